What follows belongs to an exercise in optimizing a design on an open flow for small area; a production flow would make more cautious choices.
The RTL was checked by simulation tests, not by an equivalence proof against the original design.
Runs are listed by start time; runs that overlapped did not see each other's results, and the first one shown may already differ from the original design.
The series may have gaps, and a smaller design here may also do less where the tests do not look.
Power is estimated from default activity; no workload was simulated.

<file path="design/flow/config.mk">
export PLATFORM = sky130hd
export DESIGN_NAME = top_freq_test
export DESIGN_NICKNAME = top_freq_test
export VERILOG_FILES = /design/flow/design.v
export SDC_FILE = /design/flow/constraint.sdc
export NUM_CORES = 4
export LEC_CHECK = 0
export CAP_MARGIN = 20
export CORE_MARGIN = 2
export CORE_UTILIZATION = 40
export SLEW_MARGIN = 20
</file>
<file path="design/flow/constraint.sdc">
create_clock -name core_clock -period 100.0 [get_ports {clk}]
set_input_delay 20.0000 -clock core_clock [delete_from_list [all_inputs] [get_ports {clk}]]
set_output_delay 20.0000 -clock core_clock [all_outputs]
set_load 0.01 [all_outputs]
</file>
<file path="design/flow/design.v">
module freq_detector(
    input             clk               ,
    input             rst_n             ,
    input             pulse_in          ,  
    output reg [31:0] freq                 
);
localparam CLK_FREQ = 20000000;   
localparam CLK_300MHz = 300000; 
reg [31:0] freq_reg;  
reg  pulse_in_d1, pulse_in_d2;
wire rising_edge;
always @(posedge clk or negedge rst_n) begin
     if (!rst_n) begin
         pulse_in_d1 <= 1'b0;
         pulse_in_d2 <= 1'b0;
     end 
     else begin
         pulse_in_d1 <= pulse_in;
         pulse_in_d2 <= pulse_in_d1;
     end
 end
assign rising_edge = (pulse_in_d1 && !pulse_in_d2);  
reg [31:0]PULSE_ticks;      
always @(posedge clk or negedge rst_n) begin
    if (!rst_n) begin
        PULSE_ticks <= 0;
        freq_reg <= 0;
    end
    else begin
    PULSE_ticks <= PULSE_ticks + 1;  
        if(rising_edge)begin   
            PULSE_ticks <= 1;  
            freq_reg <= CLK_FREQ / PULSE_ticks;  
        end
    end
end
always @(posedge clk or negedge rst_n) begin
    if(!rst_n)begin
        freq <= 0;
    end
    else if(freq_reg <= CLK_300MHz)begin
        freq <= freq_reg;
    end
end
endmodule
module top_freq_test (
    input wire         clk        ,  
    input wire         rst_n      ,  
    input wire         pulse_sig_1,  
    input wire         pulse_sig_2,  
    input wire         pulse_sig_3,  
    input wire         pulse_sig_4,  
    output wire [19:0] freq_out_1 ,  
    output wire [19:0] freq_out_2 ,  
    output wire [19:0] freq_out_3 ,  
    output wire [19:0] freq_out_4    
);
localparam CLK_FREQ = 20_000_000;   
reg   [19:0] freq;
wire  [31:0] freq_full_1, freq_full_2, freq_full_3, freq_full_4;
assign freq_out_1 = freq_full_1[19:0];
assign freq_out_2 = freq_full_2[19:0];
assign freq_out_3 = freq_full_3[19:0];
assign freq_out_4 = freq_full_4[19:0];
    freq_detector u_freq_detector_0(
        .clk      (clk          ),
        .rst_n    (rst_n        ),
        .pulse_in (pulse_sig_1  ),
        .freq     (freq_full_1  )
    );
    freq_detector u_freq_detector_1(
        .clk      (clk          ),
        .rst_n    (rst_n        ),
        .pulse_in (pulse_sig_2  ),
        .freq     (freq_full_2  )
    );
    freq_detector u_freq_detector_2(
        .clk      (clk          ),
        .rst_n    (rst_n        ),
        .pulse_in (pulse_sig_3 ),
        .freq     (freq_full_3  )
    );
    freq_detector u_freq_detector_3(
        .clk      (clk          ),
        .rst_n    (rst_n        ),
        .pulse_in (pulse_sig_4  ),
        .freq     (freq_full_4  )
    );
endmodule
</file>
<file path="design/flow/run.sh">
#!/bin/bash
# synth_recipe.tcl (not shown) runs the flow's synth.tcl, then flattens the netlist and writes it again
# the make line also repeats each setting of config.mk as NAME=value (left out here)
make -C /OpenROAD-flow-scripts/flow DESIGN_CONFIG=/design/flow/config.mk WORK_HOME=/design/flow/orfs CLKGATE_MAP_FILE= SYNTH_SCRIPT=/design/flow/synth_recipe.tcl finish
</file>
==> impl_metrics.yaml, run 1 <==
status:
  status: "timing/DRC/antenna clean"
finish:
  multi_input_area_sq_um: 124000
  syn2layout_area_growth_pct: 6.57
  drive_gt1_share_pct: 6.19
  n_fill_cell: 36000
  final_core_util_pct: 42.8
  ff_latch_area_sq_um: 8620
  layout.nets: 21900
timing:
  setup_viol: 0
  tns_ns: 0
  clock_skew_ns: 0.0811
  maxSlewViolCount: 0
  tightest_slew_ns: 1.25
  finalCriticalPeriod_ns: 86.64
  rsz0062_at_grt: "false"
  finalCritPeriodShare_pct: 86.6
  relSlewSlack_pct: 16.2
  fmax_ghz: 0.0115
  hold_violations: 0
yosys:
  synth-xor-area-share_pct: 9.88
  synthMuxAreaShare_pct: 3.90
  synth_top_flop_cell: "dfrtp_1"
  synthAdderAreaFrac_pct: 18.2
  yosysWarnings: 1
  avgSynthCellArea_sq_um: 6.89
  synth_area_sq_um: 138000
  seq_area_frac_synth_pct: 6.25
  yosysUniqueCellTypes: 103
  synth_common_cells: "nor2_1 (2,235), nand2_1 (2,089), ha_1 (2,000)"
  yosysMostFrequentCell: "nor2_1"
  synthCells: 20000
  synth_top_family_by_area: "compound AO/OA/AOI/OAI gates"
  synthArstFlopShare_pct: 100
  synth_edf_count: 0
  synth_area_leaders: "ha_1 (18%), xnor2_1 (6.6%), dfrtp_1 (6.3%), a21oi_1 (6.2%), nor2_1 (6.1%)"
  ys_ff_latch: 344
  synth_compound_area_share_pct: 33.5
  yosys.area_share.simple_pct: 24.6
  yosysTopAreaCellShare_pct: 18.2
  synth_largest_area_cell: "ha_1"
worst_setup_path:
  crit_fanout: 40
  worstSetupStartpointType: "flop"
  crit_path_end_kind: "flop"
  required_ns: 100.57
  arrival_ns: 87.21
  slowest_delay_ns: 0.86
  critical_path_class: "flop to flop"
  cp_slowest_cell: "o21ai_1"
  r2r_setup_slack_ns: 13.36
  crit_top_cell: "ha_1"
grt:
  grt_pass1_vias: 142000
  grt_pass1_wl_mm: 844
  grt_max_degree: 117
  antenna_found_initial: 13
  gr-total-overflow: 0
  gr-usage-all-layers_pct: 30.3
routing:
  wl_per_cell_microns: 22.7
  vias: 154000
  viasPerCell: 6.31
  ant_nets: 0
  first_iter_violations: 14500
  first_pass_iters: 9
  drc: 0
  totalWireLength_mm: 556
die:
  fp-row-count: 215
  core_area_sq_um: 343000
  die_h_microns: 591
  start_util_pct: 40.2
  die_w_microns: 591
  dieArea_sq_um: 349000
  io_pins: 86
cts:
  cts-root-buf: "clkbuf_16"
  cts_setup_buffers: 0
  clockBufferDepth: 3
  cts_resized: 0
  cts_buffers: 54
  cts_tree: "yes"
  htreeDepth: 2
  cts_hold_buf: 0
  clkLatencyLatePin_ns: 0.79
  cts.clk_slew.worst_paths_ns: 0.07
  cts_sinks: 344
min_path:
  hp-class: "flop to flop"
placed_design:
  portBuffers: 85
  place.gp.congestion: 1.02
  hpwl_mm: 432
job:
  drv_cap: 0
==> area by class of cell <==
cell class / instances / share of cell area, %
multi-input cells: 18300 / 84.7
flip-flops and latches: 344 / 5.87
well taps: 4557 / 3.88
repair buffers: 423 / 2.32
inverters: 744 / 1.90
clock buffers: 67 / 1.00
clock inverters: 33 / 0.301
diodes: 2 / 0.00341
==> through the flow <==
step           cells  setup slack, ns  cell area, sq um  hold WS [ns]
3_5_place_dp   24300            14.93            145000         0.399
3_3_place_gp   24300            13.64            145000         0.401
2_1_floorplan  20000            27.49            138000         0.368
5_1_grt        24400             8.43            147000         0.440
6_report       24400            13.36            147000         0.420
4_1_cts        24400            14.60            147000         0.424
==> worst max-delay path, delay by kind of cell, from the launching register on <==
| kind | cells | cell delay (ns) |
|---|---|---|
| xor+xnor | 1 | 0.14 |
| simple gates | 81 | 21.69 |
| flops | 1 | 0.54 |
| buf+inv | 16 | 4.48 |
| mux | 6 | 2.33 |
| compound gates | 152 | 47.01 |
| fa+ha+maj | 31 | 10.06 |
==> per-layer routing <==
metal | up-vias | share of wire [%] | track usage (%) | wire length, microns
met1 | 72200 | 44 | 41.3 | 246000
met3 | 1196 | 8.1 | 3.66 | 45100
li1 | 74300 | - | - | -
met5 | - | 0.0088 | 0 | 49
met4 | 8 | 4.7 | 12.6 | 26200
met2 | 6502 | 43 | 47.9 | 239000
==> final timing paths <==
kind | start | to | depth (start not counted)
worst min register to register | u_freq_detector_2.pulse_in_d1$_DFF_PN0_ | u_freq_detector_2.pulse_in_d2$_DFF_PN0_ | 0
min in group asynchronous | rst_n | u_freq_detector_0.freq_reg[16]$_DFFE_PN0P_ | 1
worst max-delay path | u_freq_detector_2.PULSE_ticks[20]$_DFF_PN0_ | u_freq_detector_2.freq_reg[0]$_DFFE_PN0P_ | 287
max in group asynchronous | rst_n | u_freq_detector_2.freq_reg[6]$_DFFE_PN0P_ | 3
worst max register to register | u_freq_detector_2.PULSE_ticks[20]$_DFF_PN0_ | u_freq_detector_2.freq_reg[0]$_DFFE_PN0P_ | 287
worst min-delay path | u_freq_detector_2.pulse_in_d1$_DFF_PN0_ | u_freq_detector_2.pulse_in_d2$_DFF_PN0_ | 0
==> cell families after synthesis <==
group | after synthesis
AND/OR/NAND/NOR | 7273
AO/OA/AOI/OAI | 6960
adder cells (fa/ha/maj) | 2000
XOR/XNOR | 1553
buffers and inverters | 1372
multiplexers | 491
flip-flops | 344
==> cells in the final DEF, fill, tap and decap left out, types with 267 or more instances in the layout <==
master    synthesis  layout
a21o_1          735     735
a21oi_1        1704    1693
a31oi_1         344     338
buf_4             0     337
dfrtp_1         344     340
ha_1           2000    2000
inv_1           741     724
mux2_2          353     353
nand2_1        2089    2089
nand2b_1        314     310
nand3_1         554     554
nor2_1         2235    2229
nor2b_1         271     267
nor3_1          552     549
o21a_1          535     535
o21ai_0        1368    1359
xnor2_1        1030    1030
xor2_1          523     523
Power of run 1 is left out: the tool's default activity adds up to more than one toggle a clock period on the data nets, which glitch-free logic cannot reach.
==> run 2: changes to the inputs <==
==> design/flow/design.v (replaced) <==
module freq_detector(
    input             clk,
    input             rst_n,
    input             pulse_in,
    output reg [18:0] freq
);
reg d1, d2, d3;
reg [24:0] S;       
reg [24:0] R;       
reg [14:0] Y;       
wire edge_c = d1 & ~d2;         
wire edge_d = d2 & ~d3;         
wire enext  = pulse_in & ~d1;   
wire win    = enext | edge_c | edge_d;
wire phase0 = ~(edge_c | edge_d);
wire big   = |S[24:13];
wire valid = big | (S[12:0] >= 13'd67);
wire sat   = &S;
wire [12:0] w0 = R[12:0];
wire [13:0] x1 = {w0, phase0};
wire [14:0] s1 = {1'b0, x1} - {2'b00, S[12:0]};
wire        q1 = ~s1[14];
wire [12:0] w1 = q1 ? s1[12:0] : x1[12:0];
wire [13:0] x2 = {w1, phase0};
wire [14:0] s2 = {1'b0, x2} - {2'b00, S[12:0]};
wire        q2 = ~s2[14];
wire [12:0] w2 = q2 ? s2[12:0] : x2[12:0];
wire [13:0] x3 = {w2, 1'b0};
wire [14:0] s3 = {1'b0, x3} - {2'b00, S[12:0]};
wire        q3 = ~s3[14];
wire [12:0] w3 = q3 ? s3[12:0] : x3[12:0];
wire [13:0] x4 = {w3, phase0};
wire [14:0] s4 = {1'b0, x4} - {2'b00, S[12:0]};
wire        q4 = ~s4[14];
wire [12:0] w4 = q4 ? s4[12:0] : x4[12:0];
wire [3:0]  qb = {q1, q2, q3, q4};
wire [24:0] S1 = S + 25'd1;
wire [25:0] t  = {1'b0, R} - {14'b0, Y[11:0]};
wire [24:0] t2 = t[24:0] + S1;
always @(posedge clk or negedge rst_n) begin
    if (!rst_n) begin
        d1   <= 1'b0;
        d2   <= 1'b0;
        d3   <= 1'b0;
        S    <= 25'd1;
        freq <= 19'd0;
    end else begin
        d1 <= pulse_in;
        d2 <= d1;
        d3 <= d2;
        if (edge_d)
            S <= enext ? 25'd1 : 25'd3;
        else if (!(edge_c | enext | sat))
            S <= S1;
        if (edge_d & valid)
            freq <= big ? {7'd0, Y[11:0]} : {Y, qb};
    end
end
always @(posedge clk) begin
    if (win) begin
        R[12:0] <= w4;
        if (!big)
            Y <= {Y[10:0], qb};
    end else if (S == 25'd66) begin
        Y <= 15'd72;              
        R <= 25'd58;              
    end else if (S == 25'd8191) begin
        Y <= 15'd2441;            
        R <= 25'd3328;            
    end else if (t[25]) begin
        Y[11:0] <= Y[11:0] - 12'd1;
        R <= t2;
    end else begin
        R <= t[24:0];
    end
end
endmodule
module top_freq_test (
    input wire         clk        ,
    input wire         rst_n      ,
    input wire         pulse_sig_1,
    input wire         pulse_sig_2,
    input wire         pulse_sig_3,
    input wire         pulse_sig_4,
    output wire [19:0] freq_out_1 ,
    output wire [19:0] freq_out_2 ,
    output wire [19:0] freq_out_3 ,
    output wire [19:0] freq_out_4
);
wire [18:0] f1, f2, f3, f4;
assign freq_out_1 = {1'b0, f1};
assign freq_out_2 = {1'b0, f2};
assign freq_out_3 = {1'b0, f3};
assign freq_out_4 = {1'b0, f4};
freq_detector u_freq_detector_0(.clk(clk), .rst_n(rst_n), .pulse_in(pulse_sig_1), .freq(f1));
freq_detector u_freq_detector_1(.clk(clk), .rst_n(rst_n), .pulse_in(pulse_sig_2), .freq(f2));
freq_detector u_freq_detector_2(.clk(clk), .rst_n(rst_n), .pulse_in(pulse_sig_3), .freq(f3));
freq_detector u_freq_detector_3(.clk(clk), .rst_n(rst_n), .pulse_in(pulse_sig_4), .freq(f4));
endmodule
==> run 2 against run 1 <==
  * Cell count is 77% lower
  * Synthesized cell count shrank 78%
  * Via count shrank 79%
  * Final area shrank 73%
  * Sequential share of layout area grew 17 points
  * Setup slack improved by 64 ns
  * Die area is 74% lower
  * Non-clock buffer count shrank 310
  * Largest cell class unchanged
==> impl_metrics.yaml, run 2 <==
finish:
  layout.nets: 4766
  diodes: 0
  final_cell_mix: "nor2_1 (378), nand2_1 (377), ha_1 (352)"
  final_common_cell: "nor2_1"
  n_fill_cell: 8811
  syn2layout_area_growth_pct: 9.60
  multi_input_area_sq_um: 25700
  drive_gt1_share_pct: 6.20
  ff_latch_area_sq_um: 8990
routing:
  drc: 0
  first_iter_violations: 2496
  totalWireLength_mm: 101
  viasPerCell: 5.73
  first_pass_iters: 5
  vias: 32000
  wl_per_cell_microns: 18.1
  ant_nets: 0
yosys:
  synth_edf_count: 108
  synth_top_flop_cell: "dfrtp_1"
  yosysWarnings: 1
  seq_area_frac_synth_pct: 25.0
  synthArstFlopShare_pct: 54.0
  synth_largest_area_cell: "dfrtp_1"
  yosysTopAreaCellShare_pct: 12.8
  synth_area_sq_um: 36000
  synthCells: 4350
  synth_common_cells: "nand2_1 (378), nor2_1 (378), ha_1 (352)"
  avgSynthCellArea_sq_um: 8.26
  yosysUniqueCellTypes: 104
  ys_ff_latch: 348
  synth_area_leaders: "dfrtp_1 (13%), ha_1 (12%), edfxtp_1 (9.0%), xnor2_1 (7.4%), a21oi_1 (4.5%)"
cts:
  cts_setup_buffers: 0
  cts_hold_buf: 0
  cts_resized: 0
  cts-root-buf: "clkbuf_16"
  cts_tree: "yes"
  cts.clk_slew.worst_paths_ns: 0.06
  clockBufferDepth: 3
  cts_sinks: 348
  cts_buffers: 43
  clkLatencyLatePin_ns: 0.61
  htreeDepth: 2
grt:
  antenna_found_initial: 0
  gr-total-overflow: 0
  grt_pass1_vias: 30400
  gr-usage-all-layers_pct: 21.3
  grt_max_degree: 71
  grt_pass1_wl_mm: 164
timing:
  rsz0062_at_grt: "false"
  fmax_ghz: 0.0442
  relSlewSlack_pct: 32.5
  finalCritPeriodShare_pct: 22.6
  maxSlewViolCount: 0
  hold_violations: 0
  setup_viol: 0
  tightest_slew_ns: 1.01
  tns_ns: 0
  finalCriticalPeriod_ns: 22.63
  clock_skew_ns: 0.0365
status:
  status: "timing/DRC/antenna clean"
die:
  die_w_microns: 304
  dieArea_sq_um: 92300
  start_util_pct: 40.5
  core_area_sq_um: 88800
  fp-row-count: 109
  io_pins: 86
  die_h_microns: 304
worst_setup_path:
  critical_path_class: "input pin to flop"
  crit_fanout: 38
  required_ns: 100.30
  worstSetupStartpointType: "input pin"
  worst_r2r_endpoint: "u_freq_detector_3.Y[0]$_DFFE_PP_"
  arrival_ns: 22.93
  critPathLaunch: "pulse_sig_2"
  critPathCapture: "u_freq_detector_1.Y[9]$_DFFE_PP_"
  r2r_setup_slack_ns: 87.58
  worstReg2RegStart: "u_freq_detector_3.d3$_DFF_PN0_"
  crit_path_end_kind: "flop"
  rr_worst_depth: 38
min_path:
  hp-class: "flop to flop"
  whs_path_depth: 0
placed_design:
  portBuffers: 81
  hpwl_mm: 79.4
  place.gp.congestion: 0.890
job:
  drv_cap: 0
==> run 2: worst min path at each step <==
stage	startpoint	endpoint	slack, ns
global route	u_freq_detector_1.d1$_DFF_PN0_	u_freq_detector_1.d2$_DFF_PN0_	0.41
CTS	u_freq_detector_1.d1$_DFF_PN0_	u_freq_detector_1.d2$_DFF_PN0_	0.39
floorplan	u_freq_detector_0.d1$_DFF_PN0_	u_freq_detector_0.d2$_DFF_PN0_	0.37
detailed placement	u_freq_detector_0.d1$_DFF_PN0_	u_freq_detector_0.d2$_DFF_PN0_	0.38
global placement	u_freq_detector_1.d1$_DFF_PN0_	u_freq_detector_1.d2$_DFF_PN0_	0.38
finish	u_freq_detector_1.d1$_DFF_PN0_	u_freq_detector_1.d2$_DFF_PN0_	0.39
==> run 2: stage by stage <==
step           worst slack (ns)  hold WS [ns]  utilization (%)  std cells  area, sq um
2_1_floorplan             78.13         0.367                -       4353        36000
3_3_place_gp              76.56         0.380             42.7       5501        38000
3_5_place_dp              76.45         0.379             42.8       5504        38000
4_1_cts                   77.08         0.394             44.4       5584        39400
5_1_grt                   77.07         0.411             44.4       5584        39400
6_report                  77.37         0.394             44.4       5584        39400
==> run 2: worst max-delay path, stage by stage <==
cell             delay, ns
clkdlybuf4s50_1       0.48
nand2b_1              0.09
nand2_1               0.47
clkinv_1              0.13
buf_4                 0.28
o21ai_1               0.35
nor2_1                0.24
a22oi_1               0.57
buf_4                 0.28
==> run 2: metal layers <==
metal  routed length [microns]  vias to the layer above  global-route usage (%)
met2                     45300                      742                    34.4
met3                      4810                      106                    2.31
met5                         0                        -                       0
met1                     49100                    15100                    30.9
li1                          -                    16000                       -
met4                      1750                        0                    4.11
==> run 2: cells by family after synthesis <==
group	synth area share (%)
mux	5.37
buf+inv	3.65
fa+ha+maj	13.6
xor+xnor	11.1
simple gates	19.2
other cells	0.0104
compound gates	22.1
flops	25.0
==> run 2: area by class of cell <==
cell class,count,area share [%]
clock buffers,60,3.18
clock inverters,20,0.416
inverters,207,1.97
multi-input cells,3671,65.2
flip-flops and latches,348,22.8
well taps,1165,3.70
repair buffers,113,2.69
Power of run 2 is left out for the same reason.
==> run 3: changes to the inputs <==
--- a/design/flow/design.v
+++ b/design/flow/design.v
@@ -1,2 +1,33 @@
+module rca #(parameter N = 8) (
+    input  [N-1:0] a,
+    input  [N-1:0] b,
+    input          ci,
+    output [N-1:0] s,
+    output         co
+);
+wire [N:0] c;
+assign c[0] = ci;
+genvar i;
+generate
+    for (i = 0; i < N; i = i + 1) begin : g
+        assign s[i]   = a[i] ^ b[i] ^ c[i];
+        assign c[i+1] = (a[i] & b[i]) | (a[i] & c[i]) | (b[i] & c[i]);
+    end
+endgenerate
+assign co = c[N];
+endmodule
+module divrow (
+    input  [12:0] w,
+    input         a,
+    input  [12:0] nd,      
+    output [12:0] wo,
+    output        q
+);
+wire [12:0] diff;
+wire        c13;
+rca #(13) u_sub(.a({w[11:0], a}), .b(nd), .ci(1'b1), .s(diff), .co(c13));
+assign q  = w[12] | c13;
+assign wo = q ? diff : {w[11:0], a};
+endmodule
 module freq_detector(
     input             clk,
@@ -8,5 +39,5 @@
 reg [24:0] S;       
 reg [24:0] R;       
-reg [14:0] Y;       
+reg [11:0] Z;       
 wire edge_c = d1 & ~d2;         
 wire edge_d = d2 & ~d3;         
@@ -15,27 +46,29 @@
 wire phase0 = ~(edge_c | edge_d);
 wire big   = |S[24:13];
-wire valid = big | (S[12:0] >= 13'd67);
-wire sat   = &S;
-wire [12:0] w0 = R[12:0];
-wire [13:0] x1 = {w0, phase0};
-wire [14:0] s1 = {1'b0, x1} - {2'b00, S[12:0]};
-wire        q1 = ~s1[14];
-wire [12:0] w1 = q1 ? s1[12:0] : x1[12:0];
-wire [13:0] x2 = {w1, phase0};
-wire [14:0] s2 = {1'b0, x2} - {2'b00, S[12:0]};
-wire        q2 = ~s2[14];
-wire [12:0] w2 = q2 ? s2[12:0] : x2[12:0];
-wire [13:0] x3 = {w2, 1'b0};
-wire [14:0] s3 = {1'b0, x3} - {2'b00, S[12:0]};
-wire        q3 = ~s3[14];
-wire [12:0] w3 = q3 ? s3[12:0] : x3[12:0];
-wire [13:0] x4 = {w3, phase0};
-wire [14:0] s4 = {1'b0, x4} - {2'b00, S[12:0]};
-wire        q4 = ~s4[14];
-wire [12:0] w4 = q4 ? s4[12:0] : x4[12:0];
-wire [3:0]  qb = {q1, q2, q3, q4};
-wire [24:0] S1 = S + 25'd1;
-wire [25:0] t  = {1'b0, R} - {14'b0, Y[11:0]};
-wire [24:0] t2 = t[24:0] + S1;
+wire valid = big | (|S[12:7]) | (S[6:0] >= 7'd67);
+wire [24:0] S1;
+wire        sat;
+rca #(25) u_inc(.a(S), .b(25'd0), .ci(1'b1), .s(S1), .co(sat));
+wire [12:0] nS = ~S[12:0];
+wire [12:0] w1, w2, w3, w4;
+wire        q1, q2, q3, q4;
+divrow u_r1(.w(R[12:0]), .a(phase0), .nd(nS), .wo(w1), .q(q1));
+divrow u_r2(.w(w1),      .a(phase0), .nd(nS), .wo(w2), .q(q2));
+divrow u_r3(.w(w2),      .a(1'b0),   .nd(nS), .wo(w3), .q(q3));
+divrow u_r4(.w(w3),      .a(phase0), .nd(nS), .wo(w4), .q(q4));
+wire [3:0] qb = {q1, q2, q3, q4};
+wire [11:0] tl, t2l;
+wire        tc, t2c;
+rca #(12) u_t (.a(R[11:0]), .b(Z), .ci(1'b1), .s(tl), .co(tc));
+wire        wrap = ~tc & ~|R[24:12];
+rca #(12) u_t2(.a(S1[11:0]), .b(tl), .ci(1'b0), .s(t2l), .co(t2c));
+wire [12:0] uh = wrap ? S1[24:12] : R[24:12];
+wire        ub = wrap ? ~t2c : ~tc;
+wire [12:0] th;
+wire        thc;
+rca #(13) u_th(.a(uh), .b(13'h1fff), .ci(~ub), .s(th), .co(thc));
+wire [11:0] Zp1;
+wire        zc;
+rca #(12) u_zinc(.a(Z), .b(12'd0), .ci(1'b1), .s(Zp1), .co(zc));
 always @(posedge clk or negedge rst_n) begin
     if (!rst_n) begin
@@ -54,23 +87,21 @@
             S <= S1;
         if (edge_d & valid)
-            freq <= big ? {7'd0, Y[11:0]} : {Y, qb};
+            freq <= big ? {7'd0, ~Z} : {~Z[6:0], R[20:13], qb};
     end
 end
 always @(posedge clk) begin
     if (win) begin
-        R[12:0] <= w4;
-        if (!big)
-            Y <= {Y[10:0], qb};
+        R[12:0]  <= w4;
+        R[20:13] <= {R[16:13], qb};
     end else if (S == 25'd66) begin
-        Y <= 15'd72;              
+        Z <= ~12'd72;             
         R <= 25'd58;              
     end else if (S == 25'd8191) begin
-        Y <= 15'd2441;            
+        Z <= ~12'd2441;           
         R <= 25'd3328;            
-    end else if (t[25]) begin
-        Y[11:0] <= Y[11:0] - 12'd1;
-        R <= t2;
     end else begin
-        R <= t[24:0];
+        if (wrap)
+            Z <= Zp1;
+        R <= {th, wrap ? t2l : tl};
     end
 end
==> run 3 against run 2 <==
  * Worst hold slack improved by 0.015 ns
  * Setup slack lost 2.0 ns
  * Synthesized cell count is 42% lower
  * Global-route usage is 0.40 points lower
  * Clock-buffer cell count up 1
  * Maximum frequency is 8.1% lower
  * Die area shrank 28%
==> impl_metrics.yaml, run 3 <==
yosys:
  synth_top_flop_cell: "dfrtp_1"
  yosysTopAreaCellShare_pct: 21.3
  synthArstFlopShare_pct: 56.0
  yosysWarnings: 1
  synth_area_sq_um: 25900
  ys_ff_latch: 336
  yosysUniqueCellTypes: 75
  avgSynthCellArea_sq_um: 10.2
  synth_area_leaders: "fa_1 (21%), dfrtp_1 (18%), ha_1 (10%), edfxtp_1 (7.4%), dfxtp_1 (6.5%)"
  synth_largest_area_cell: "fa_1"
  synth_edf_count: 64
  seq_area_frac_synth_pct: 32.1
  yosysMostFrequentCell: "nand2_1"
  synthCells: 2529
  synth_common_cells: "nand2_1 (322), fa_1 (276), inv_1 (265)"
worst_setup_path:
  crit_fanout: 20
  required_ns: 100.46
  arrival_ns: 25.07
  slowest_delay_ns: 0.61
  cp_slowest_cell: "o21a_1"
  critical_path_class: "flop to flop"
  worstSetupStartpointType: "flop"
  crit_path_end_kind: "flop"
  crit_top_cell: "fa_1"
timing:
  relSlewSlack_pct: 30.2
  finalCriticalPeriod_ns: 24.61
  finalCritPeriodShare_pct: 24.6
  rsz0062_at_grt: "false"
  tns_ns: 0
  clock_skew_ns: 0.0200
  maxSlewViolCount: 0
  setup_viol: 0
  hold_violations: 0
  fmax_ghz: 0.0406
  tightest_slew_ns: 1.04
routing:
  first_pass_iters: 5
  vias: 19200
  totalWireLength_mm: 68.0
  drc: 0
  wl_per_cell_microns: 19.6
  first_iter_violations: 1331
  viasPerCell: 5.56
  ant_nets: 0
grt:
  gr-usage-all-layers_pct: 20.9
  gr-total-overflow: 0
  antenna_found_initial: 0
  grt_pass1_vias: 20300
  grt_pass1_wl_mm: 112
  grt_max_degree: 67
die:
  die_h_microns: 258
  start_util_pct: 40.3
  dieArea_sq_um: 66800
  io_pins: 86
  fp-row-count: 93
  core_area_sq_um: 64200
  die_w_microns: 258
placed_design:
  place_area_sq_um: 27600
  place.gp.congestion: 0.931
  hpwl_mm: 52.3
  portBuffers: 81
  dp.cells: 3383
cts:
  cts_tree: "yes"
  cts_sinks: 336
  clkLatencyLatePin_ns: 0.58
  htreeDepth: 2
  cts.clk_slew.worst_paths_ns: 0.06
  cts_resized: 0
  cts-root-buf: "clkbuf_16"
  cts_hold_buf: 0
  cts_buffers: 43
  clockBufferDepth: 3
  cts_setup_buffers: 0
power:
  combPwrFrac_pct: 53.6
  power.density_nw_per_um2: 26.3
  power.switching_mw: 0.322
  internal_power_mw: 0.447
  irDropWorstVdd_uv: 15.9
  p_sw_share_pct: 41.9
  clkPwrFrac_pct: 23.0
  power_frac_seq_pct: 23.5
  p_leak_nw: 13.1
status:
  status: "timing/DRC/antenna clean"
job:
  drv_cap: 0
finish:
  diodes: 0
  syn2layout_area_growth_pct: 13.0
  drive_gt1_share_pct: 6.67
  fin_cells: 3463
  final_cell_mix: "nand2_1 (322), fa_1 (276), inv_1 (265)"
  final_cell_area_sq_um: 29300
  final_common_cell: "nand2_1"
  layout.nets: 3067
  n_fill_cell: 6022
min_path:
  hp-class: "flop to flop"
-- run 3: metal layers --
metal / GRT usage, % / share of wire, %
met5: 0 / 0
met4: 6.60 / 2.8
met3: 3.43 / 5.5
met2: 34.0 / 47
met1: 28.7 / 45
-- run 3: worst paths after layout --
check / cells past startpoint / slack [ns] / end / startpoint
min in group asynchronous: 1 / 19.38 / u_freq_detector_1.S[1]$_DFFE_PN0P_ / rst_n
max: 72 / 75.39 / u_freq_detector_0.R[11]$_DFF_P_ / u_freq_detector_0.d2$_DFF_PN0_
max in group asynchronous: 2 / 79.26 / u_freq_detector_2.d1$_DFF_PN0_ / rst_n
min reg2reg: 0 / 0.41 / u_freq_detector_0.d2$_DFF_PN0_ / u_freq_detector_0.d1$_DFF_PN0_
max reg2reg: 72 / 75.39 / u_freq_detector_0.R[11]$_DFF_P_ / u_freq_detector_0.d2$_DFF_PN0_
min: 0 / 0.41 / u_freq_detector_0.d2$_DFF_PN0_ / u_freq_detector_0.d1$_DFF_PN0_
-- run 3: area by class of cell --
cell class	count	area [sq um]	share of cell area (%)
clock buffer	61	1270	4.33
clock inverter	19	345	1.18
inverter	266	998	3.41
multi-input combinational	1810	16200	55.3
sequential	336	8310	28.4
tap	855	1070	3.66
timing repair buffer	116	1080	3.70
-- run 3: critical path, delay by kind of cell, from the launching register on --
kind,cells,cell delay [ns]
mux,2,0.60
compound gates,5,1.41
buf+inv,7,0.76
simple gates,10,1.67
flops,1,0.40
fa+ha+maj,48,19.61
-- run 3: metrics by stage --
step,setup slack (ns),hold WS [ns],total power [mW],util [%]
floorplan,76.57,0.367,0.491,-
global placement,75.79,0.378,0.583,43.0
detailed placement,75.34,0.400,0.598,43.0
CTS,75.28,0.413,0.778,45.5
global route,73.99,0.419,0.849,45.5
finish,75.39,0.410,0.769,45.5
-- run 3: power by group through the flow --
stage          sequential, mW  combinational (mW)  clock [mW]
6_report                0.180               0.412       0.177
2_1_floorplan           0.174               0.317           0
4_1_cts                 0.180               0.418       0.181
3_3_place_gp            0.182               0.400           0
5_1_grt                 0.183               0.479       0.186
3_5_place_dp            0.183               0.416           0
-- run 3: kinds of logic after synthesis --
family	count (synthesis)	share of synthesized area, %
XOR/XNOR	12	0.406
other	1	0.0145
flip-flops	336	32.1
buffers and inverters	386	5.75
AO/OA/AOI/OAI	578	15.3
AND/OR/NAND/NOR	644	11.6
multiplexers	84	3.35
adder cells (fa/ha/maj)	488	31.6
==> run 4: changes to the inputs <==
--- a/design/flow/design.v
+++ b/design/flow/design.v
@@ -46,8 +46,11 @@
 wire phase0 = ~(edge_c | edge_d);
 wire big   = |S[24:13];
-wire valid = big | (|S[12:7]) | (S[6:0] >= 7'd67);
+wire mid   = |S[12:7];
+wire valid = big | mid | (S[6:0] >= 7'd67);
+wire sat   = &S;
+wire        inc = ~(edge_c | enext | sat);
 wire [24:0] S1;
-wire        sat;
-rca #(25) u_inc(.a(S), .b(25'd0), .ci(1'b1), .s(S1), .co(sat));
+wire        s1c;
+rca #(25) u_inc(.a(S), .b(25'd0), .ci(inc), .s(S1), .co(s1c));
 wire [12:0] nS = ~S[12:0];
 wire [12:0] w1, w2, w3, w4;
@@ -62,13 +65,14 @@
 rca #(12) u_t (.a(R[11:0]), .b(Z), .ci(1'b1), .s(tl), .co(tc));
 wire        wrap = ~tc & ~|R[24:12];
-rca #(12) u_t2(.a(S1[11:0]), .b(tl), .ci(1'b0), .s(t2l), .co(t2c));
-wire [12:0] uh = wrap ? S1[24:12] : R[24:12];
-wire        ub = wrap ? ~t2c : ~tc;
+rca #(12) u_t2(.a(tl), .b(S1[11:0] & {12{wrap}}), .ci(1'b0), .s(t2l), .co(t2c));
+wire [12:0] uh = R[24:12] | (S1[24:12] & {13{wrap}});
 wire [12:0] th;
 wire        thc;
-rca #(13) u_th(.a(uh), .b(13'h1fff), .ci(~ub), .s(th), .co(thc));
-wire [11:0] Zp1;
+rca #(13) u_th(.a(uh), .b(13'h1fff), .ci(tc | t2c), .s(th), .co(thc));
+wire [11:0] Zn;
 wire        zc;
-rca #(12) u_zinc(.a(Z), .b(12'd0), .ci(1'b1), .s(Zp1), .co(zc));
+rca #(12) u_zinc(.a(Z), .b(12'd0), .ci(wrap & ~win), .s(Zn), .co(zc));
+wire init_small = ~win & ~big & ~mid & (S[6:0] == 7'd65);
+wire init_big   = ~win & ~big & (&S[12:0]);
 always @(posedge clk or negedge rst_n) begin
     if (!rst_n) begin
@@ -82,8 +86,5 @@
         d2 <= d1;
         d3 <= d2;
-        if (edge_d)
-            S <= enext ? 25'd1 : 25'd3;
-        else if (!(edge_c | enext | sat))
-            S <= S1;
+        S  <= edge_d ? {23'd0, ~enext, 1'b1} : S1;
         if (edge_d & valid)
             freq <= big ? {7'd0, ~Z} : {~Z[6:0], R[20:13], qb};
@@ -91,17 +92,18 @@
 end
 always @(posedge clk) begin
-    if (win) begin
-        R[12:0]  <= w4;
-        R[20:13] <= {R[16:13], qb};
-    end else if (S == 25'd66) begin
-        Z <= ~12'd72;             
-        R <= 25'd58;              
-    end else if (S == 25'd8191) begin
+    if (init_small) begin
+        Z <= ~12'd73;             
+        R <= 25'd64;              
+    end else if (init_big) begin
         Z <= ~12'd2441;           
         R <= 25'd3328;            
     end else begin
-        if (wrap)
-            Z <= Zp1;
-        R <= {th, wrap ? t2l : tl};
+        Z <= Zn;
+        if (win) begin
+            R[12:0]  <= w4;
+            R[20:13] <= {R[16:13], qb};
+        end else begin
+            R <= {th, t2l};
+        end
     end
 end
==> run 4 against run 3 <==
  * Die area decreased by 5.6%
  * Register-to-register slack got worse by 1.4 ns
  * Clock-buffer cell count increased by 3
  * Synthesized cell count decreased by 6.5%
  * Non-clock buffer count decreased by 5
  * Cell count decreased by 6.9%
  * Via count decreased by 11%
  * Clock power decreased by 12%
  * Largest cell class unchanged
==> impl_metrics.yaml, run 4 <==
status:
  status: "timing/DRC/antenna clean"
power:
  irDropWorstVdd_uv: 14.5
  internal_power_mw: 0.417
  p_leak_nw: 12.4
  power.density_nw_per_um2: 26.0
  combPwrFrac_pct: 52.9
  power_frac_seq_pct: 25.5
  power.switching_mw: 0.297
  total_power_mw: 0.714
  clkPwrFrac_pct: 21.7
  p_sw_share_pct: 41.6
cts:
  clockBufferDepth: 3
  cts_hold_buf: 0
  cts-root-buf: "clkbuf_16"
  htreeDepth: 2
  clkLatencyLatePin_ns: 0.56
  cts_tree: "yes"
  cts_buffers: 40
  cts_setup_buffers: 0
  cts_resized: 0
  cts.clk_slew.worst_paths_ns: 0.06
  cts_sinks: 336
yosys:
  yosysWarnings: 1
  avgSynthCellArea_sq_um: 10.3
  synth_top_flop_cell: "dfrtp_1"
  ys_ff_latch: 336
  synthCells: 2364
  yosysMostFrequentCell: "fa_1"
  synthArstFlopShare_pct: 56.0
  synth_common_cells: "fa_1 (276), inv_1 (213), ha_1 (208)"
  seq_area_frac_synth_pct: 31.4
  synth_area_leaders: "fa_1 (23%), dfrtp_1 (19%), dfxtp_1 (12%), ha_1 (11%), mux2i_1 (3.4%)"
  synth_largest_area_cell: "fa_1"
  yosysUniqueCellTypes: 59
  yosysTopAreaCellShare_pct: 22.6
  synth_area_sq_um: 24400
  synth_edf_count: 0
worst_setup_path:
  path_delay_family: "adder cells"
  arrival_ns: 28.59
  cp_slowest_cell: "clkdlybuf4s50_1"
  crit_fanout: 4
  required_ns: 100.42
  critPathLaunch: "pulse_sig_4"
  worstSetupStartpointType: "input pin"
  slowest_delay_ns: 0.47
  crit_buf_inv: 3
  r2r_setup_slack_ns: 74.03
  crit_path_end_kind: "flop"
  critical_path_class: "input pin to flop"
  crit_top_cell: "ha_1"
  worstReg2RegStart: "u_freq_detector_3.d3$_DFF_PN0_"
timing:
  timing.final.ws_setup_ns: 71.83
  setup_viol: 0
  rsz0062_at_grt: "false"
  fmax_ghz: 0.0355
  hold_slack_ns: 0.395
  relSlewSlack_pct: 29.1
  tightest_slew_ns: 1.06
  hold_violations: 0
  finalCriticalPeriod_ns: 28.17
  finalCritPeriodShare_pct: 28.2
  clock_skew_ns: 0.0265
  tns_ns: 0
  maxSlewViolCount: 0
finish:
  layout.nets: 2899
  final_common_cell: "fa_1"
  final_cell_mix: "fa_1 (276), inv_1 (213), ha_1 (208)"
  drive_gt1_share_pct: 7.74
  syn2layout_area_growth_pct: 12.4
  diodes: 0
  final_cell_area_sq_um: 27500
routing:
  vias: 17100
  totalWireLength_mm: 60.0
  drc: 0
  wl_per_cell_microns: 18.6
  first_pass_iters: 5
  ant_nets: 0
  first_iter_violations: 920
  viasPerCell: 5.31
min_path:
  min_from: "u_freq_detector_3.d1$_DFF_PN0_"
  hp-class: "flop to flop"
grt:
  antenna_found_initial: 0
  gr-usage-all-layers_pct: 19.8
  grt_pass1_wl_mm: 100
  grt_pass1_vias: 18400
  grt_max_degree: 96
  gr-total-overflow: 0
die:
  io_pins: 86
  start_util_pct: 40.5
  die_h_microns: 251
  dieArea_sq_um: 63100
  fp-row-count: 90
  die_w_microns: 251
  core_area_sq_um: 60400
placed_design:
  place.gp.congestion: 0.884
  hpwl_mm: 46.0
  portBuffers: 81
  place_area_sq_um: 26100
  place_ws_ns: 71.22
job:
  drv_cap: 0
==> run 4: cell types whose count changed after synthesis, sizes merged, moves of 52 or more <==
cell and change:
nand2 -122, and2 +97, a22o -93, nor2 +65, dfxtp +64, edfxtp -64
inv -52
==> run 4: per-stage QoR <==
step,cells,utilization [%]
floorplan,2367,-
global placement,3149,43.2
detailed placement,3149,43.2
CTS,3223,45.5
global route,3223,45.5
finish,3223,45.5
==> run 4: cell families (layout without fill, tap and decap cells) <==
kind of cell	Yosys count	count (layout)	synth area share (%)
flip-flops	336	336	31.4
other	1	4	0.0154
AND/OR/NAND/NOR	666	666	13.4
AO/OA/AOI/OAI	408	408	10.6
multiplexers	133	133	5.71
XOR/XNOR	12	12	0.430
buffers and inverters	324	398	5.21
adder cells (fa/ha/maj)	484	484	33.3
==> run 4: per-layer routing <==
layer	global-route usage, %	vias up	wire [microns]
li1	-	8115	-
met1	27.3	8513	27400
met2	32.7	379	28600
met3	2.83	103	2510
met4	5.48	0	1510
met5	0	-	0
==> run 4: final timing paths <==
| path | to | cells after the start |
|---|---|---|
| hold reg to reg | u_freq_detector_3.d2$_DFF_PN0_ | 0 |
| setup reg to reg | u_freq_detector_3.R[0]$_SDFF_PP0_ | 73 |
| max in group asynchronous | u_freq_detector_3.freq[6]$_DFFE_PN0P_ | 3 |
| min in group asynchronous | u_freq_detector_2.freq[14]$_DFFE_PN0P_ | 1 |
| hold / removal | u_freq_detector_3.d2$_DFF_PN0_ | 0 |
| setup / recovery | u_freq_detector_3.R[24]$_SDFFE_PP0P_ | 36 |
==> run 4: power groups by stage <==
stage,combinational [mW],clock (mW),sequential [mW]
2_1_floorplan,0.290,0,0.175
3_3_place_gp,0.367,0,0.184
3_5_place_dp,0.382,0,0.184
4_1_cts,0.386,0.159,0.182
5_1_grt,0.445,0.164,0.185
6_report,0.378,0.155,0.182
==> run 4: area by class of cell <==
cell class | instances | area (sq um)
Clock buffer | 64 | 1200
Clock inverter | 10 | 189
Multi-Input combinational cell | 1707 | 15600
Sequential cell | 336 | 7670
Timing Repair Buffer | 111 | 1040
Fill cell | 5639 | 32900
Tap cell | 782 | 978
Inverter | 213 | 800
==> run 4: worst reg2reg max path, delay by kind of cell (launching register included) <==
family                   cells  cell delay, ns
adder cells (fa/ha/maj)     48           19.92
flip-flops                   1            0.38
buffers and inverters        9            0.97
AO/OA/AOI/OAI                7            2.13
AND/OR/NAND/NOR              6            1.58
multiplexers                 3            0.92
==> run 5: changes to the inputs <==
--- a/design/flow/config.mk
+++ b/design/flow/config.mk
@@ -9,3 +9,4 @@
 export CORE_MARGIN = 2
 export CORE_UTILIZATION = 40
+export CTS_BUF_LIST = sky130_fd_sc_hd__clkbuf_4 sky130_fd_sc_hd__clkbuf_8
 export SLEW_MARGIN = 20
==> run 5 against run 4 <==
  * Still clean
  * Global-route usage is essentially flat
  * Final area is essentially flat
  * Clock-buffer cell count grew 39
  * Synthesized cell count is the same
  * Sequential share of layout area is essentially flat
==> impl_metrics.yaml, run 5 <==
routing:
  drc: 0
  first_iter_violations: 1028
  first_pass_iters: 7
  wl_per_cell_microns: 18.5
  totalWireLength_mm: 60.5
  vias: 17300
  ant_nets: 0
  viasPerCell: 5.31
die:
  start_util_pct: 40.5
  fp-row-count: 90
  die_w_microns: 251
  core_area_sq_um: 60400
  io_pins: 86
  die_h_microns: 251
  dieArea_sq_um: 63100
finish:
  diodes: 0
  final_common_cell: "fa_1"
  drive_gt1_share_pct: 9.87
  final_core_util_pct: 45.5
  syn2layout_area_growth_pct: 12.4
  final_cell_mix: "fa_1 (276), inv_1 (213), ha_1 (208)"
  layout.nets: 2920
timing:
  fmax_ghz: 0.0356
  hold_violations: 0
  rsz0062_at_grt: "false"
  setup_viol: 0
  finalCriticalPeriod_ns: 28.08
  relSlewSlack_pct: 26.4
  clock_skew_ns: 0.0397
  finalCritPeriodShare_pct: 28.1
  tightest_slew_ns: 1.10
  tns_ns: 0
  maxSlewViolCount: 0
grt:
  antenna_found_initial: 0
  grt_max_degree: 96
  grt_pass1_vias: 18600
  gr-total-overflow: 0
  grt_pass1_wl_mm: 101
  gr-usage-all-layers_pct: 19.8
cts:
  cts_sinks: 336
  htreeDepth: 2
  cts_buffers: 61
  clkLatencyLatePin_ns: 0.66
  cts.clk_slew.worst_paths_ns: 0.06
  clockBufferDepth: 3
  cts_resized: 0
  cts_hold_buf: 0
  cts_tree: "yes"
  cts-root-buf: "clkbuf_8"
  cts_setup_buffers: 0
yosys:
  synthArstFlopShare_pct: 56.0
  avgSynthCellArea_sq_um: 10.3
  seq_area_frac_synth_pct: 31.4
  synth_largest_area_cell: "fa_1"
  synth_area_leaders: "fa_1 (23%), dfrtp_1 (19%), dfxtp_1 (12%), ha_1 (11%), mux2i_1 (3.4%)"
  yosysTopAreaCellShare_pct: 22.6
  synth_edf_count: 0
  yosysUniqueCellTypes: 59
  synthCells: 2364
  ys_ff_latch: 336
  yosysWarnings: 1
  synth_top_flop_cell: "dfrtp_1"
  synth_common_cells: "fa_1 (276), inv_1 (213), ha_1 (208)"
  synth_area_sq_um: 24400
  yosysMostFrequentCell: "fa_1"
worst_setup_path:
  required_ns: 100.51
  cp_slowest_cell: "clkdlybuf4s50_1"
  worst_r2r_endpoint: "u_freq_detector_3.R[0]$_SDFF_PP0_"
  rr_worst_depth: 73
  worstReg2RegStart: "u_freq_detector_3.d3$_DFF_PN0_"
  r2r_setup_slack_ns: 74.11
  crit_fanout: 4
  critical_path_class: "input pin to flop"
  critPathLaunch: "pulse_sig_4"
  slowest_delay_ns: 0.48
  worstSetupStartpointType: "input pin"
  arrival_ns: 28.59
  crit_path_end_kind: "flop"
  crit_top_cell: "ha_1"
min_path:
  hold-path-endpoint: "u_freq_detector_2.d2$_DFF_PN0_"
  hp-class: "flop to flop"
  min_from: "u_freq_detector_2.d1$_DFF_PN0_"
  whs_path_depth: 0
power:
  power.density_nw_per_um2: 25.8
  p_leak_nw: 12.4
  irDropWorstVdd_uv: 14.5
placed_design:
  place.gp.congestion: 0.884
  portBuffers: 81
  hpwl_mm: 46.0
status:
  status: "timing/DRC/antenna clean"
job:
  drv_cap: 0
-- run 5: power by group --
| part | internal, mW | switching, mW |
|---|---|---|
| registers | 0.157 | 0.0256 |
| logic | 0.165 | 0.212 |
| clock network | 0.0872 | 0.0603 |
| total | 0.409 | 0.298 |
-- run 5: logic make-up (layout without fill, tap and decap cells) --
kind of cell,after synthesis,in the layout,synth area share (%)
simple gates,666,666,13.4
compound gates,408,408,10.6
fa+ha+maj,484,484,33.3
buf+inv,324,439,5.21
mux,133,133,5.71
flops,336,336,31.4
xor+xnor,12,12,0.430
other cells,1,4,0.0154
-- run 5: critical path, delay by kind of cell --
family	cells	cell delay, ns
simple gates	5	0.66
fa+ha+maj	25	6.96
compound gates	2	0.27
mux	1	0.06
buf+inv	3	0.63
-- run 5: per-layer routing --
metal,share of wire (%),global-route usage [%]
met4,2.0,4.98
met3,4.8,2.96
met1,45,27.2
met2,48,33.0
met5,0,0
-- run 5: final cells by class --
type / count / area [sq um]
Fill cell: 5666 / 32900
Multi-Input combinational cell: 1707 / 15600
Sequential cell: 336 / 7670
Clock buffer: 103 / 1220
Timing Repair Buffer: 111 / 1040
Tap cell: 782 / 978
Inverter: 213 / 800
Clock inverter: 12 / 171
-- run 5: worst max path at each step --
stage	endpoint
after CTS	u_freq_detector_3.R[24]$_SDFFE_PP0P_
after global routing	u_freq_detector_3.R[24]$_SDFFE_PP0P_
after floorplan	u_freq_detector_3.R[24]$_SDFFE_PP0P_
after detailed placement	u_freq_detector_3.R[24]$_SDFFE_PP0P_
after global placement	u_freq_detector_3.R[24]$_SDFFE_PP0P_
final	u_freq_detector_3.R[24]$_SDFFE_PP0P_
-- run 5: stage by stage --
step	power (mW)	hold WS, ns	cell area [sq um]	cells	setup slack [ns]
2_1_floorplan	0.465	0.367	24400	2367	72.35
3_3_place_gp	0.550	0.389	26100	3149	71.39
3_5_place_dp	0.566	0.386	26100	3149	71.22
4_1_cts	0.720	0.397	27500	3264	71.95
5_1_grt	0.788	0.410	27500	3264	71.55
6_report	0.707	0.390	27500	3264	71.92
==> run 6: changes to the inputs <==
==> design/flow/flow/run.sh (new file) <==
#!/bin/bash
# Standard ORFS layout (standard.sh, unchanged synthesis) with two
# changes: ports are buffered with the small sky130 buf_1 instead of the
# default pick, and clock tree synthesis uses small clock buffers and no
# dummy loads.
set -euo pipefail
export BUFFER_PORTS_ARGS="-buffer_cell sky130_fd_sc_hd__buf_1"
export CTS_ARGS="-sink_clustering_enable -repair_clock_nets -dont_use_dummy_load -buf_list sky130_fd_sc_hd__clkbuf_4 sky130_fd_sc_hd__clkbuf_8"
bash standard.sh > standard.log 2>&1
==> design/flow/standard.sh (new file) <==
#!/bin/bash
# synth_recipe.tcl (not shown) runs the flow's synth.tcl, then flattens the netlist and writes it again
# the make line also repeats each setting of config.mk as NAME=value (left out here)
make -C /OpenROAD-flow-scripts/flow DESIGN_CONFIG=/design/flow/config.mk WORK_HOME=/design/flow/orfs CLKGATE_MAP_FILE= SYNTH_SCRIPT=/design/flow/synth_recipe.tcl "${@:-finish}"
--- a/design/flow/config.mk
+++ b/design/flow/config.mk
@@ -9,4 +9,3 @@
 export CORE_MARGIN = 2
 export CORE_UTILIZATION = 40
-export CTS_BUF_LIST = sky130_fd_sc_hd__clkbuf_4 sky130_fd_sc_hd__clkbuf_8
 export SLEW_MARGIN = 20
removed: design/flow/run.sh
==> run 6 against run 5 <==
  * The flow now stops in clock tree synthesis
  * Area after synthesis is the same
  * Synthesized cell count is the same
==> impl_metrics.yaml, run 6 <==
placed_design:
  portBuffers: 81
  place.gp.congestion: 0.888
  hpwl_mm: 46.1
yosys:
  yosysTopAreaCellShare_pct: 22.6
  synthArstFlopShare_pct: 56.0
  yosysMostFrequentCell: "fa_1"
  synth_area_leaders: "fa_1 (23%), dfrtp_1 (19%), dfxtp_1 (12%), ha_1 (11%), mux2i_1 (3.4%)"
  synth_common_cells: "fa_1 (276), inv_1 (213), ha_1 (208)"
  avgSynthCellArea_sq_um: 10.3
  synthCells: 2364
  yosysWarnings: 1
  synth_area_sq_um: 24400
  ys_ff_latch: 336
  synth_edf_count: 0
  synth_top_flop_cell: "dfrtp_1"
  synth_largest_area_cell: "fa_1"
  seq_area_frac_synth_pct: 31.4
  yosysUniqueCellTypes: 59
die:
  io_pins: 86
  fp-row-count: 90
  die_h_microns: 251
  die_w_microns: 251
  start_util_pct: 40.5
status:
  lastStage: "clock tree synthesis"
  error_line: "[ERROR STA-0564] clock_tree_synthesis positional arguments not supported."
  status: "stopped before the end"
run 6: cell counts after synthesis:
Identical to the previous run, type by type.
run 6: how the worst min path moves through the flow:
| stage | startpoint | cells past startpoint | slack (ns) | end |
|---|---|---|---|---|
| global placement | u_freq_detector_2.d1$_DFF_PN0_ | 0 | 0.39 | u_freq_detector_2.d2$_DFF_PN0_ |
| detailed placement | u_freq_detector_2.d1$_DFF_PN0_ | 0 | 0.38 | u_freq_detector_2.d2$_DFF_PN0_ |
| floorplan | u_freq_detector_2.d1$_DFF_PN0_ | 0 | 0.37 | u_freq_detector_2.d2$_DFF_PN0_ |
run 6: logic make-up after synthesis:
kind of cell	share of synthesized area, %
flops	31.4
other cells	0.0154
fa+ha+maj	33.3
mux	5.71
compound gates	10.6
buf+inv	5.21
simple gates	13.4
xor+xnor	0.430
run 6: stage by stage:
step | utilization, % | worst slack, ns | cells | instance area, sq um
after global placement | 42.4 | 71.81 | 3151 | 25600
after floorplan | - | 72.35 | 2367 | 24400
after detailed placement | 42.4 | 71.70 | 3151 | 25600
==> run 7: changes to the inputs <==
--- a/design/flow/flow/run.sh
+++ b/design/flow/flow/run.sh
@@ -6,4 +6,4 @@
 set -euo pipefail
 export BUFFER_PORTS_ARGS="-buffer_cell sky130_fd_sc_hd__buf_1"
-export CTS_ARGS="-sink_clustering_enable -repair_clock_nets -dont_use_dummy_load -buf_list sky130_fd_sc_hd__clkbuf_4 sky130_fd_sc_hd__clkbuf_8"
+export CTS_ARGS="-sink_clustering_enable -repair_clock_nets -dont_use_dummy_load -buf_list {sky130_fd_sc_hd__clkbuf_4 sky130_fd_sc_hd__clkbuf_8}"
 bash standard.sh > standard.log 2>&1
==> run 7 against run 6 <==
  * The run now finishes clean
  * Area after synthesis unchanged
  * Synthesized cell count stayed put
==> impl_metrics.yaml, run 7 <==
cts:
  cts.clk_slew.worst_paths_ns: 0.05
  cts_resized: 0
  cts_buffers: 61
  cts_setup_buffers: 0
  cts_sinks: 336
  cts-root-buf: "clkbuf_8"
  clkLatencyLatePin_ns: 0.64
  htreeDepth: 2
  cts_hold_buf: 0
  clockBufferDepth: 3
  cts_tree: "yes"
die:
  io_pins: 86
  die_h_microns: 251
  start_util_pct: 40.5
  core_area_sq_um: 60400
  dieArea_sq_um: 63100
  die_w_microns: 251
  fp-row-count: 90
finish:
  layout.nets: 2922
  diodes: 0
  drive_gt1_share_pct: 7.98
  fin_cells: 3212
  final_common_cell: "fa_1"
  n_fill_cell: 5794
  final_cell_mix: "fa_1 (276), inv_1 (213), ha_1 (208)"
  syn2layout_area_growth_pct: 8.13
yosys:
  synth-xor-area-share_pct: 0.430
  synth_area_leaders: "fa_1 (23%), dfrtp_1 (19%), dfxtp_1 (12%), ha_1 (11%), mux2i_1 (3.4%)"
  yosysUniqueCellTypes: 59
  synth_largest_area_cell: "fa_1"
  synth_edf_count: 0
  synthAdderAreaFrac_pct: 33.3
  synth_top_flop_cell: "dfrtp_1"
  synth_area_sq_um: 24400
  yosysWarnings: 1
  synthArstFlopShare_pct: 56.0
  synth_compound_area_share_pct: 10.6
  synth_top_family_by_area: "adder cells"
  seq_area_frac_synth_pct: 31.4
  ys_ff_latch: 336
  synth_common_cells: "fa_1 (276), inv_1 (213), ha_1 (208)"
  avgSynthCellArea_sq_um: 10.3
  synthCells: 2364
  synthMuxAreaShare_pct: 5.71
  yosysTopAreaCellShare_pct: 22.6
  yosys.area_share.simple_pct: 13.4
  yosysMostFrequentCell: "fa_1"
placed_design:
  place_ws_ns: 71.70
  dp.cells: 3151
  portBuffers: 81
  hpwl_mm: 46.1
  place.gp.congestion: 0.888
routing:
  drc: 0
  first_pass_iters: 5
  viasPerCell: 5.41
  ant_nets: 0
  totalWireLength_mm: 59.8
  wl_per_cell_microns: 18.6
  first_iter_violations: 1057
  vias: 17400
grt:
  grt_pass1_wl_mm: 99.8
  grt_max_degree: 67
  grt_pass1_vias: 18500
  antenna_found_initial: 0
  gr-total-overflow: 0
  gr-usage-all-layers_pct: 19.7
  met1_usage_pct: 26.5
  use_met3_pct: 3.21
  grtUsageMet2_pct: 32.8
  grt_busiest_layer: "met2"
worst_setup_path:
  worst_r2r_endpoint: "u_freq_detector_1.R[0]$_SDFF_PP0_"
  crit_buf_inv: 3
  worstSetupStartpointType: "input pin"
  crit_fanout: 4
  critical_path_class: "input pin to flop"
  worstReg2RegStart: "u_freq_detector_1.d3$_DFF_PN0_"
  path_delay_family: "adder cells"
  crit_top_cell: "ha_1"
  crit_path_end_kind: "flop"
  rr_worst_depth: 73
  arrival_ns: 28.12
  slowest_delay_ns: 0.43
  cp_slowest_cell: "fa_1"
  r2r_setup_slack_ns: 74.37
  required_ns: 100.49
min_path:
  hp-class: "flop to flop"
  hold-path-endpoint: "u_freq_detector_2.d2$_DFF_PN0_"
  whs_path_depth: 0
  min_from: "u_freq_detector_2.d1$_DFF_PN0_"
timing:
  relSlewSlack_pct: 32.4
  timing.final.ws_setup_ns: 72.37
  finalCritPeriodShare_pct: 27.6
  clock_skew_ns: 0.0312
  tns_ns: 0
  hold_violations: 0
  rsz0062_at_grt: "false"
  setup_viol: 0
  tightest_slew_ns: 1.01
  fmax_ghz: 0.0362
  maxSlewViolCount: 0
  finalCriticalPeriod_ns: 27.63
power:
  power.density_nw_per_um2: 25.3
  p_leak_nw: 12.0
  irDropWorstVdd_uv: 13.7
status:
  status: "timing/DRC/antenna clean"
job:
  drv_cap: 0
-- run 7: routing by layer --
metal / vias to the layer above / wire (microns)
met5: - / 0
met4: 0 / 1540
met3: 116 / 3020
met2: 439 / 28700
met1: 8697 / 26600
li1: 8114 / -
-- run 7: worst max-delay path by stage --
stage	start	depth (start not counted)	end
2_1_floorplan	pulse_sig_4	35	u_freq_detector_3.R[24]$_SDFFE_PP0P_
3_3_place_gp	pulse_sig_4	36	u_freq_detector_3.R[24]$_SDFFE_PP0P_
3_5_place_dp	pulse_sig_4	36	u_freq_detector_3.R[24]$_SDFFE_PP0P_
4_1_cts	pulse_sig_4	36	u_freq_detector_3.R[24]$_SDFFE_PP0P_
5_1_grt	pulse_sig_4	36	u_freq_detector_3.R[24]$_SDFFE_PP0P_
6_report	pulse_sig_4	36	u_freq_detector_3.R[24]$_SDFFE_PP0P_
-- run 7: cell type report --
cell class                 instances  area [sq um]  area share [%]
clock buffer                      61           840            3.18
timing repair buffer             113           548            2.07
sequential                       336          7670            29.0
inverter                         213           800            3.03
tap                              782           978            3.70
multi-input combinational       1707         15600            59.0
-- run 7: stage by stage --
step | power [mW] | instance area (sq um) | hold WS [ns] | utilization [%]
floorplan | 0.465 | 24400 | 0.367 | -
global route | 0.746 | 26400 | 0.418 | 43.8
global placement | 0.550 | 25600 | 0.387 | 42.4
CTS | 0.678 | 26400 | 0.396 | 43.8
finish | 0.667 | 26400 | 0.390 | 43.8
detailed placement | 0.566 | 25600 | 0.384 | 42.4
-- run 7: cells by family after synthesis --
group | Yosys count
adders and majority gates | 484
and+or+nand+nor | 666
buffers and inverters | 324
other | 1
muxes | 133
AOI/OAI and AO/OA | 408
DFF | 336
xor gates and xnor gates | 12
-- run 7: report_power, final --
| group | switching [mW] | total [mW] | internal (mW) | leakage [nW] |
|---|---|---|---|---|
| Combinational | 0.214 | 0.378 | 0.165 | 7.74 |
| Sequential | 0.0250 | 0.182 | 0.157 | 3.79 |
| Clock | 0.0540 | 0.107 | 0.0532 | 0.439 |
==> run 8: changes to the inputs <==
==> design/flow/flow/run.sh (replaced) <==
#!/bin/bash
# Standard ORFS layout (standard.sh, unchanged synthesis) with two
# changes: ports are buffered with the small sky130 buf_1 instead of the
# default pick, and clock tree synthesis uses larger sink clusters, clkbuf_8 and clkbuf_16
# buffers and no dummy loads.
set -euo pipefail
export BUFFER_PORTS_ARGS="-buffer_cell sky130_fd_sc_hd__buf_1"
export CTS_ARGS="-sink_clustering_enable -repair_clock_nets -dont_use_dummy_load -sink_clustering_size 20 -sink_clustering_max_diameter 60 -buf_list {sky130_fd_sc_hd__clkbuf_8 sky130_fd_sc_hd__clkbuf_16}"
bash standard.sh > standard.log 2>&1
==> run 8 against run 7 <==
  * Sequential share of layout area fell by 0.095 points
  * Via count fell by 0.14%
  * Clock-buffer cell count fell by 24
  * Maximum frequency fell by 0.27%
  * Largest power group unchanged
  * Highest routed layer unchanged
==> impl_metrics.yaml, run 8 <==
placed_design:
  portBuffers: 81
  place_ws_ns: 71.70
  place_area_sq_um: 25600
  hpwl_mm: 46.1
  place.gp.congestion: 0.888
grt:
  grt_pass1_vias: 18400
  gr-usage-all-layers_pct: 19.7
  antenna_found_initial: 0
  grt_pass1_wl_mm: 99.5
  grt_max_degree: 67
  gr-total-overflow: 0
worst_setup_path:
  r2r_setup_slack_ns: 74.34
  crit_top_cell: "ha_1"
  crit_fanout: 4
  crit_buf_inv: 3
  required_ns: 100.41
  path_delay_family: "adder cells"
  worstSetupStartpointType: "input pin"
  cp_slowest_cell: "fa_1"
  arrival_ns: 28.11
  slowest_delay_ns: 0.43
  crit_path_end_kind: "flop"
  critical_path_class: "input pin to flop"
cts:
  cts_buffers: 37
  clockBufferDepth: 3
  cts_sinks: 336
  cts_resized: 0
  htreeDepth: 2
  cts_tree: "yes"
  cts.clk_slew.worst_paths_ns: 0.06
  cts_hold_buf: 0
  cts_setup_buffers: 0
  clkLatencyLatePin_ns: 0.56
  cts-root-buf: "clkbuf_16"
routing:
  vias: 17300
  first_pass_iters: 5
  ant_nets: 0
  viasPerCell: 5.44
  first_iter_violations: 1167
  totalWireLength_mm: 59.6
  wl_per_cell_microns: 18.7
  drc: 0
finish:
  n_fill_cell: 5787
  layout.nets: 2898
  final_common_cell: "fa_1"
  final_cell_mix: "fa_1 (276), inv_1 (213), ha_1 (208)"
  diodes: 0
  syn2layout_area_growth_pct: 8.48
  drive_gt1_share_pct: 7.07
  final_cell_area_sq_um: 26500
yosys:
  seq_area_frac_synth_pct: 31.4
  synth_area_leaders: "fa_1 (23%), dfrtp_1 (19%), dfxtp_1 (12%), ha_1 (11%), mux2i_1 (3.4%)"
  yosysWarnings: 1
  yosysMostFrequentCell: "fa_1"
  synth_common_cells: "fa_1 (276), inv_1 (213), ha_1 (208)"
  ys_ff_latch: 336
  yosysTopAreaCellShare_pct: 22.6
  synth_area_sq_um: 24400
  synthCells: 2364
  synth_largest_area_cell: "fa_1"
  synth_edf_count: 0
  avgSynthCellArea_sq_um: 10.3
  synthArstFlopShare_pct: 56.0
  synth_top_flop_cell: "dfrtp_1"
  yosysUniqueCellTypes: 59
die:
  io_pins: 86
  core_area_sq_um: 60400
  dieArea_sq_um: 63100
  die_h_microns: 251
  die_w_microns: 251
  fp-row-count: 90
  start_util_pct: 40.5
timing:
  finalCritPeriodShare_pct: 27.7
  clock_skew_ns: 0.0505
  hold_slack_ns: 0.393
  tns_ns: 0
  timing.final.ws_setup_ns: 72.29
  rsz0062_at_grt: "false"
  hold_violations: 0
  finalCriticalPeriod_ns: 27.71
  maxSlewViolCount: 0
  setup_viol: 0
  relSlewSlack_pct: 31.2
  fmax_ghz: 0.0361
  tightest_slew_ns: 1.03
power:
  p_leak_nw: 12.0
  total_power_mw: 0.678
  irDropWorstVdd_uv: 14.4
  power.density_nw_per_um2: 25.6
job:
  drv_cap: 0
min_path:
  hp-class: "flop to flop"
status:
  status: "timing/DRC/antenna clean"
## run 8: kinds of logic (layout without fill, tap and decap cells)
kind of cell	after synthesis	in the layout	share of synthesized area (%)
compound gates	408	408	10.6
simple gates	666	666	13.4
other cells	1	4	0.0154
xor+xnor	12	12	0.430
fa+ha+maj	484	484	33.3
buf+inv	324	363	5.21
mux	133	133	5.71
flops	336	336	31.4
## run 8: per-stage QoR
step | cells | util, %
after detailed placement | 3151 | 42.4
after floorplan | 2367 | -
after CTS | 3188 | 43.9
after global routing | 3188 | 43.9
after global placement | 3151 | 42.4
final | 3188 | 43.9
## run 8: cell type report
type	instances	area, sq um	share of cell area (%)
flip-flops and latches	336	7670	29.0
repair buffers	113	548	2.07
multi-input cells	1707	15600	58.8
clock buffers	37	926	3.49
well taps	782	978	3.69
inverters	213	800	3.02
## run 8: worst paths after layout
path,start,end,cells past startpoint
max,pulse_sig_4,u_freq_detector_3.R[24]$_SDFFE_PP0P_,36
min,u_freq_detector_2.d1$_DFF_PN0_,u_freq_detector_2.d2$_DFF_PN0_,0
max reg2reg,u_freq_detector_1.d3$_DFF_PN0_,u_freq_detector_1.R[0]$_SDFF_PP0_,73
min reg2reg,u_freq_detector_2.d1$_DFF_PN0_,u_freq_detector_2.d2$_DFF_PN0_,0
max in group asynchronous,rst_n,u_freq_detector_3.freq[3]$_DFFE_PN0P_,3
min in group asynchronous,rst_n,u_freq_detector_1.S[1]$_DFF_PN0_,1
## run 8: report_power, final
group	switching, mW	internal [mW]	total (mW)
clock network	0.0530	0.0649	0.118
registers	0.0251	0.156	0.182
logic	0.214	0.165	0.379
## run 8: worst reg2reg max path: cells and delay by family (launching register included)
kind / cells / cell delay (ns)
simple gates: 6 / 1.68
compound gates: 7 / 2.08
flops: 1 / 0.36
buf+inv: 9 / 0.89
mux: 3 / 1.01
fa+ha+maj: 48 / 19.60
## run 8: per-layer routing
metal | vias up | GRT usage, % | share of wire, %
met5 | - | 0 | 0
met1 | 8734 | 26.7 | 44
li1 | 8073 | - | -
met2 | 440 | 32.8 | 48
met3 | 94 | 2.97 | 5.2
met4 | 0 | 5.34 | 2.4
==> run 9: changes to the inputs <==
==> design/flow/flow/run.sh (replaced) <==
#!/bin/bash
# Standard ORFS layout (standard.sh, unchanged synthesis) with two
# changes: ports are buffered with the small sky130 buf_1 instead of the
# default pick, and clock tree synthesis uses larger sink clusters, clkbuf_16
# buffers and no dummy loads.
set -euo pipefail
export BUFFER_PORTS_ARGS="-buffer_cell sky130_fd_sc_hd__buf_1"
export CTS_ARGS="-sink_clustering_enable -repair_clock_nets -dont_use_dummy_load -sink_clustering_size 25 -sink_clustering_max_diameter 80 -buf_list {sky130_fd_sc_hd__clkbuf_16}"
bash standard.sh > standard.log 2>&1
==> run 9 against run 8 <==
  * Wire length is 0.55% lower
  * Largest power group unchanged
  * Final area is 1.0% lower
  * Combinational power is essentially flat
  * Cell count shrank 0.35%
  * Non-clock buffer count unchanged
  * Worst hold slack hardly changed
  * Sequential power about the same
  * Maximum frequency hardly changed
  * Critical path type unchanged
  * Clock-buffer cell count decreased by 11
  * Area after synthesis is the same
==> impl_metrics.yaml, run 9 <==
routing:
  first_iter_violations: 1073
  ant_nets: 0
  viasPerCell: 5.40
  wl_per_cell_microns: 18.7
  drc: 0
  first_pass_iters: 6
  vias: 17200
  totalWireLength_mm: 59.3
cts:
  cts_sinks: 336
  cts_buffers: 26
  clockBufferDepth: 3
  cts_resized: 0
  cts_hold_buf: 0
  cts-root-buf: "clkbuf_16"
  cts_tree: "yes"
  cts.clk_slew.worst_paths_ns: 0.06
  cts_setup_buffers: 0
  htreeDepth: 1
  clkLatencyLatePin_ns: 0.58
grt:
  grt_pass1_wl_mm: 99.0
  antenna_found_initial: 0
  grt_max_degree: 67
  gr-usage-all-layers_pct: 19.4
  gr-total-overflow: 0
  grt_pass1_vias: 18300
yosys:
  yosysTopAreaCellShare_pct: 22.6
  synth_top_flop_cell: "dfrtp_1"
  synth_largest_area_cell: "fa_1"
  yosysUniqueCellTypes: 59
  yosysWarnings: 1
  synth_area_leaders: "fa_1 (23%), dfrtp_1 (19%), dfxtp_1 (12%), ha_1 (11%), mux2i_1 (3.4%)"
  synth_area_sq_um: 24400
  synthCells: 2364
  synth_common_cells: "fa_1 (276), inv_1 (213), ha_1 (208)"
  synthArstFlopShare_pct: 56.0
  yosysMostFrequentCell: "fa_1"
  synth_edf_count: 0
  seq_area_frac_synth_pct: 31.4
  avgSynthCellArea_sq_um: 10.3
  ys_ff_latch: 336
worst_setup_path:
  worstSetupStartpointType: "input pin"
  arrival_ns: 28.11
  cp_slowest_cell: "fa_1"
  crit_top_cell: "ha_1"
  required_ns: 100.41
  slowest_delay_ns: 0.43
  crit_path_end_kind: "flop"
  critical_path_class: "input pin to flop"
  critPathLaunch: "pulse_sig_4"
  worstReg2RegStart: "u_freq_detector_1.d3$_DFF_PN0_"
  crit_fanout: 4
finish:
  final_cell_mix: "fa_1 (276), inv_1 (213), ha_1 (208)"
  layout.nets: 2887
  diodes: 0
  final_core_util_pct: 43.4
  syn2layout_area_growth_pct: 7.36
  drive_gt1_share_pct: 6.64
  final_common_cell: "fa_1"
placed_design:
  portBuffers: 81
  place_ws_ns: 71.70
  place.gp.congestion: 0.888
  hpwl_mm: 46.1
job:
  drv_cap: 0
timing:
  hold_slack_ns: 0.393
  finalCriticalPeriod_ns: 27.70
  fmax_ghz: 0.0361
  relSlewSlack_pct: 30.3
  timing.final.ws_setup_ns: 72.30
  finalCritPeriodShare_pct: 27.7
  maxSlewViolCount: 0
  setup_viol: 0
  clock_skew_ns: 0.0621
  hold_violations: 0
  tightest_slew_ns: 1.05
  rsz0062_at_grt: "false"
  tns_ns: 0
min_path:
  hp-class: "flop to flop"
  min_from: "u_freq_detector_2.d1$_DFF_PN0_"
die:
  io_pins: 86
  fp-row-count: 90
  core_area_sq_um: 60400
  start_util_pct: 40.5
  die_w_microns: 251
  die_h_microns: 251
  dieArea_sq_um: 63100
power:
  p_leak_nw: 11.9
  irDropWorstVdd_uv: 14.0
  power.density_nw_per_um2: 25.0
status:
  status: "timing/DRC/antenna clean"
run 9: cell counts after synthesis:
Identical to the previous run, type by type.
run 9: logic make-up (layout without fill, tap and decap cells):
family / count (synthesis) / after routing / synth area share [%]
other: 1 / 4 / 0.0154
adder cells (fa/ha/maj): 484 / 484 / 33.3
AND/OR/NAND/NOR: 666 / 666 / 13.4
AO/OA/AOI/OAI: 408 / 408 / 10.6
flip-flops: 336 / 336 / 31.4
multiplexers: 133 / 133 / 5.71
XOR/XNOR: 12 / 12 / 0.430
buffers and inverters: 324 / 352 / 5.21
run 9: routing by layer:
layer  routed length, microns  up-vias  share of wire [%]  GRT usage, %
li1                         -     8055                  -             -
met1                    26600     8606                 45          26.6
met2                    28500      415                 48          32.8
met3                     2690       91                4.5          2.39
met4                     1510        0                2.5          4.88
met5                        0        -                  0             0
run 9: final timing paths:
path                                                              to  cells past startpoint  slack (ns)
worst max-delay path            u_freq_detector_3.R[24]$_SDFFE_PP0P_                     36       72.30
worst min-delay path                  u_freq_detector_2.d2$_DFF_PN0_                      0        0.39
worst max register to register     u_freq_detector_1.R[0]$_SDFF_PP0_                     73       74.28
worst min register to register        u_freq_detector_2.d2$_DFF_PN0_                      0        0.39
max in group asynchronous           u_freq_detector_3.S[9]$_DFF_PN0_                      3       78.89
min in group asynchronous           u_freq_detector_2.S[3]$_DFF_PN0_                      1       19.44
run 9: area by class of cell:
type | count | area, sq um
Clock buffer | 26 | 651
Tap cell | 782 | 978
Timing Repair Buffer | 113 | 548
Fill cell | 5813 | 34100
Sequential cell | 336 | 7670
Multi-Input combinational cell | 1707 | 15600
Inverter | 213 | 800
run 9: critical path, delay by kind of cell:
family,cells,cell delay [ns]
buffers and inverters,3,0.20
AO/OA/AOI/OAI,2,0.26
AND/OR/NAND/NOR,5,0.64
multiplexers,1,0.06
adder cells (fa/ha/maj),25,6.92
run 9: power by group:
| group | internal, mW | total (mW) | leakage, nW | switching, mW |
|---|---|---|---|---|
| combinational | 0.165 | 0.379 | 7.74 | 0.214 |
| sequential | 0.156 | 0.181 | 3.79 | 0.0250 |
| clock | 0.0457 | 0.0942 | 0.320 | 0.0485 |
| total | 0.367 | 0.655 | 11.9 | 0.288 |
run 9: stage by stage:
stage / area (sq um) / power [mW] / instances
5_1_grt: 26200 / 0.731 / 3177
6_report: 26200 / 0.655 / 3177
3_3_place_gp: 25600 / 0.550 / 3151
4_1_cts: 26200 / 0.665 / 3177
2_1_floorplan: 24400 / 0.465 / 2367
3_5_place_dp: 25600 / 0.566 / 3151
==> run 10: changes to the inputs <==
==> design/flow/flow/run.sh (replaced) <==
#!/bin/bash
# Standard ORFS layout (standard.sh, unchanged synthesis) with two
# changes: ports are buffered with the small sky130 buf_1 instead of the
# default pick, and clock tree synthesis uses larger sink clusters, clkbuf_16
# buffers and no dummy loads.
set -euo pipefail
export BUFFER_PORTS_ARGS="-buffer_cell sky130_fd_sc_hd__buf_1"
export CTS_ARGS="-sink_clustering_enable -repair_clock_nets -dont_use_dummy_load -sink_clustering_size 32 -sink_clustering_max_diameter 90 -buf_list {sky130_fd_sc_hd__clkbuf_16}"
bash standard.sh > standard.log 2>&1
==> run 10 against run 9 <==
  * Largest power group unchanged
  * Cell count is 0.13% lower
  * Combinational power hardly changed
  * Highest routed layer unchanged
  * Maximum frequency about the same
==> impl_metrics.yaml, run 10 <==
yosys:
  synth_common_cells: "fa_1 (276), inv_1 (213), ha_1 (208)"
  synthCells: 2364
  synth_largest_area_cell: "fa_1"
  yosysUniqueCellTypes: 59
  avgSynthCellArea_sq_um: 10.3
  ys_ff_latch: 336
  seq_area_frac_synth_pct: 31.4
  synth_area_leaders: "fa_1 (23%), dfrtp_1 (19%), dfxtp_1 (12%), ha_1 (11%), mux2i_1 (3.4%)"
  synth_edf_count: 0
  synth_area_sq_um: 24400
  synthArstFlopShare_pct: 56.0
  yosysTopAreaCellShare_pct: 22.6
  yosysMostFrequentCell: "fa_1"
  synth_top_flop_cell: "dfrtp_1"
  yosysWarnings: 1
timing:
  finalCriticalPeriod_ns: 27.68
  rsz0062_at_grt: "false"
  maxSlewViolCount: 0
  finalCritPeriodShare_pct: 27.7
  fmax_ghz: 0.0361
  tns_ns: 0
  relSlewSlack_pct: 26.9
  setup_viol: 0
  hold_violations: 0
  tightest_slew_ns: 1.10
  clock_skew_ns: 0.0662
finish:
  n_fill_cell: 5814
  fin_cells: 3173
  ff_latch_area_sq_um: 7670
  layout.nets: 2883
  multi_input_area_sq_um: 15600
  final_common_cell: "fa_1"
  final_cell_area_sq_um: 26100
  final_cell_mix: "fa_1 (276), inv_1 (213), ha_1 (208)"
  drive_gt1_share_pct: 6.48
  syn2layout_area_growth_pct: 6.95
  final_core_util_pct: 43.3
  diodes: 0
worst_setup_path:
  cp_slowest_cell: "fa_1"
  worstReg2RegStart: "u_freq_detector_1.d3$_DFF_PN0_"
  crit_path_end_kind: "flop"
  arrival_ns: 28.08
  slowest_delay_ns: 0.42
  crit_fanout: 4
  critPathLaunch: "pulse_sig_3"
  crit_top_cell: "ha_1"
  required_ns: 100.40
  worstSetupStartpointType: "input pin"
  critical_path_class: "input pin to flop"
grt:
  grt_pass1_vias: 18300
  grtUsageMet2_pct: 32.9
  gr-usage-all-layers_pct: 19.4
  antenna_found_initial: 0
  gr-total-overflow: 0
  grt_pass1_wl_mm: 99.0
  met1_usage_pct: 26.7
  use_met3_pct: 2.39
  grt_busiest_layer: "met2"
  grt_max_degree: 67
die:
  core_area_sq_um: 60400
  io_pins: 86
  die_h_microns: 251
  start_util_pct: 40.5
  fp-row-count: 90
  dieArea_sq_um: 63100
  die_w_microns: 251
routing:
  totalWireLength_mm: 59.1
  drc: 0
  first_iter_violations: 1081
  vias: 17200
  wl_per_cell_microns: 18.6
  ant_nets: 0
  first_pass_iters: 5
  viasPerCell: 5.41
min_path:
  hp-class: "flop to flop"
  min_from: "u_freq_detector_2.d1$_DFF_PN0_"
cts:
  cts_buffers: 22
  cts_setup_buffers: 0
  cts_hold_buf: 0
  cts_tree: "yes"
  cts_sinks: 336
  cts.clk_slew.worst_paths_ns: 0.08
  cts-root-buf: "clkbuf_16"
  htreeDepth: 1
  clockBufferDepth: 3
  clkLatencyLatePin_ns: 0.56
  cts_resized: 0
placed_design:
  portBuffers: 81
  dp.cells: 3151
  hpwl_mm: 46.1
  place_area_sq_um: 25600
  place.gp.congestion: 0.888
status:
  status: "timing/DRC/antenna clean"
power:
  power.density_nw_per_um2: 24.8
  irDropWorstVdd_uv: 13.6
  total_power_mw: 0.647
  p_leak_nw: 11.8
job:
  drv_cap: 0
run 10: critical path, delay by kind of cell:
family	cells	cell delay [ns]
AND/OR/NAND/NOR	5	0.67
AO/OA/AOI/OAI	2	0.28
buffers and inverters	4	0.30
adder cells (fa/ha/maj)	25	6.78
multiplexers	1	0.07
run 10: worst paths after layout:
check	slack (ns)	end	cells after the start
worst max-delay path	72.32	u_freq_detector_2.R[24]$_SDFFE_PP0P_	37
worst min-delay path	0.40	u_freq_detector_2.d2$_DFF_PN0_	0
worst max register to register	74.25	u_freq_detector_1.R[0]$_SDFF_PP0_	73
worst min register to register	0.40	u_freq_detector_2.d2$_DFF_PN0_	0
max in group asynchronous	78.84	u_freq_detector_0.S[8]$_DFF_PN0_	3
min in group asynchronous	19.45	u_freq_detector_1.d2$_DFF_PN0_	1
run 10: cell families after synthesis:
family	share of synthesized area, %
multiplexers	5.71
adder cells (fa/ha/maj)	33.3
XOR/XNOR	0.430
other	0.0154
buffers and inverters	5.21
AND/OR/NAND/NOR	13.4
AO/OA/AOI/OAI	10.6
flip-flops	31.4
run 10: area by class of cell:
cell class / count / area share [%]
Clock buffer: 22 / 2.11
Inverter: 213 / 3.06
Multi-Input combinational cell: 1707 / 59.6
Sequential cell: 336 / 29.4
Tap cell: 782 / 3.75
Timing Repair Buffer: 113 / 2.10
run 10: through the flow:
step	hold WS, ns	worst slack, ns
6_report	0.396	72.32
5_1_grt	0.420	71.96
4_1_cts	0.399	72.33
3_5_place_dp	0.384	71.70
3_3_place_gp	0.387	71.81
2_1_floorplan	0.367	72.35
run 10: per-layer routing:
metal | part of all wire, % | vias up | wire length (microns)
met4 | 2.2 | 0 | 1310
met2 | 48 | 432 | 28400
li1 | - | 8042 | -
met5 | 0 | - | 0
met1 | 45 | 8620 | 26600
met3 | 4.6 | 83 | 2720
run 10: where the power goes:
group / switching [mW] / total, mW / leakage, nW / internal (mW)
clock: 0.0470 / 0.0861 / 0.271 / 0.0391
sequential: 0.0250 / 0.181 / 3.79 / 0.156
combinational: 0.214 / 0.380 / 7.74 / 0.165
total: 0.286 / 0.647 / 11.8 / 0.361
==> run 11: changes to the inputs <==
==> design/flow/flow/run.sh (replaced) <==
#!/bin/bash
# Standard ORFS layout (standard.sh, unchanged synthesis) with two
# changes: ports are buffered with the small sky130 buf_1 instead of the
# default pick, and clock tree synthesis uses larger sink clusters, clkbuf_16 leaf buffers (clkbuf_4 above them)
# buffers and no dummy loads.
set -euo pipefail
export BUFFER_PORTS_ARGS="-buffer_cell sky130_fd_sc_hd__buf_1"
export CTS_ARGS="-sink_clustering_enable -repair_clock_nets -dont_use_dummy_load -sink_clustering_size 25 -sink_clustering_max_diameter 80 -buf_list {sky130_fd_sc_hd__clkbuf_16} -tree_buf sky130_fd_sc_hd__clkbuf_4 -root_buf sky130_fd_sc_hd__clkbuf_4"
bash standard.sh > standard.log 2>&1
==> run 11 against run 10 <==
  * Still clean
  * Die area unchanged
  * Worst hold slack got worse by 0.0017 ns
  * Critical path depth decreased by 1
  * Via count decreased by 0.19%
  * Clock skew decreased by 0.0016 ns
  * Clock-buffer cell count increased by 4
  * Cell count increased by 0.19%
  * Synthesized cell count unchanged
  * Combinational power about the same
  * Total power increased by 0.39%
  * Largest cell class unchanged
==> impl_metrics.yaml, run 11 <==
yosys:
  synth_area_leaders: "fa_1 (23%), dfrtp_1 (19%), dfxtp_1 (12%), ha_1 (11%), mux2i_1 (3.4%)"
  synth_top_flop_cell: "dfrtp_1"
  yosysUniqueCellTypes: 59
  synth_area_sq_um: 24400
  synthCells: 2364
  avgSynthCellArea_sq_um: 10.3
  ys_ff_latch: 336
  yosysWarnings: 1
  synthArstFlopShare_pct: 56.0
  seq_area_frac_synth_pct: 31.4
  yosysTopAreaCellShare_pct: 22.6
  synth_edf_count: 0
  synth_common_cells: "fa_1 (276), inv_1 (213), ha_1 (208)"
  synth_largest_area_cell: "fa_1"
  yosysMostFrequentCell: "fa_1"
die:
  die_h_microns: 251
  start_util_pct: 40.5
  fp-row-count: 90
  die_w_microns: 251
  core_area_sq_um: 60400
  dieArea_sq_um: 63100
  io_pins: 86
finish:
  final_cell_mix: "fa_1 (276), inv_1 (213), ha_1 (208)"
  final_core_util_pct: 43.4
  drive_gt1_share_pct: 6.64
  n_fill_cell: 5819
  layout.nets: 2887
  fin_cells: 3179
  final_cell_area_sq_um: 26200
  final_common_cell: "fa_1"
  syn2layout_area_growth_pct: 7.16
placed_design:
  place_area_sq_um: 25600
  hpwl_mm: 46.1
  place.gp.congestion: 0.888
  dp.cells: 3151
  portBuffers: 81
  place_ws_ns: 71.70
cts:
  cts_resized: 0
  clkLatencyLatePin_ns: 0.86
  cts-root-buf: "clkbuf_4"
  cts_hold_buf: 0
  cts_buffers: 26
  cts.clk_slew.worst_paths_ns: 0.07
  htreeDepth: 1
  cts_setup_buffers: 0
  cts_tree: "yes"
  cts_sinks: 336
  clockBufferDepth: 3
worst_setup_path:
  critPathLaunch: "pulse_sig_4"
  arrival_ns: 28.11
  required_ns: 100.70
  cp_slowest_cell: "fa_1"
  crit_buf_inv: 3
  path_delay_family: "adder cells"
  worstReg2RegStart: "u_freq_detector_1.d3$_DFF_PN0_"
  slowest_delay_ns: 0.43
  crit_path_end_kind: "flop"
  crit_fanout: 4
  worstSetupStartpointType: "input pin"
  critical_path_class: "input pin to flop"
  crit_top_cell: "ha_1"
min_path:
  hp-class: "flop to flop"
  min_from: "u_freq_detector_2.d1$_DFF_PN0_"
routing:
  totalWireLength_mm: 59.1
  wl_per_cell_microns: 18.6
  ant_nets: 0
  vias: 17100
  first_pass_iters: 8
  first_iter_violations: 1120
  drc: 0
  viasPerCell: 5.39
timing:
  clock_skew_ns: 0.0646
  tns_ns: 0
  hold_violations: 0
  maxSlewViolCount: 0
  rsz0062_at_grt: "false"
  setup_viol: 0
  timing.final.ws_setup_ns: 72.59
  fmax_ghz: 0.0365
  finalCriticalPeriod_ns: 27.41
  hold_slack_ns: 0.395
  finalCritPeriodShare_pct: 27.4
  relSlewSlack_pct: 30.3
  tightest_slew_ns: 1.05
power:
  total_power_mw: 0.650
  p_leak_nw: 11.8
  power.density_nw_per_um2: 24.8
  irDropWorstVdd_uv: 14.0
grt:
  grt_pass1_wl_mm: 98.8
  gr-total-overflow: 0
  grt_pass1_vias: 18300
  gr-usage-all-layers_pct: 19.4
  antenna_found_initial: 1
  grt_max_degree: 67
status:
  status: "timing/DRC/antenna clean"
job:
  drv_cap: 0
[run 11: changes by cell type in the layout (fill, tap and decap cells not counted), sizes merged]
cell / before / now
clkbuf: 23 / 27
diode: 0 / 2
[run 11: kinds of logic after synthesis]
kind of cell	count (synthesis)	synth area share (%)
AOI/OAI and AO/OA	408	10.6
xor gates and xnor gates	12	0.430
adders and majority gates	484	33.3
buffers and inverters	324	5.21
DFF	336	31.4
muxes	133	5.71
other	1	0.0154
and+or+nand+nor	666	13.4
[run 11: worst reg2reg max path: cells and delay by family, from the launching register on]
| kind | cells | cell delay [ns] |
|---|---|---|
| flip-flops | 1 | 0.38 |
| multiplexers | 3 | 1.00 |
| AO/OA/AOI/OAI | 7 | 2.06 |
| AND/OR/NAND/NOR | 6 | 1.68 |
| buffers and inverters | 9 | 0.89 |
| adder cells (fa/ha/maj) | 48 | 19.62 |
[run 11: where the power goes]
part           switching, mW  internal, mW  total, mW  leakage, nW
logic                  0.214         0.165      0.380         7.74
registers             0.0249         0.156      0.181         3.79
clock network         0.0478        0.0410     0.0889        0.297
[run 11: area by class of cell]
cell class | count | area (sq um) | share of cell area (%)
antenna | 2 | 5.00 | 0.0191
clock buffer | 26 | 598 | 2.28
inverter | 213 | 800 | 3.05
multi-input combinational | 1707 | 15600 | 59.5
sequential | 336 | 7670 | 29.3
tap | 782 | 978 | 3.74
timing repair buffer | 113 | 548 | 2.09
[run 11: routing by layer]
layer	track usage (%)	vias up	part of all wire (%)	wire length, microns
met2	32.8	400	48	28500
met1	26.5	8607	45	26700
met3	2.50	88	4.4	2580
li1	-	8050	-	-
met5	0	-	0	0
met4	4.47	0	2.3	1390
[run 11: final timing paths]
kind,slack [ns],cells past startpoint,endpoint
min,0.39,0,u_freq_detector_2.d2$_DFF_PN0_
min reg2reg,0.39,0,u_freq_detector_2.d2$_DFF_PN0_
max in group asynchronous,79.17,3,u_freq_detector_3.S[9]$_DFF_PN0_
max reg2reg,74.33,73,u_freq_detector_1.R[0]$_SDFF_PP0_
min in group asynchronous,19.12,1,u_freq_detector_2.S[3]$_DFF_PN0_
max,72.59,36,u_freq_detector_3.R[24]$_SDFFE_PP0P_
==> run 12: changes to the inputs <==
--- a/design/flow/config.mk
+++ b/design/flow/config.mk
@@ -6,6 +6,6 @@
 export NUM_CORES = 4
 export LEC_CHECK = 0
-export CAP_MARGIN = 20
+export CAP_MARGIN = 5
 export CORE_MARGIN = 2
 export CORE_UTILIZATION = 40
-export SLEW_MARGIN = 20
+export SLEW_MARGIN = 5
==> run 12 against run 11 <==
  * Final area down 0.11%
  * Critical endpoint unchanged
  * Utilization about the same
  * Area after synthesis did not move
  * Still clean
  * Wire length is essentially flat
  * Flip-flop and latch count unchanged
  * Critical path depth stayed put
==> impl_metrics.yaml, run 12 <==
die:
  fp-row-count: 90
  io_pins: 86
  start_util_pct: 40.5
  die_w_microns: 251
  dieArea_sq_um: 63100
  core_area_sq_um: 60400
  die_h_microns: 251
routing:
  wl_per_cell_microns: 18.6
  viasPerCell: 5.38
  drc: 0
  wl_met1_mm: 26.8
  vias: 17100
  first_iter_violations: 1137
  first_pass_iters: 7
  wl_met3_mm: 2.42
  totalWireLength_mm: 59.2
  top_layer: "met4"
  wl_met2_mm: 28.6
  ant_nets: 0
yosys:
  yosysUniqueCellTypes: 59
  synth_edf_count: 0
  synth_largest_area_cell: "fa_1"
  yosysTopAreaCellShare_pct: 22.6
  synthArstFlopShare_pct: 56.0
  yosysWarnings: 1
  synth_common_cells: "fa_1 (276), inv_1 (213), ha_1 (208)"
  avgSynthCellArea_sq_um: 10.3
  synthCells: 2364
  synth_area_sq_um: 24400
  yosysMostFrequentCell: "fa_1"
  synth_area_leaders: "fa_1 (23%), dfrtp_1 (19%), dfxtp_1 (12%), ha_1 (11%), mux2i_1 (3.4%)"
  ys_ff_latch: 336
  seq_area_frac_synth_pct: 31.4
  synth_top_flop_cell: "dfrtp_1"
placed_design:
  portBuffers: 81
  place.gp.congestion: 0.888
  hpwl_mm: 46.0
  place_ws_ns: 71.69
cts:
  cts-root-buf: "clkbuf_4"
  cts_sinks: 336
  cts.clk_slew.worst_paths_ns: 0.09
  clkLatencyLatePin_ns: 0.88
  htreeDepth: 1
  cts_setup_buffers: 0
  cts_hold_buf: 0
  cts_tree: "yes"
  cts_resized: 0
  cts_buffers: 25
  clockBufferDepth: 3
worst_setup_path:
  critPathLaunch: "pulse_sig_4"
  worst_r2r_endpoint: "u_freq_detector_1.R[0]$_SDFF_PP0_"
  crit_fanout: 4
  crit_path_end_kind: "flop"
  critical_path_class: "input pin to flop"
  required_ns: 100.73
  critPathCapture: "u_freq_detector_3.R[24]$_SDFFE_PP0P_"
  crit_top_cell: "ha_1"
  rr_worst_depth: 73
  worstSetupStartpointType: "input pin"
  slowest_delay_ns: 0.43
  worstReg2RegStart: "u_freq_detector_1.d3$_DFF_PN0_"
  cp_slowest_cell: "fa_1"
  arrival_ns: 28.14
  r2r_setup_slack_ns: 74.33
timing:
  maxSlewViolCount: 0
  finalCriticalPeriod_ns: 27.41
  setup_viol: 0
  hold_violations: 0
  relSlewSlack_pct: 16.9
  finalCritPeriodShare_pct: 27.4
  clock_skew_ns: 0.0442
  tightest_slew_ns: 1.25
  rsz0062_at_grt: "false"
  timing.final.ws_setup_ns: 72.59
  fmax_ghz: 0.0365
  tns_ns: 0
grt:
  gr-total-overflow: 0
  grt_pass1_wl_mm: 98.8
  gr-usage-all-layers_pct: 19.4
  grt_pass1_vias: 18200
  antenna_found_initial: 1
  grt_max_degree: 67
power:
  p_sw_share_pct: 44.3
  clkPwrFrac_pct: 13.5
  irDropWorstVdd_uv: 15.0
  internal_power_mw: 0.360
  combPwrFrac_pct: 58.5
  power_frac_seq_pct: 28.0
  p_leak_nw: 11.8
  power.switching_mw: 0.286
  power.density_nw_per_um2: 24.7
finish:
  drive_gt1_share_pct: 6.43
  syn2layout_area_growth_pct: 7.05
  final_common_cell: "fa_1"
  layout.nets: 2886
  final_cell_mix: "fa_1 (276), inv_1 (213), ha_1 (208)"
  n_fill_cell: 5820
min_path:
  hp-class: "flop to flop"
  whs_path_depth: 0
status:
  status: "timing/DRC/antenna clean"
job:
  drv_cap: 0
## run 12: cell counts after synthesis
No cell type changed its count.
## run 12: stage by stage
step                total power [mW]  utilization, %  hold slack, ns  area, sq um  instances
floorplan                      0.465               -           0.367        24400       2367
global placement               0.550            42.4           0.387        25600       3151
detailed placement             0.565            42.4           0.382        25600       3151
CTS                            0.657            43.3           0.398        26100       3176
global route                   0.724            43.3           0.411        26100       3178
finish                         0.647            43.3           0.393        26100       3179
## run 12: layout make-up
cell class	count	area, sq um	area share [%]
antenna	3	7.51	0.0287
clock buffer	25	573	2.19
inverter	213	800	3.06
multi-input combinational	1707	15600	59.5
sequential	336	7670	29.3
tap	782	978	3.74
timing repair buffer	113	548	2.10
## run 12: power by group through the flow
stage          clock, mW  combinational (mW)  sequential [mW]
6_report          0.0875               0.378            0.181
5_1_grt           0.0949               0.445            0.184
4_1_cts           0.0909               0.385            0.181
3_5_place_dp           0               0.381            0.184
3_3_place_gp           0               0.367            0.183
2_1_floorplan          0               0.290            0.175
## run 12: metal layers
metal / GRT usage [%] / vias up
li1: - / 8056
met1: 26.6 / 8582
met2: 32.9 / 392
met3: 2.37 / 77
met4: 4.40 / 0
met5: 0 / -
## run 12: cells by family (layout without fill, tap and decap cells)
kind of cell    after synthesis  count (layout)  synth area share, %
xor+xnor                     12              12                0.430
mux                         133             133                 5.71
fa+ha+maj                   484             484                 33.3
other cells                   1               7               0.0154
flops                       336             336                 31.4
compound gates              408             408                 10.6
buf+inv                     324             351                 5.21
simple gates                666             666                 13.4
## run 12: worst min-delay path by stage
stage	end	from
final	u_freq_detector_2.d2$_DFF_PN0_	u_freq_detector_2.d1$_DFF_PN0_
after global routing	u_freq_detector_2.d2$_DFF_PN0_	u_freq_detector_2.d1$_DFF_PN0_
after CTS	u_freq_detector_2.d2$_DFF_PN0_	u_freq_detector_2.d1$_DFF_PN0_
after detailed placement	u_freq_detector_2.d2$_DFF_PN0_	u_freq_detector_2.d1$_DFF_PN0_
after global placement	u_freq_detector_2.d2$_DFF_PN0_	u_freq_detector_2.d1$_DFF_PN0_
after floorplan	u_freq_detector_2.d2$_DFF_PN0_	u_freq_detector_2.d1$_DFF_PN0_
## run 12: worst max-delay path, delay by kind of cell
kind                       cells  cell delay [ns]
muxes                          1             0.06
and+or+nand+nor                5             0.66
adders and majority gates     25             6.93
AOI/OAI and AO/OA              2             0.27
buffers and inverters          3             0.21
==> run 13: changes to the inputs <==
--- a/design/flow/config.mk
+++ b/design/flow/config.mk
@@ -8,4 +8,5 @@
 export CAP_MARGIN = 5
 export CORE_MARGIN = 2
-export CORE_UTILIZATION = 40
+export CORE_UTILIZATION = 85
+export PLACE_DENSITY = 0.92
 export SLEW_MARGIN = 5
==> run 13 against run 12 <==
  * Clock skew decreased by 0.011 ns
  * Global-route usage is 23 points higher
  * Total power is 1.1% higher
  * Critical path depth did not move
  * Final area fell by 2.6%
  * First-iteration DRC count rose by 69%
  * Maximum frequency fell by 1.5%
  * Clock power shrank 16%
  * Clock-buffer cell count shrank 6
  * Utilization is 46 points higher
  * Die area decreased by 52%
  * Setup slack worse by 0.40 ns
  * Critical path type unchanged
  * Largest cell class unchanged
==> impl_metrics.yaml, run 13 <==
status:
  status: "timing/DRC/antenna clean"
yosys:
  seq_area_frac_synth_pct: 31.4
  yosysUniqueCellTypes: 59
  synth_edf_count: 0
  synthArstFlopShare_pct: 56.0
  avgSynthCellArea_sq_um: 10.3
  synth_common_cells: "fa_1 (276), inv_1 (213), ha_1 (208)"
  synth_area_sq_um: 24400
  synth_top_flop_cell: "dfrtp_1"
  ys_ff_latch: 336
  synth_largest_area_cell: "fa_1"
  synth_area_leaders: "fa_1 (23%), dfrtp_1 (19%), dfxtp_1 (12%), ha_1 (11%), mux2i_1 (3.4%)"
  synthCells: 2364
  yosysTopAreaCellShare_pct: 22.6
  yosysWarnings: 1
  yosysMostFrequentCell: "fa_1"
power:
  power.density_nw_per_um2: 25.7
  total_power_mw: 0.654
  irDropWorstVdd_uv: 19.2
  p_leak_nw: 11.7
routing:
  drc: 0
  wl_per_cell_microns: 22.1
  viasPerCell: 6.82
  first_iter_violations: 1923
  ant_nets: 0
  first_pass_iters: 6
  totalWireLength_mm: 61.3
  vias: 18900
timing:
  tightest_slew_ns: 1.25
  maxSlewViolCount: 0
  hold_slack_ns: 0.400
  setup_viol: 0
  tns_ns: 0
  finalCritPeriodShare_pct: 27.8
  finalCriticalPeriod_ns: 27.82
  rsz0062_at_grt: "false"
  fmax_ghz: 0.0360
  relSlewSlack_pct: 16.4
  hold_violations: 0
  clock_skew_ns: 0.0330
worst_setup_path:
  arrival_ns: 28.43
  crit_top_cell: "ha_1"
  crit_path_end_kind: "flop"
  rr_worst_depth: 73
  crit_fanout: 4
  cp_slowest_cell: "fa_1"
  critPathLaunch: "pulse_sig_4"
  critical_path_class: "input pin to flop"
  required_ns: 100.61
  worstReg2RegStart: "u_freq_detector_3.d3$_DFF_PN0_"
  r2r_setup_slack_ns: 73.82
  worstSetupStartpointType: "input pin"
  critPathCapture: "u_freq_detector_3.R[24]$_SDFFE_PP0P_"
  worst_r2r_endpoint: "u_freq_detector_3.R[0]$_SDFF_PP0_"
  slowest_delay_ns: 0.42
finish:
  layout.nets: 2874
  final_cell_area_sq_um: 25500
  n_fill_cell: 1319
  multi_input_area_sq_um: 15600
  final_cell_mix: "fa_1 (276), inv_1 (213), ha_1 (208)"
  ff_latch_area_sq_um: 7670
  syn2layout_area_growth_pct: 4.25
  drive_gt1_share_pct: 5.96
  final_common_cell: "fa_1"
cts:
  cts.clk_slew.worst_paths_ns: 0.10
  cts_tree: "yes"
  cts_resized: 0
  htreeDepth: 1
  clockBufferDepth: 3
  cts_hold_buf: 0
  cts-root-buf: "clkbuf_4"
  cts_buffers: 19
  clkLatencyLatePin_ns: 0.77
  cts_setup_buffers: 0
  cts_sinks: 336
job:
  drv_cap: 0
grt:
  gr-total-overflow: 0
  gr-usage-all-layers_pct: 42.4
  antenna_found_initial: 2
  grt_pass1_vias: 20100
  grt_max_degree: 84
  grt_pass1_wl_mm: 102
placed_design:
  place.gp.congestion: 0.973
  place_area_sq_um: 25000
  portBuffers: 81
  hpwl_mm: 45.6
die:
  die_w_microns: 174
  core_area_sq_um: 28500
  io_pins: 86
  start_util_pct: 85.8
  dieArea_sq_um: 30100
  fp-row-count: 62
  die_h_microns: 174
min_path:
  hp-class: "flop to flop"
-- run 13: area by class of cell --
type | count | share of cell area [%]
Timing Repair Buffer | 107 | 2.03
Antenna cell | 1 | 0.00983
Tap cell | 384 | 1.89
Clock buffer | 19 | 1.66
Inverter | 213 | 3.14
Sequential cell | 336 | 30.1
Multi-Input combinational cell | 1707 | 61.1
-- run 13: cells by family after synthesis --
kind of cell	count (synthesis)	synth area share, %
simple gates	666	13.4
fa+ha+maj	484	33.3
xor+xnor	12	0.430
other cells	1	0.0154
flops	336	31.4
buf+inv	324	5.21
compound gates	408	10.6
mux	133	5.71
-- run 13: worst max-delay path: cells and delay by family --
family | cells | cell delay (ns)
muxes | 1 | 0.08
AOI/OAI and AO/OA | 2 | 0.30
buffers and inverters | 3 | 0.30
adders and majority gates | 25 | 7.03
and+or+nand+nor | 5 | 0.71
-- run 13: worst min path at each step --
stage                                               from                             end  slack [ns]  depth (start not counted)
after floorplan           u_freq_detector_2.d1$_DFF_PN0_  u_freq_detector_2.d2$_DFF_PN0_        0.37                          0
final                     u_freq_detector_1.d1$_DFF_PN0_  u_freq_detector_1.d2$_DFF_PN0_        0.40                          0
after global routing      u_freq_detector_2.d1$_DFF_PN0_  u_freq_detector_2.d2$_DFF_PN0_        0.43                          0
after CTS                 u_freq_detector_1.d1$_DFF_PN0_  u_freq_detector_1.d2$_DFF_PN0_        0.40                          0
after detailed placement  u_freq_detector_2.d1$_DFF_PN0_  u_freq_detector_2.d2$_DFF_PN0_        0.39                          0
after global placement    u_freq_detector_3.d1$_DFF_PN0_  u_freq_detector_3.d2$_DFF_PN0_        0.38                          0
-- run 13: where the power goes --
| group | switching (mW) | internal [mW] |
|---|---|---|
| registers | 0.0265 | 0.156 |
| logic | 0.228 | 0.170 |
| clock network | 0.0441 | 0.0294 |
-- run 13: layer usage --
metal  share of wire, %  wire length (microns)  track usage, %
met3                9.4                   5780            7.15
met4                5.0                   3040            18.9
met1                 37                  22500            56.3
met5                  0                      0               0
met2                 49                  30000            69.8
-- run 13: per-stage QoR --
step | utilization [%] | setup WS (ns) | instances
5_1_grt | 89.4 | 71.86 | 2767
6_report | 89.4 | 72.18 | 2767
3_5_place_dp | 87.8 | 71.49 | 2745
4_1_cts | 89.3 | 72.24 | 2764
2_1_floorplan | - | 72.35 | 2367
3_3_place_gp | 87.8 | 71.79 | 2745
==> run 14: changes to the inputs <==
--- a/design/flow/config.mk
+++ b/design/flow/config.mk
@@ -8,5 +8,4 @@
 export CAP_MARGIN = 5
 export CORE_MARGIN = 2
-export CORE_UTILIZATION = 85
-export PLACE_DENSITY = 0.92
+export CORE_UTILIZATION = 75
 export SLEW_MARGIN = 5
==> run 14 against run 13 <==
  * Critical path depth is the same
  * Sequential power is essentially flat
  * Clock power grew 3%
  * Area after synthesis is the same
  * Worst hold slack gained 0.0069 ns
  * Critical path type unchanged
==> impl_metrics.yaml, run 14 <==
yosys:
  yosysTopAreaCellShare_pct: 22.6
  seq_area_frac_synth_pct: 31.4
  yosysMostFrequentCell: "fa_1"
  yosysWarnings: 1
  avgSynthCellArea_sq_um: 10.3
  synth_area_leaders: "fa_1 (23%), dfrtp_1 (19%), dfxtp_1 (12%), ha_1 (11%), mux2i_1 (3.4%)"
  synth_top_flop_cell: "dfrtp_1"
  synthArstFlopShare_pct: 56.0
  synth_area_sq_um: 24400
  synthCells: 2364
  synth_edf_count: 0
  synth_common_cells: "fa_1 (276), inv_1 (213), ha_1 (208)"
  ys_ff_latch: 336
  synth_largest_area_cell: "fa_1"
  yosysUniqueCellTypes: 59
worst_setup_path:
  worst_r2r_endpoint: "u_freq_detector_1.R[0]$_SDFF_PP0_"
  critPathCapture: "u_freq_detector_3.R[24]$_SDFFE_PP0P_"
  crit_top_cell: "ha_1"
  arrival_ns: 28.22
  worst-path-stages: 36
  critPathLaunch: "pulse_sig_4"
  worstReg2RegStart: "u_freq_detector_1.d2$_DFF_PN0_"
  r2r_setup_slack_ns: 74.31
  crit_buf_inv: 3
  crit_path_end_kind: "flop"
  crit_fanout: 4
  cp_slowest_cell: "fa_1"
  rr_worst_depth: 72
  path_delay_family: "adder cells"
  required_ns: 100.66
  worstSetupStartpointType: "input pin"
  slowest_delay_ns: 0.42
  critical_path_class: "input pin to flop"
cts:
  clkLatencyLatePin_ns: 0.81
  cts.clk_slew.worst_paths_ns: 0.10
  htreeDepth: 1
  cts_setup_buffers: 0
  cts_resized: 0
  cts_sinks: 336
  cts_buffers: 20
  cts-root-buf: "clkbuf_4"
  cts_tree: "yes"
  clockBufferDepth: 3
  cts_hold_buf: 0
routing:
  wl_per_cell_microns: 20.0
  first_iter_violations: 1306
  drc: 0
  ant_nets: 0
  totalWireLength_mm: 56.7
  viasPerCell: 6.27
  vias: 17700
  first_pass_iters: 6
finish:
  drive_gt1_share_pct: 6.20
  final_common_cell: "fa_1"
  multi_input_area_sq_um: 15600
  ff_latch_area_sq_um: 7670
  n_fill_cell: 2139
  final_core_util_pct: 79.3
  final_cell_mix: "fa_1 (276), inv_1 (213), ha_1 (208)"
  layout.nets: 2880
  syn2layout_area_growth_pct: 4.84
timing:
  fmax_ghz: 0.0363
  timing.final.ws_setup_ns: 72.45
  rsz0062_at_grt: "false"
  finalCritPeriodShare_pct: 27.6
  relSlewSlack_pct: 17.4
  tightest_slew_ns: 1.24
  tns_ns: 0
  clock_skew_ns: 0.0954
  hold_violations: 0
  setup_viol: 0
  finalCriticalPeriod_ns: 27.55
  maxSlewViolCount: 0
grt:
  grt_pass1_vias: 18500
  use_met3_pct: 6.60
  grt_max_degree: 74
  antenna_found_initial: 2
  gr-total-overflow: 0
  grtUsageMet2_pct: 56.3
  grt_pass1_wl_mm: 94.8
  grt_busiest_layer: "met2"
  gr-usage-all-layers_pct: 35.4
  met1_usage_pct: 49.0
die:
  io_pins: 86
  fp-row-count: 66
  start_util_pct: 75.7
  core_area_sq_um: 32300
  die_h_microns: 184
  dieArea_sq_um: 34000
  die_w_microns: 184
placed_design:
  place_ws_ns: 71.73
  hpwl_mm: 43.7
  portBuffers: 81
  place.gp.congestion: 0.916
power:
  total_power_mw: 0.637
  power.density_nw_per_um2: 24.9
  irDropWorstVdd_uv: 22.6
  p_leak_nw: 11.8
status:
  status: "timing/DRC/antenna clean"
min_path:
  hp-class: "flop to flop"
job:
  drv_cap: 0
## run 14: cell counts after synthesis
Identical to the previous run, type by type.
## run 14: final cells by class
| type | count | area share, % |
|---|---|---|
| inverters | 213 | 3.12 |
| repair buffers | 112 | 2.20 |
| diodes | 1 | 0.00977 |
| multi-input cells | 1707 | 60.8 |
| clock buffers | 20 | 1.75 |
| flip-flops and latches | 336 | 30.0 |
| well taps | 442 | 2.16 |
## run 14: worst min path at each step
stage                              startpoint                             end  slack (ns)  cells after the start
6_report       u_freq_detector_3.d1$_DFF_PN0_  u_freq_detector_3.d2$_DFF_PN0_        0.41                      0
5_1_grt        u_freq_detector_3.d1$_DFF_PN0_  u_freq_detector_3.d2$_DFF_PN0_        0.43                      0
4_1_cts        u_freq_detector_3.d1$_DFF_PN0_  u_freq_detector_3.d2$_DFF_PN0_        0.40                      0
3_5_place_dp   u_freq_detector_3.d1$_DFF_PN0_  u_freq_detector_3.d2$_DFF_PN0_        0.38                      0
3_3_place_gp   u_freq_detector_3.d1$_DFF_PN0_  u_freq_detector_3.d2$_DFF_PN0_        0.38                      0
2_1_floorplan  u_freq_detector_2.d1$_DFF_PN0_  u_freq_detector_2.d2$_DFF_PN0_        0.37                      0
## run 14: power breakdown
part           internal (mW)  switching [mW]  leakage (nW)
Sequential             0.156          0.0258          3.79
Clock                 0.0311          0.0444         0.223
Combinational          0.166           0.214          7.74
## run 14: logic make-up (layout without fill, tap and decap cells)
logic type      after synthesis  count (layout)  synth area share (%)
flops                       336             336                  31.4
compound gates              408             408                  10.6
other cells                   1               5                0.0154
mux                         133             133                  5.71
simple gates                666             666                  13.4
fa+ha+maj                   484             484                  33.3
buf+inv                     324             345                  5.21
xor+xnor                     12              12                 0.430
## run 14: per-layer routing
layer	part of all wire, %	vias up
met5	0.012	-
met4	3.7	2
met3	7.7	190
met2	47	767
met1	42	8744
li1	-	8036
## run 14: metrics by stage
step	hold slack [ns]	instances	instance area (sq um)
after global placement	0.379	2807	25100
final	0.407	2831	25600
after floorplan	0.367	2367	24400
after global routing	0.427	2831	25600
after CTS	0.404	2827	25600
after detailed placement	0.384	2807	25100
==> run 15: changes to the inputs <==
--- a/design/flow/config.mk
+++ b/design/flow/config.mk
@@ -8,4 +8,4 @@
 export CAP_MARGIN = 5
 export CORE_MARGIN = 2
-export CORE_UTILIZATION = 75
+export CORE_UTILIZATION = 60
 export SLEW_MARGIN = 5
==> run 15 against run 14 <==
  * Register-to-register slack gained 0.04 ns
  * First-iteration DRC count shrank 19%
  * Final area grew 0.40%
  * Clock skew shrank 0.040 ns
  * Still clean
==> impl_metrics.yaml, run 15 <==
min_path:
  min_from: "u_freq_detector_3.d1$_DFF_PN0_"
  hp-class: "flop to flop"
worst_setup_path:
  slowest_delay_ns: 0.41
  critical_path_class: "input pin to flop"
  crit_path_end_kind: "flop"
  crit_top_cell: "ha_1"
  worstSetupStartpointType: "input pin"
  crit_fanout: 4
  required_ns: 100.66
  worstReg2RegStart: "u_freq_detector_3.d3$_DFF_PN0_"
  critPathLaunch: "pulse_sig_4"
  arrival_ns: 28.27
  cp_slowest_cell: "fa_1"
yosys:
  ys_ff_latch: 336
  synthCells: 2364
  synth_top_flop_cell: "dfrtp_1"
  synth_largest_area_cell: "fa_1"
  synth_area_leaders: "fa_1 (23%), dfrtp_1 (19%), dfxtp_1 (12%), ha_1 (11%), mux2i_1 (3.4%)"
  avgSynthCellArea_sq_um: 10.3
  yosysTopAreaCellShare_pct: 22.6
  yosysMostFrequentCell: "fa_1"
  seq_area_frac_synth_pct: 31.4
  synth_edf_count: 0
  yosysWarnings: 1
  synthArstFlopShare_pct: 56.0
  synth_common_cells: "fa_1 (276), inv_1 (213), ha_1 (208)"
  yosysUniqueCellTypes: 59
  synth_area_sq_um: 24400
timing:
  hold_violations: 0
  finalCritPeriodShare_pct: 27.6
  rsz0062_at_grt: "false"
  tightest_slew_ns: 1.23
  fmax_ghz: 0.0362
  maxSlewViolCount: 0
  tns_ns: 0
  setup_viol: 0
  clock_skew_ns: 0.0551
  hold_slack_ns: 0.404
  timing.final.ws_setup_ns: 72.38
  relSlewSlack_pct: 18.1
  finalCriticalPeriod_ns: 27.62
placed_design:
  place_area_sq_um: 25200
  portBuffers: 81
  place.gp.congestion: 0.879
  dp.cells: 2892
  hpwl_mm: 44.8
  place_ws_ns: 71.59
die:
  io_pins: 86
  core_area_sq_um: 39900
  fp-row-count: 73
  die_h_microns: 206
  start_util_pct: 61.2
  die_w_microns: 206
  dieArea_sq_um: 42300
finish:
  syn2layout_area_growth_pct: 5.25
  final_common_cell: "fa_1"
  n_fill_cell: 3347
  final_cell_area_sq_um: 25700
  drive_gt1_share_pct: 6.24
  fin_cells: 2914
  layout.nets: 2880
  final_cell_mix: "fa_1 (276), inv_1 (213), ha_1 (208)"
status:
  status: "timing/DRC/antenna clean"
power:
  power_frac_seq_pct: 28.6
  internal_power_mw: 0.353
  power.switching_mw: 0.281
  irDropWorstVdd_uv: 18.8
  power.density_nw_per_um2: 24.6
  clkPwrFrac_pct: 12.4
  combPwrFrac_pct: 59.0
  p_leak_nw: 11.8
  p_sw_share_pct: 44.3
cts:
  cts_tree: "yes"
  cts.clk_slew.worst_paths_ns: 0.09
  cts-root-buf: "clkbuf_4"
  cts_resized: 0
  clkLatencyLatePin_ns: 0.83
  clockBufferDepth: 3
  cts_hold_buf: 0
  cts_sinks: 336
  cts_setup_buffers: 0
  htreeDepth: 1
  cts_buffers: 21
grt:
  grt_pass1_wl_mm: 96.0
  gr-total-overflow: 0
  antenna_found_initial: 1
  grt_pass1_vias: 18100
  grt_max_degree: 75
  gr-usage-all-layers_pct: 28.7
routing:
  first_iter_violations: 1056
  vias: 17100
  ant_nets: 0
  wl_per_cell_microns: 19.7
  drc: 0
  viasPerCell: 5.87
  totalWireLength_mm: 57.5
  first_pass_iters: 5
job:
  drv_cap: 0
-- run 15: per-layer routing --
metal,track usage (%),up-vias,part of all wire (%)
met3,2.74,76,4.3
met1,42.2,8560,47
met5,0,-,0
li1,-,8046,-
met2,46.5,409,47
met4,6.10,0,2.2
-- run 15: path summary, 6_finish.rpt --
path / to / slack [ns] / cells after the start
max reg2reg: u_freq_detector_3.R[8]$_SDFF_PP0_ / 74.35 / 73
min reg2reg: u_freq_detector_3.d2$_DFF_PN0_ / 0.40 / 0
max: u_freq_detector_3.R[24]$_SDFFE_PP0P_ / 72.38 / 37
min: u_freq_detector_3.d2$_DFF_PN0_ / 0.40 / 0
max in group asynchronous: u_freq_detector_2.S[8]$_DFF_PN0_ / 78.36 / 3
min in group asynchronous: u_freq_detector_2.S[2]$_DFF_PN0_ / 19.26 / 1
-- run 15: area by class of cell --
type                    instances  area, sq um  share of cell area, %
diodes                          1         2.50                0.00973
well taps                     525          657                   2.55
multi-input cells            1707        15600                   60.6
repair buffers                111          533                   2.07
flip-flops and latches        336         7670                   29.8
clock buffers                  21          473                   1.84
inverters                     213          800                   3.11
-- run 15: through the flow --
step                power, mW  utilization [%]
floorplan               0.465                -
global placement        0.546             63.2
detailed placement      0.559             63.2
CTS                     0.641             64.4
global route            0.709             64.4
finish                  0.634             64.4
-- run 15: worst max-delay path, delay by kind of cell --
kind,cells,cell delay [ns]
AOI/OAI and AO/OA,2,0.27
adders and majority gates,25,6.84
buffers and inverters,4,0.36
muxes,1,0.07
and+or+nand+nor,5,0.72
-- run 15: power by group through the flow --
| stage | clock network [mW] | logic [mW] | registers (mW) |
|---|---|---|---|
| 2_1_floorplan | 0 | 0.290 | 0.175 |
| 3_3_place_gp | 0 | 0.362 | 0.184 |
| 3_5_place_dp | 0 | 0.375 | 0.184 |
| 4_1_cts | 0.0805 | 0.379 | 0.181 |
| 5_1_grt | 0.0851 | 0.440 | 0.184 |
| 6_report | 0.0788 | 0.374 | 0.181 |
-- run 15: cell families (layout without fill, tap and decap cells) --
group	Yosys count	in the layout	synth area share [%]
and+or+nand+nor	666	666	13.4
adders and majority gates	484	484	33.3
AOI/OAI and AO/OA	408	408	10.6
DFF	336	336	31.4
buffers and inverters	324	345	5.21
muxes	133	133	5.71
xor gates and xnor gates	12	12	0.430
other	1	5	0.0154
==> run 16: changes to the inputs <==
--- a/design/flow/config.mk
+++ b/design/flow/config.mk
@@ -6,6 +6,6 @@
 export NUM_CORES = 4
 export LEC_CHECK = 0
-export CAP_MARGIN = 5
+export CAP_MARGIN = 0
 export CORE_MARGIN = 2
-export CORE_UTILIZATION = 60
-export SLEW_MARGIN = 5
+export CORE_UTILIZATION = 70
+export SLEW_MARGIN = 0
==> run 16 against run 15 <==
  * Global-route usage up 4.4 points
  * Sequential share of layout area up 0.13 points
  * Combinational power about the same
  * Largest cell class unchanged
  * Cell count down 2.5%
  * Flip-flop and latch count unchanged
==> impl_metrics.yaml, run 16 <==
status:
  status: "timing/DRC/antenna clean"
power:
  clkPwrFrac_pct: 11.9
  power.switching_mw: 0.282
  internal_power_mw: 0.352
  irDropWorstVdd_uv: 31.8
  p_sw_share_pct: 44.5
  p_leak_nw: 11.7
  power_frac_seq_pct: 28.6
  power.density_nw_per_um2: 24.8
  combPwrFrac_pct: 59.5
worst_setup_path:
  arrival_ns: 28.26
  crit_fanout: 4
  slowest_delay_ns: 0.42
  worstSetupStartpointType: "input pin"
  critical_path_class: "input pin to flop"
  crit_path_end_kind: "flop"
  crit_top_cell: "ha_1"
  cp_slowest_cell: "fa_1"
  required_ns: 100.70
cts:
  cts-root-buf: "clkbuf_4"
  cts_setup_buffers: 0
  cts_hold_buf: 0
  cts_sinks: 336
  htreeDepth: 1
  clkLatencyLatePin_ns: 0.85
  cts_buffers: 20
  cts_resized: 0
  cts.clk_slew.worst_paths_ns: 0.10
  cts_tree: "yes"
  clockBufferDepth: 3
yosys:
  synth_largest_area_cell: "fa_1"
  yosysMostFrequentCell: "fa_1"
  synth_top_flop_cell: "dfrtp_1"
  yosysTopAreaCellShare_pct: 22.6
  synth_area_sq_um: 24400
  synth_edf_count: 0
  yosysUniqueCellTypes: 59
  synthCells: 2364
  synth_area_leaders: "fa_1 (23%), dfrtp_1 (19%), dfxtp_1 (12%), ha_1 (11%), mux2i_1 (3.4%)"
  synth_common_cells: "fa_1 (276), inv_1 (213), ha_1 (208)"
  avgSynthCellArea_sq_um: 10.3
  seq_area_frac_synth_pct: 31.4
  ys_ff_latch: 336
  yosysWarnings: 1
  synthArstFlopShare_pct: 56.0
routing:
  totalWireLength_mm: 56.7
  first_iter_violations: 1203
  ant_nets: 0
  first_pass_iters: 7
  viasPerCell: 6.18
  wl_per_cell_microns: 20.0
  drc: 0
  vias: 17600
min_path:
  hp-class: "flop to flop"
timing:
  relSlewSlack_pct: 18.0
  rsz0062_at_grt: "false"
  fmax_ghz: 0.0363
  finalCriticalPeriod_ns: 27.55
  maxSlewViolCount: 0
  clock_skew_ns: 0.0979
  setup_viol: 0
  hold_violations: 0
  tightest_slew_ns: 1.23
  tns_ns: 0
  finalCritPeriodShare_pct: 27.6
placed_design:
  hpwl_mm: 43.6
  dp.cells: 2819
  place.gp.congestion: 0.892
  portBuffers: 81
job:
  drv_cap: 0
die:
  io_pins: 86
  dieArea_sq_um: 36400
  core_area_sq_um: 34500
  die_w_microns: 191
  fp-row-count: 68
  start_util_pct: 70.9
  die_h_microns: 191
finish:
  n_fill_cell: 2559
  final_cell_mix: "fa_1 (276), inv_1 (213), ha_1 (208)"
  multi_input_area_sq_um: 15600
  fin_cells: 2842
  drive_gt1_share_pct: 6.12
  layout.nets: 2877
  final_core_util_pct: 74.3
  ff_latch_area_sq_um: 7670
  syn2layout_area_growth_pct: 4.78
  final_common_cell: "fa_1"
grt:
  gr-usage-all-layers_pct: 33.1
  use_met3_pct: 4.55
  grt_pass1_vias: 18500
  grt_max_degree: 79
  grt_pass1_wl_mm: 95.3
  grtUsageMet2_pct: 52.7
  antenna_found_initial: 3
  gr-total-overflow: 0
  met1_usage_pct: 47.7
  grt_busiest_layer: "met2"
-- run 16: power groups by stage --
stage | sequential (mW) | combinational, mW | clock (mW)
finish | 0.182 | 0.377 | 0.0755
detailed placement | 0.184 | 0.376 | 0
global placement | 0.183 | 0.358 | 0
global route | 0.185 | 0.439 | 0.0810
CTS | 0.181 | 0.381 | 0.0772
floorplan | 0.175 | 0.290 | 0
-- run 16: cell type report --
cell class	count	area share [%]
repair buffers	109	2.05
clock buffers	20	1.75
diodes	2	0.0196
inverters	213	3.12
multi-input cells	1707	60.9
well taps	455	2.22
flip-flops and latches	336	30.0
-- run 16: path summary, 6_finish.rpt --
path | start | to | slack [ns] | cells past startpoint
worst max-delay path | pulse_sig_4 | u_freq_detector_3.R[24]$_SDFFE_PP0P_ | 72.45 | 36
worst min register to register | u_freq_detector_2.d1$_DFF_PN0_ | u_freq_detector_2.d2$_DFF_PN0_ | 0.41 | 0
worst min-delay path | u_freq_detector_2.d1$_DFF_PN0_ | u_freq_detector_2.d2$_DFF_PN0_ | 0.41 | 0
max in group asynchronous | rst_n | u_freq_detector_0.S[21]$_DFF_PN0_ | 79.23 | 2
min in group asynchronous | rst_n | u_freq_detector_1.S[2]$_DFF_PN0_ | 19.25 | 1
worst max register to register | u_freq_detector_1.d3$_DFF_PN0_ | u_freq_detector_1.R[1]$_SDFF_PP0_ | 74.30 | 72
-- run 16: logic make-up after synthesis --
logic type,count (synthesis),share of synthesized area [%]
compound gates,408,10.6
xor+xnor,12,0.430
fa+ha+maj,484,33.3
buf+inv,324,5.21
flops,336,31.4
mux,133,5.71
other cells,1,0.0154
simple gates,666,13.4
-- run 16: stage by stage --
stage	hold WS, ns	power (mW)	instance area [sq um]	setup WS (ns)
2_1_floorplan	0.367	0.465	24400	72.35
3_3_place_gp	0.383	0.541	25100	71.75
3_5_place_dp	0.383	0.560	25100	71.64
4_1_cts	0.421	0.639	25600	72.54
5_1_grt	0.442	0.704	25600	72.18
6_report	0.413	0.634	25600	72.45
-- run 16: worst max-delay path: cells and delay by family --
kind            cells  cell delay [ns]
buf+inv             3             0.29
fa+ha+maj          25             6.96
mux                 1             0.07
compound gates      2             0.26
simple gates        5             0.66
-- run 16: layer usage --
metal  wire length (microns)  vias up
li1                        -     8026
met1                   25000     8816
met2                   26600      602
met3                    3560      126
met4                    1590        2
met5                      20        -
==> run 17: changes to the inputs <==
==> design/flow/flow/run.sh (replaced) <==
#!/bin/bash
# Standard ORFS layout (standard.sh, unchanged synthesis) with two
# changes: ports are buffered with the small sky130 buf_1 instead of the
# default pick, and clock tree synthesis uses larger sink clusters, clkbuf_16 leaf buffers (clkbuf_4 above them)
# buffers and no dummy loads.
set -euo pipefail
export BUFFER_PORTS_ARGS="-buffer_cell sky130_fd_sc_hd__buf_1"
export CTS_ARGS="-sink_clustering_enable -repair_clock_nets -dont_use_dummy_load -sink_clustering_size 28 -sink_clustering_max_diameter 70 -buf_list {sky130_fd_sc_hd__clkbuf_16} -tree_buf sky130_fd_sc_hd__clkbuf_4 -root_buf sky130_fd_sc_hd__clkbuf_4"
bash standard.sh > standard.log 2>&1
--- a/design/flow/config.mk
+++ b/design/flow/config.mk
@@ -6,6 +6,6 @@
 export NUM_CORES = 4
 export LEC_CHECK = 0
-export CAP_MARGIN = 0
+export CAP_MARGIN = 5
 export CORE_MARGIN = 2
 export CORE_UTILIZATION = 70
-export SLEW_MARGIN = 0
+export SLEW_MARGIN = 5
==> run 17 against run 16 <==
  * First-iteration DRC count shrank 10%
  * Setup slack gained 0.031 ns
  * Clock power grew 11%
  * Clock-buffer cell count grew 4
  * Highest routed layer unchanged
  * Utilization grew 0.28 points
  * Die area is the same
  * Sequential power is essentially flat
  * Critical path depth is the same
  * Combinational power is essentially flat
  * Cell count grew 0.11%
==> impl_metrics.yaml, run 17 <==
yosys:
  avgSynthCellArea_sq_um: 10.3
  synth_edf_count: 0
  synth-xor-area-share_pct: 0.430
  yosysUniqueCellTypes: 59
  yosysMostFrequentCell: "fa_1"
  yosys.area_share.simple_pct: 13.4
  synth_compound_area_share_pct: 10.6
  synthArstFlopShare_pct: 56.0
  synth_common_cells: "fa_1 (276), inv_1 (213), ha_1 (208)"
  synth_largest_area_cell: "fa_1"
  synth_area_leaders: "fa_1 (23%), dfrtp_1 (19%), dfxtp_1 (12%), ha_1 (11%), mux2i_1 (3.4%)"
  synth_top_flop_cell: "dfrtp_1"
  synthAdderAreaFrac_pct: 33.3
  synthMuxAreaShare_pct: 5.71
  synth_area_sq_um: 24400
  synthCells: 2364
  yosysTopAreaCellShare_pct: 22.6
  ys_ff_latch: 336
  seq_area_frac_synth_pct: 31.4
  synth_top_family_by_area: "adder cells"
  yosysWarnings: 1
placed_design:
  hpwl_mm: 43.6
  place.gp.congestion: 0.892
  portBuffers: 81
  place_ws_ns: 71.64
worst_setup_path:
  arrival_ns: 28.23
  worstSetupStartpointType: "input pin"
  crit_top_cell: "ha_1"
  required_ns: 100.71
  crit_fanout: 4
  r2r_setup_slack_ns: 74.24
  cp_slowest_cell: "fa_1"
  critical_path_class: "input pin to flop"
  crit_path_end_kind: "flop"
  slowest_delay_ns: 0.42
timing:
  tightest_slew_ns: 1.22
  finalCriticalPeriod_ns: 27.52
  relSlewSlack_pct: 18.8
  timing.final.ws_setup_ns: 72.48
  maxSlewViolCount: 0
  tns_ns: 0
  rsz0062_at_grt: "false"
  setup_viol: 0
  finalCritPeriodShare_pct: 27.5
  hold_violations: 0
  clock_skew_ns: 0.0677
  fmax_ghz: 0.0363
grt:
  grt_max_degree: 79
  grt_pass1_wl_mm: 95.0
  met1_usage_pct: 47.4
  grt_pass1_vias: 18500
  gr-usage-all-layers_pct: 32.9
  antenna_found_initial: 2
  gr-total-overflow: 0
  grtUsageMet2_pct: 52.7
  use_met3_pct: 4.36
  grt_busiest_layer: "met2"
finish:
  drive_gt1_share_pct: 6.28
  final_cell_mix: "fa_1 (276), inv_1 (213), ha_1 (208)"
  syn2layout_area_growth_pct: 5.18
  layout.nets: 2881
  final_common_cell: "fa_1"
cts:
  clockBufferDepth: 3
  cts_resized: 0
  cts-root-buf: "clkbuf_4"
  htreeDepth: 1
  cts_hold_buf: 0
  cts_tree: "yes"
  cts_sinks: 336
  cts_setup_buffers: 0
  cts_buffers: 24
  clkLatencyLatePin_ns: 0.86
  cts.clk_slew.worst_paths_ns: 0.10
routing:
  totalWireLength_mm: 56.5
  ant_nets: 0
  first_pass_iters: 5
  viasPerCell: 6.18
  drc: 0
  wl_per_cell_microns: 19.9
  vias: 17600
  first_iter_violations: 1080
power:
  power.density_nw_per_um2: 25.0
  irDropWorstVdd_uv: 32.1
  p_leak_nw: 11.8
die:
  dieArea_sq_um: 36400
  die_w_microns: 191
  core_area_sq_um: 34500
  start_util_pct: 70.9
  die_h_microns: 191
  fp-row-count: 68
  io_pins: 86
job:
  drv_cap: 0
status:
  status: "timing/DRC/antenna clean"
min_path:
  hp-class: "flop to flop"
[run 17: routing by layer]
metal / share of wire, % / wire length [microns] / up-vias
met2: 47 / 26600 / 630
met1: 43 / 24600 / 8773
li1: - / - / 8046
met3: 6.6 / 3710 / 122
met5: 0.035 / 20 / -
met4: 2.9 / 1650 / 2
[run 17: layout make-up]
type,instances,area [sq um]
Clock buffer,24,548
Tap cell,455,569
Timing Repair Buffer,109,526
Multi-Input combinational cell,1707,15600
Fill cell,2540,8760
Antenna cell,1,2.50
Inverter,213,800
Sequential cell,336,7670
[run 17: power breakdown]
part | total [mW] | switching, mW | internal (mW)
Clock | 0.0837 | 0.0460 | 0.0377
Combinational | 0.378 | 0.213 | 0.165
Sequential | 0.182 | 0.0254 | 0.156
Total | 0.643 | 0.284 | 0.359
[run 17: worst max-delay path: cells and delay by family]
family | cells | cell delay, ns
multiplexers | 1 | 0.07
buffers and inverters | 3 | 0.28
adder cells (fa/ha/maj) | 25 | 6.94
AO/OA/AOI/OAI | 2 | 0.27
AND/OR/NAND/NOR | 5 | 0.67
[run 17: path summary, 6_finish.rpt]
kind,startpoint,to,cells after the start
setup / recovery,pulse_sig_4,u_freq_detector_3.R[24]$_SDFFE_PP0P_,36
hold / removal,u_freq_detector_3.d1$_DFF_PN0_,u_freq_detector_3.d2$_DFF_PN0_,0
setup reg to reg,u_freq_detector_1.d3$_DFF_PN0_,u_freq_detector_1.R[0]$_SDFF_PP0_,72
hold reg to reg,u_freq_detector_3.d1$_DFF_PN0_,u_freq_detector_3.d2$_DFF_PN0_,0
max in group asynchronous,rst_n,u_freq_detector_2.S[21]$_DFF_PN0_,2
min in group asynchronous,rst_n,u_freq_detector_2.S[2]$_DFF_PN0_,1
[run 17: kinds of logic (layout without fill, tap and decap cells)]
group,Yosys count,in the layout
buffers and inverters,324,346
AND/OR/NAND/NOR,666,666
other,1,5
multiplexers,133,133
adder cells (fa/ha/maj),484,484
flip-flops,336,336
XOR/XNOR,12,12
AO/OA/AOI/OAI,408,408
[run 17: through the flow]
stage               hold slack (ns)  utilization [%]  cell area [sq um]  total power, mW  instances
floorplan                     0.367                -              24400            0.465       2367
global placement              0.383             72.9              25100            0.541       2819
detailed placement            0.383             72.9              25100            0.560       2819
CTS                           0.401             74.5              25700            0.648       2843
global route                  0.409             74.6              25700            0.713       2845
finish                        0.401             74.6              25700            0.643       2845

## re-timing with driven ports
How much do the figures lean on ideal ports? The routed layouts below were timed once more, with nothing changed but the port constraints. Step 1 assumes that a clkbuf_16 drives the clock port and a buf_2 every other input. Step 2, shift: input delay + t, output delay - t, t = (earliest + latest rising clock arrival at the registers) / 2. This alone moves slack from input paths to output paths. Slacks: ideal ports / drivers / drivers and shift; pairs: ideal ports / drivers.
| run | t, ns | slack for setup (ns) | worst hold slack (ns) | worst setup path after step 2 | worst slew at a driven data input, ns |
|---|---|---|---|---|---|
| run 1 | 0.853 | 13.360 / 13.360 / 13.360 | 0.420 / 0.420 / 0.420 | register to register | 0.05 |
| run 2 | 0.658 | 77.372 / 77.411 / 76.753 | 0.394 / 0.394 / 0.394 | input to register | 0.04 |
| run 3 | 0.625 | 75.390 / 75.390 / 75.390 | 0.410 / 0.410 / 0.410 | register to register | 0.08 |
| run 4 | 0.604 | 71.828 / 71.856 / 71.252 | 0.395 / 0.395 / 0.395 | input to register | 0.05 |
| run 5 | 0.692 | 71.921 / 71.948 / 71.256 | 0.390 / 0.390 / 0.390 | input to register | 0.05 |
| run 7 | 0.673 | 72.371 / 72.398 / 71.725 | 0.390 / 0.390 / 0.390 | input to register | 0.04 |
| run 8 | 0.583 | 72.295 / 72.325 / 71.743 | 0.393 / 0.393 / 0.393 | input to register | 0.04 |
| run 9 | 0.603 | 72.299 / 72.331 / 71.728 | 0.393 / 0.393 / 0.393 | input to register | 0.04 |
| run 10 | 0.595 | 72.319 / 72.338 / 71.743 | 0.396 / 0.396 / 0.396 | input to register | 0.04 |
| run 11 | 0.895 | 72.590 / 72.620 / 71.724 | 0.395 / 0.395 / 0.395 | input to register | 0.04 |
| run 12 | 0.911 | 72.588 / 72.614 / 71.704 | 0.393 / 0.393 / 0.393 | input to register | 0.04 |
| run 13 | 0.800 | 72.184 / 72.205 / 71.405 | 0.400 / 0.400 / 0.400 | input to register | 0.03 |
| run 14 | 0.810 | 72.449 / 72.476 / 71.666 | 0.407 / 0.407 / 0.407 | input to register | 0.03 |
| run 15 | 0.857 | 72.385 / 72.417 / 71.559 | 0.404 / 0.404 / 0.404 | input to register | 0.03 |
| run 16 | 0.851 | 72.445 / 72.466 / 71.615 | 0.413 / 0.413 / 0.413 | input to register | 0.03 |
| run 17 | 0.873 | 72.476 / 72.497 / 71.623 | 0.401 / 0.401 / 0.401 | input to register | 0.03 |
After both steps every run listed still meets setup and hold. For run 12, which loses most, drivers alone change the setup slack by +0.026 ns; drivers and shift together by -0.884 ns.
